Source: an optimization exercise on an open RTL-to-GDS flow (aim: small area). Production flows keep margins and buffers that such runs may drop. In this exercise RTL edits were held to simulation tests only and were not proved equivalent to the original. Order is by start time. A run may have started before the one above it ended, and the first run may already hold edits. The series may have gaps, and a smaller design here may also do less where the tests do not look. Power and IR drop assume default switching activity.

<file path="design/flow/config.mk">
export PLATFORM = sky130hd
export DESIGN_NAME = MIPS
export DESIGN_NICKNAME = MIPS
export VERILOG_FILES = /design/flow/design.v
export SDC_FILE = /design/flow/constraint.sdc
export NUM_CORES = 4
export LEC_CHECK = 0
export CAP_MARGIN = 20
export CORE_MARGIN = 2
export CORE_UTILIZATION = 40
export SLEW_MARGIN = 20
</file>
<file path="design/flow/constraint.sdc">
create_clock -name core_clock -period 6.5 [get_ports {clk}]
set_input_delay 1.3000 -clock core_clock [delete_from_list [all_inputs] [get_ports {clk}]]
set_output_delay 1.3000 -clock core_clock [all_outputs]
set_load 0.01 [all_outputs]
</file>
<file path="design/flow/design.v">
module MIPS(
    clk,
    rst_n,
    in_valid,
    instruction,
	output_reg,
    out_valid,
    out_1,
	out_2,
	out_3,
	out_4,
	instruction_fail
);
input clk;
input rst_n;
input in_valid;
input [31:0] instruction;
input [19:0] output_reg;
output logic out_valid, instruction_fail;
output logic [31:0] out_1, out_2, out_3, out_4;
logic out_valid_comb;
logic [31:0] out_1_comb, out_2_comb, out_3_comb, out_4_comb;
logic instruction_fail_comb;
logic [31:0] judge;
logic [31:0] address[0:5], address_reg[0:5];
logic [31:0] ins_reg1, ins_reg1_comb, ins_reg2;
logic [31:0] write_value, write_value_reg, rt, rs, write_value1, write_value2;
logic [2:0] write_address, write_address_reg, rs_index, rt_index, rd_index;
logic [19:0] out_reg1, out_reg1_comb, out_reg2, out_reg3;
logic fail, fail_reg, in_valid1, in_valid1_comb, in_valid2, in_valid3;
logic func_judge;
assign judge = 32'b10000000100001110000000100000000;
assign ins_reg1_comb = (in_valid) ? instruction : 0;
assign out_reg1_comb = (in_valid) ? output_reg : 0;
always_ff @(posedge clk or negedge rst_n) begin
    if(!rst_n) 
        ins_reg1 <= 0;
    else
        ins_reg1 <= ins_reg1_comb;
end
always_ff @(posedge clk ) begin
    out_reg1 <= out_reg1_comb;
end
always_ff @(posedge clk or negedge rst_n) begin
    if(!rst_n) 
        in_valid1 <= 0;
    else
        in_valid1 <= in_valid;
end
always_ff @(posedge clk ) begin
    ins_reg2 <= ins_reg1;
end
always_ff @(posedge clk) begin
    out_reg2 <= out_reg1;
end
always_ff @(posedge clk or negedge rst_n) begin
    if(!rst_n) 
        in_valid2 <= 0;
    else
        in_valid2 <= in_valid1;
end
always_ff @(posedge clk or negedge rst_n) begin
    if(!rst_n) 
        out_valid_comb <= 0;
    else
        out_valid_comb <= in_valid2;
end
assign rs_index = {ins_reg2[25]^ins_reg2[21],ins_reg2[24],ins_reg2[22]};
assign rt_index = {ins_reg2[20]^ins_reg2[16],ins_reg2[19],ins_reg2[17]};
assign rd_index = {ins_reg2[15]^ins_reg2[11],ins_reg2[14],ins_reg2[12]};
assign rs = address[rs_index];
assign rt = address[rt_index];
assign write_value1 = rs + ins_reg2[15:0];
always_comb begin
    func_judge = 0;
    case(ins_reg2[5:0])
        6'b100000: begin write_value2 = rs + rt; end
        6'b100100: begin write_value2 = rs & rt; end
        6'b100101: begin write_value2 = rs | rt; end
        6'b100111: begin write_value2 = ~(rs | rt); end
        6'b000000: begin write_value2 = rt << ins_reg2[10:6]; end
        6'b000010: begin write_value2 = rt >> ins_reg2[10:6]; end
        default: begin write_value2 = 0; func_judge = 1; end
    endcase
end
assign fail = ((ins_reg2[31:30] || ins_reg2[28:26]) || (!(judge[ins_reg2[25:21]] && judge[ins_reg2[20:16]]))) || ((!(ins_reg2[29] || judge[ins_reg2[15:11]]))||(!ins_reg2[29] && func_judge) );
assign write_value = (ins_reg2[29]) ? write_value1 : write_value2;
assign write_address = (ins_reg2[29]) ? rt_index : rd_index;
always_ff @(posedge clk) begin
    fail_reg <= fail;
end
always_ff @(posedge clk) begin
    write_address_reg <= write_address;
end
always_ff @(posedge clk) begin
    write_value_reg <= write_value;
end
always_ff @(posedge clk) begin
    out_reg3 <= out_reg2;
end
always_comb begin
    for (int k=0;k<6;k++) address[k] = address_reg[k];
    if(out_valid_comb && !fail_reg)
        address[write_address_reg] = write_value_reg;
end
always_ff @(posedge clk or negedge rst_n) begin
    if(!rst_n)
        for (int k=0;k<6;k++) address_reg[k] <= 0;
    else
        for (int k=0;k<6;k++) address_reg[k] <= address[k];
end
assign instruction_fail_comb = (out_valid_comb) ? fail_reg : 0;
assign out_1_comb = (fail_reg) ? 0 : address[{out_reg3[4]^out_reg3[0],out_reg3[3],out_reg3[1]}];
assign out_2_comb = (fail_reg) ? 0 : address[{out_reg3[9]^out_reg3[5],out_reg3[8],out_reg3[6]}];
assign out_3_comb = (fail_reg) ? 0 : address[{out_reg3[14]^out_reg3[10],out_reg3[13],out_reg3[11]}];
assign out_4_comb = (fail_reg) ? 0 : address[{out_reg3[19]^out_reg3[15],out_reg3[18],out_reg3[16]}];
always_ff @(posedge clk or negedge rst_n) begin
    if(!rst_n)
        out_valid <= 0;
    else 
        out_valid <= out_valid_comb;
end
always_ff @(posedge clk or negedge rst_n) begin
    if(!rst_n)
        out_1 <= 0;
    else 
        out_1 <= out_1_comb;
end
always_ff @(posedge clk or negedge rst_n) begin
    if(!rst_n)
        out_2 <= 0;
    else 
        out_2 <= out_2_comb;
end
always_ff @(posedge clk or negedge rst_n) begin
    if(!rst_n)
        out_3 <= 0;
    else 
        out_3 <= out_3_comb;
end
always_ff @(posedge clk or negedge rst_n) begin
    if(!rst_n)
        out_4 <= 0;
    else 
        out_4 <= out_4_comb;
end
always_ff @(posedge clk or negedge rst_n) begin
    if(!rst_n)
        instruction_fail <= 0;
    else 
        instruction_fail <= instruction_fail_comb;
end
endmodule
</file>
<file path="design/flow/run.sh">
#!/bin/bash
# synth_recipe.tcl (not shown) runs the flow's synth.tcl, then flattens the netlist and writes it again
# the make line also repeats each setting of config.mk as NAME=value (left out here)
make -C /OpenROAD-flow-scripts/flow DESIGN_CONFIG=/design/flow/config.mk WORK_HOME=/design/flow/orfs CLKGATE_MAP_FILE= SYNTH_SCRIPT=/design/flow/synth_recipe.tcl finish
</file>
==> impl_metrics.tcl, run 1 <==
set metrics [dict create \
    ios 185 \
    grt_usage_pct 37.4 \
    synth_top_area_share_pct 29.9 \
    rsz0062_at_grt "no" \
    initial_core_util_pct 40.3 \
    ctsHoldBuffers 0 \
    required_ns 7.01 \
    worstHoldPathCells 0 \
    grt_overflow_total 0 \
    power.leakage_nw 16.7 \
    fmax_mhz 168 \
    ctsResizeCount 0 \
    clock-sinks 473 \
    cp_cell_sequence "nor3b_4 > and3b_2 > buf_12 > mux2i_1 > o22ai_1 > or4_1 > a21boi_0 > buf_4 > fa_1 > a211oi_1 > nor4_1 > nor2_1 > a21oi_1 > buf_4 > o211ai_1 > a211oi_1 > buf_4 > a311oi_1 > a21oi_1 > xnor2_1 > o311ai_1" \
    relSlewSlack_pct 17.8 \
    ir_drop_v 0.000232 \
    gp_congestion 1.09 \
    synthToLayoutAreaGrowth_pct 22.1 \
    min_period_ns 5.94 \
    timing.final.crit_share_pct 91.4 \
    largest_register_ffs 192 \
    outcome "timing/DRC/antenna clean" \
    die_h_um 277 \
    cts_buffer_depth 3 \
    startpoint_type "flop" \
    crit_cells 21 \
    clk_pin_slew_worst_paths_ns 0.06 \
    synth_edf_count 0 \
    synthMostInstantiatedCell "o22ai_1" \
    setup_tns_ns 0 \
    vias 32100 \
    hold_viol 0 \
    syn_nets 3562 \
    tightest_slew_ns 1.22 \
    die_width_um 277 \
    synthCells 3425 \
    worstSetupPathType "flop to flop" \
    critical-path-top-delay-family "compound AO/OA/AOI/OAI gates" \
    crit_path_frequent_cell "buf_4" \
    drive_gt1_share_pct 13.8 \
    stdcell_count 4743 \
    arrival_ns 6.45 \
    ys_types 89 \
    clkLatencyLatePin_ns 0.67 \
    ys.flop_type "dfrtp_1" \
    synth_seq_area_share_pct 37.7 \
    synth_top_cell_by_area "dfrtp_1" \
    antenna_found_initial 3 \
    rows 100 \
    synth_area_um2 29900 \
    cts_max_level 2 \
    dp_hpwl_mm 101 \
    wl_per_cell_um 31.5 \
    end_kind "flop" \
    cts_tree "built" \
    p_total_mw 8.63 \
    hold_ws_ns 0.321 \
    dpl.cell_count 4641 \
    clockRootBuffer "clkbuf_16" \
    fill_cells 7107 \
    setup-violations-final 0 \
    r2r_cells 21 \
    portBuffers 180 \
    drtAntennaViolNets 0 \
    critPathMaxStageDelay_ns 0.69 \
    worstPathMaxFanout 23 \
    grt_max_degree 136 \
    finalClockSkew_ns 0.0643 \
    synth_top_cells_by_area "dfrtp_1, o22ai_1, mux2i_1" \
    drv_cap 0 \
    avgSynthCellArea_um2 8.72 \
    postCtsSetupRepairBufs 0 \
    die-area_um2 76900 \
    core-area_um2 74200 \
    vias_per_cell 6.76 \
    nets 3865 \
    grt_pass1_wl_mm 213 \
    hold_path_class "flop to flop" \
    drt_iter0_drc 4945 \
    path_buf_inv 4 \
    finalMaxSlewViolations 0 \
    dr.pass1.iters 12 \
    grt_pass1_vias 30300 \
    drc 0 \
    async_reset_ff_share_pct 75.5 \
    yosysWarningCount 3 \
    cts_buffers 54 \
    cp_slowest_cell "a311oi_1" \
    powerDensity_nw_per_um2 236 \
    synth_common_cells "o22ai_1, dfrtp_1, nor2_1" \
    ys_seq_elements 473 \
    wl_mm 149 \
]
[stage by stage]
step | instance area [µm²] | worst slack [ns] | util, %
finish | 36500 | 0.556 | 49.2
global route | 36500 | 0.338 | 49.2
CTS | 36500 | 0.729 | 49.2
detailed placement | 34500 | 0.762 | 46.5
global placement | 34500 | 0.812 | 46.5
floorplan | 29900 | 1.46 | -
[worst register-to-register path: cells and delay by family, from the launching register on]
kind	cells	cell delay, ns
buffers and inverters	4	0.85
flip-flops	1	0.42
multiplexers	1	0.30
adder cells (fa/ha/maj)	1	0.43
XOR/XNOR	1	0.17
AND/OR/NAND/NOR	5	1.47
AO/OA/AOI/OAI	9	2.17
[layer usage]
layer	share of wire, %	global-route usage (%)
met2	41	53.5
met4	7.1	21.5
met5	0.086	0
met3	14	13.1
met1	38	48.9
[power by group]
part	internal (mW)	switching (mW)
clock network	2.01	1.35
registers	3.01	0.0887
logic	0.690	1.48
total	5.71	2.92
[area by class of cell]
type                    count  area (µm²)  share of cell area, %
inverters                 274        1030                   2.82
clock inverters            29         450                   1.23
multi-input cells        2425       16700                   45.7
clock buffers              72        1540                   4.23
repair buffers            500        4320                   11.8
well taps                 969        1210                   3.32
flip-flops and latches    473       11300                   30.9
diodes                      1        2.50                0.00686
[placed cells by master, fill, tap and decap left out, drive strengths merged, types with 30 or more instances in the layout]
cell	instances
o221ai	33
a21oi	93
buf	322
dfxtp	116
inv	276
xnor2	77
nor2	295
ha	80
a22oi	52
o21ai	113
dfrtp	357
and2	55
o22ai	500
nand2	151
clkdlybuf4s50	178
mux2i	269
nand3	64
o32a	30
clkbuf	72
nor3	162
[logic make-up after synthesis]
kind of cell / share of synthesized area, %
buffers and inverters: 6.95
xor gates and xnor gates: 2.67
muxes: 10.4
and+or+nand+nor: 13.5
adders and majority gates: 3.48
DFF: 37.7
AOI/OAI and AO/OA: 25.3
[worst paths after layout]
kind | startpoint | endpoint | slack [ns]
hold reg to reg | out_reg2[4] | out_reg3[4] | 0.32
min in group asynchronous | rst_n | address_reg[0][22] | 0.66
max in group asynchronous | rst_n | address_reg[0][4] | 4.55
hold / removal | out_reg2[4] | out_reg3[4] | 0.32
setup / recovery | out_valid_comb | write_value_reg[28] | 0.56
setup reg to reg | out_valid_comb | write_value_reg[28] | 0.56
==> run 2: changes to the inputs <==
==> design/flow/design.v (replaced) <==
module MIPS(
    clk,
    rst_n,
    in_valid,
    instruction,
    output_reg,
    out_valid,
    out_1,
    out_2,
    out_3,
    out_4,
    instruction_fail
);
input clk;
input rst_n;
input in_valid;
input [31:0] instruction;
input [19:0] output_reg;
output logic out_valid, instruction_fail;
output logic [31:0] out_1, out_2, out_3, out_4;
function automatic [5:0] dec(input [2:0] c);
    dec[0] = ~c[2] & ~c[1] & ~c[0];
    dec[1] = ~c[2] & ~c[1] &  c[0];
    dec[2] = ~c[2] &  c[1] & ~c[0];
    dec[3] = ~c[2] &  c[1] &  c[0];
    dec[4] =  c[2] & ~c[0];
    dec[5] =  c[2] &  c[0];
endfunction
function automatic legal_reg(input [4:0] r);
    legal_reg = (r == 5'd8) || (r == 5'd16) || (r == 5'd17) ||
                (r == 5'd18) || (r == 5'd23) || (r == 5'd31);
endfunction
logic is_r, is_i, funct_ok, legal_r, legal_i;
logic [1:0] st0;
always_comb begin
    is_r = instruction[31:26] == 6'b000000;
    is_i = instruction[31:26] == 6'b001000;
    case (instruction[5:0])
        6'b100000, 6'b100100, 6'b100101, 6'b100111, 6'b000000, 6'b000010: funct_ok = 1'b1;
        default: funct_ok = 1'b0;
    endcase
    legal_i = is_i & legal_reg(instruction[25:21]) & legal_reg(instruction[20:16]);
    legal_r = is_r & legal_reg(instruction[25:21]) & legal_reg(instruction[20:16]) &
              legal_reg(instruction[15:11]) & funct_ok;
    st0[1] = in_valid & (legal_r | legal_i);
    st0[0] = in_valid & ~legal_r;
end
logic [1:0] st1, st2, st3, st4;
logic [2:0] rs1, rs2, rs3, rt1, rt2, rt3;
logic [15:0] imm1, imm2, imm3;
logic [11:0] or1, or2, or3, or4;
always_ff @(posedge clk or negedge rst_n) begin
    if (!rst_n) begin
        st1 <= 2'b00;
        st2 <= 2'b00;
        st3 <= 2'b00;
        st4 <= 2'b00;
    end else begin
        st1 <= st0;
        st2 <= st1;
        st3 <= st2;
        st4 <= st3;
    end
end
always_ff @(posedge clk) begin
    rs1  <= {instruction[24], instruction[22], instruction[21]};
    rt1  <= {instruction[19], instruction[17], instruction[16]};
    imm1 <= instruction[15:0];
    or1  <= {output_reg[18], output_reg[16], output_reg[15],
             output_reg[13], output_reg[11], output_reg[10],
             output_reg[8],  output_reg[6],  output_reg[5],
             output_reg[3],  output_reg[1],  output_reg[0]};
    rs2 <= rs1;  rt2 <= rt1;  imm2 <= imm1;  or2 <= or1;
    rs3 <= rs2;  rt3 <= rt2;  imm3 <= imm2;  or3 <= or2;
    or4 <= or3;
end
logic [31:0] rf [0:5];
logic [5:0] wr;    
logic is_addi3, we3;
logic [5:0] rs_sel, rt_sel, wsel;
logic [31:0] a, b, rtv, sum, lg, shx, shy, wdata;
logic [4:0] shamt;
logic [2:0] dst;
always_comb begin
    is_addi3 = st3[1] & st3[0];
    we3 = st3[1];
    rs_sel = dec(rs3) & wr;
    rt_sel = dec(rt3) & wr & {6{~st3[0]}};
    a = 32'd0;
    rtv = 32'd0;
    for (int i = 0; i < 6; i++) begin
        a   = a   | (rf[i] & {32{rs_sel[i]}});
        rtv = rtv | (rf[i] & {32{rt_sel[i]}});
    end
    b = rtv | {16'd0, imm3 & {16{st3[0]}}};
    sum = a + b;
    if (imm3[1])
        lg = ~(a | rtv);
    else if (imm3[0])
        lg = a | rtv;
    else
        lg = a & rtv;
    shamt = imm3[10:6];
    for (int i = 0; i < 32; i++)
        shx[i] = imm3[1] ? rtv[i] : rtv[31 - i];
    shy = shx >> shamt;
    if (st3[0] | (imm3[5] & ~imm3[2]))
        wdata = sum;
    else if (imm3[5])
        wdata = lg;
    else
        for (int i = 0; i < 32; i++)
            wdata[i] = imm3[1] ? shy[i] : shy[31 - i];
    dst = st3[0] ? rt3 : {imm3[14], imm3[12], imm3[11]};
    wsel = dec(dst) & {6{we3}};
end
always_ff @(posedge clk or negedge rst_n) begin
    if (!rst_n)
        wr <= 6'd0;
    else
        wr <= wr | wsel;
end
always_ff @(posedge clk) begin
    for (int i = 0; i < 6; i++)
        if (wsel[i])
            rf[i] <= wdata;
end
logic [5:0] s1, s2, s3, s4;
logic oe;
always_comb begin
    oe = st4[1];
    s1 = dec(or4[2:0])  & wr & {6{oe}};
    s2 = dec(or4[5:3])  & wr & {6{oe}};
    s3 = dec(or4[8:6])  & wr & {6{oe}};
    s4 = dec(or4[11:9]) & wr & {6{oe}};
    out_1 = 32'd0;
    out_2 = 32'd0;
    out_3 = 32'd0;
    out_4 = 32'd0;
    for (int i = 0; i < 6; i++) begin
        out_1 = out_1 | (rf[i] & {32{s1[i]}});
        out_2 = out_2 | (rf[i] & {32{s2[i]}});
        out_3 = out_3 | (rf[i] & {32{s3[i]}});
        out_4 = out_4 | (rf[i] & {32{s4[i]}});
    end
    out_valid = st4[1] | st4[0];
    instruction_fail = ~st4[1] & st4[0];
end
endmodule
==> run 2 against run 1 <==
  * Still clean on timing, DRC and antenna
  * Routed wire length is 36% lower
  * Flip-flop and latch count is 153 lower
  * Sequential power is 28% lower
  * First-iteration DRC count is 19% higher
  * Area after synthesis is 33% lower
  * Sequential share of layout area is 4.2 points higher
  * Worst setup slack better by 0.072 ns
  * Hold slack worse by 0.020 ns
  * Power is 45% lower
  * Combinational power is 84% lower
==> impl_metrics.tcl, run 2 <==
set metrics [dict create \
    r2r_cells 17 \
    fin_area_um2 23900 \
    relSlewSlack_pct 16.2 \
    postPlaceCellArea_um2 22700 \
    cts_tree "built" \
    min_period_ns 5.87 \
    grt_max_degree 47 \
    core-area_um2 50000 \
    drv_cap 0 \
    synth_edf_count 192 \
    hold_viol 0 \
    worstSetupPathType "flop to flop" \
    pwr-share-seq_pct 47.2 \
    ir_drop_v 0.000206 \
    portBuffers 176 \
    clock-sinks 320 \
    r2r_setup_slack_ns 0.63 \
    p_int_mw 3.58 \
    r2r-start "rt3[2]" \
    required_ns 6.77 \
    gp_congestion 1.06 \
    power_frac_comb_pct 7.6 \
    vias_per_cell 7.59 \
    regArea_um2 8400 \
    hold_path_class "flop to flop" \
    startpoint "rt3[2]" \
    synth_top_cells_by_area "edfxtp_1, a222oi_1, dfxtp_1" \
    rr_endpoint "rf[1][20]" \
    die_h_um 228 \
    netSwitchingFraction_pct 24.1 \
    synthMostInstantiatedCell "a222oi_1" \
    setup-violations-final 0 \
    async_reset_ff_share_pct 4.38 \
    wl_per_cell_um 34.2 \
    vias 21200 \
    dr.pass1.iters 22 \
    synthToLayoutAreaGrowth_pct 18.8 \
    fill_cells 4537 \
    ys_types 73 \
    layout_common_cells "a222oi_1, nand2_1, edfxtp_1" \
    ys_seq_elements 320 \
    finalClockSkew_ns 0.0465 \
    drt_iter0_drc 5903 \
    synthCells 1992 \
    synth_seq_area_share_pct 41.7 \
    wl_mm 95.6 \
    ys.flop_type "edfxtp_1" \
    rsz0062_at_grt "no" \
    power.leakage_nw 9.16 \
    synth_top_cell_by_area "edfxtp_1" \
    rows 82 \
    synth_top_area_share_pct 28.6 \
    tightest_slew_ns 1.26 \
    p_total_mw 4.71 \
    antenna_found_initial 1 \
    startpoint_type "flop" \
    grt_pass1_wl_mm 137 \
    avgSynthCellArea_um2 10.1 \
    finalMaxSlewViolations 0 \
    synth_common_cells "a222oi_1, nand2_1, edfxtp_1" \
    drtAntennaViolNets 0 \
    final_common_cell "a222oi_1" \
    fmax_mhz 170 \
    die-area_um2 52200 \
    stdcell_count 2791 \
    die_width_um 228 \
    finalWorstSetupSlack_ns 0.628 \
    cts_buffers 36 \
    dpl_worst_slack_ns 0.899 \
    grt_pass1_vias 20300 \
    switching_power_mw 1.14 \
    grt_overflow_total 0 \
    powerDensity_nw_per_um2 197 \
    ctsResizeCount 0 \
    drc 0 \
    cts_max_level 2 \
    nets 2194 \
    largest_register_ffs 192 \
    outcome "timing/DRC/antenna clean" \
    cts_buffer_depth 3 \
    clk_pin_slew_worst_paths_ns 0.06 \
    worstPathMaxFanout 16 \
    postCtsSetupRepairBufs 0 \
    syn_nets 2096 \
    dpl.cell_count 2724 \
    timing.final.crit_share_pct 90.3 \
    grt_usage_pct 34.9 \
    dp_hpwl_mm 62.5 \
    clkLatencyLatePin_ns 0.58 \
    yosysWarningCount 2 \
    clockRootBuffer "clkbuf_16" \
    ios 185 \
    ctsHoldBuffers 0 \
    initial_core_util_pct 40.3 \
    drive_gt1_share_pct 11.7 \
    multi_input_area_um2 10900 \
    synth_area_um2 20100 \
    end_kind "flop" \
    arrival_ns 6.14 \
    endpoint "rf[1][20]" \
    p_clk_share_pct 45.2 \
    setup_tns_ns 0 \
]
run 2: worst min path at each step:
stage	from	end	slack, ns	depth (start not counted)
final	imm1[13]	imm2[13]	0.30	0
after detailed placement	imm2[6]	imm3[6]	0.31	0
after CTS	imm1[13]	imm2[13]	0.30	0
after floorplan	imm1[0]	imm2[0]	0.31	0
after global routing	imm2[0]	imm3[0]	0.31	0
after global placement	rs1[2]	rs2[2]	0.31	0
run 2: per-layer routing:
metal,routed length [µm],vias to the layer above,track usage (%)
li1,-,8548,-
met1,33400,9986,43.2
met2,41200,2105,52.7
met3,13900,543,11.4
met4,7110,0,21.6
met5,0,-,0
run 2: area by class of cell:
cell class	count	area share (%)
antenna	1	0.0105
clock buffer	46	4.25
multi-input combinational	1427	45.5
timing repair buffer	252	9.75
clock inverter	20	1.01
tap	672	3.52
sequential	320	35.1
inverter	53	0.832
run 2: worst max-delay path: stages (launching register included):
cell,delay (ns)
dfxtp_1,0.35
nor2_1,0.24
and4b_1,0.98
nand2_1,0.18
nand3_1,0.33
a21o_1,0.13
ha_1,0.24
inv_1,0.09
fa_1,0.46
nor2b_1,0.12
o21ai_0,0.16
a211oi_1,0.36
nor3_1,0.16
nor4_1,0.57
o21a_1,0.20
o21ai_0,0.14
o31a_1,0.28
o21ai_0,0.58
run 2: stage by stage:
| step | utilization, % | hold slack [ns] |
|---|---|---|
| 3_3_place_gp | 45.3 | 0.310 |
| 2_1_floorplan | - | 0.310 |
| 5_1_grt | 47.9 | 0.308 |
| 3_5_place_dp | 45.3 | 0.312 |
| 4_1_cts | 47.9 | 0.303 |
| 6_report | 47.9 | 0.301 |
run 2: cell families after synthesis:
kind of cell	Yosys count	synth area share, %
AO/OA/AOI/OAI	739	29.9
XOR/XNOR	23	1.00
adder cells (fa/ha/maj)	64	3.83
buffers and inverters	245	5.02
flip-flops	320	41.7
multiplexers	97	6.78
AND/OR/NAND/NOR	504	11.7
run 2: power groups by stage:
stage	clock [mW]	sequential [mW]	combinational, mW
floorplan	0	2.25	0.204
global placement	0	2.27	0.346
detailed placement	0	2.27	0.346
CTS	2.16	2.23	0.348
global route	2.24	2.23	0.375
finish	2.13	2.23	0.357
==> run 3: changes to the inputs <==
==> design/flow/flow/run.sh (new file) <==
#!/bin/bash
# The standard layout (standard.sh), with two changes:
#  - ports are buffered with the smallest buffer (buf_1) instead of the default;
#  - CTS uses small clock buffers and inserts no dummy loads.
set -euo pipefail
export BUFFER_PORTS_ARGS="-buffer_cell sky130_fd_sc_hd__buf_1"
export CTS_ARGS="-sink_clustering_enable -repair_clock_nets -dont_use_dummy_load -buf_list {sky130_fd_sc_hd__clkbuf_2 sky130_fd_sc_hd__clkbuf_4}"
bash standard.sh > standard.log 2>&1
==> design/flow/standard.sh (new file) <==
#!/bin/bash
# synth_recipe.tcl (not shown) runs the flow's synth.tcl, then flattens the netlist and writes it again
# the make line also repeats each setting of config.mk as NAME=value (left out here)
make -C /OpenROAD-flow-scripts/flow DESIGN_CONFIG=/design/flow/config.mk WORK_HOME=/design/flow/orfs CLKGATE_MAP_FILE= SYNTH_SCRIPT=/design/flow/synth_recipe.tcl "${@:-finish}"
removed: design/flow/run.sh
==> run 3 against run 2 <==
  * Global-route usage is 0.82 points higher
  * Routed wire length is 1.2% higher
  * Still clean
  * Power is 18% lower
==> impl_metrics.tcl, run 3 <==
set metrics [dict create \
    outcome "timing/DRC/antenna clean" \
    grt_usage_pct 35.7 \
    dr.pass1.iters 13 \
    syn_nets 2096 \
    wl_per_cell_um 34.3 \
    synth_area_um2 20100 \
    synth_top_area_share_pct 28.6 \
    hold_viol 0 \
    postCtsSetupRepairBufs 0 \
    die_h_um 228 \
    synth_edf_count 192 \
    fin_area_um2 22300 \
    postPlaceCellArea_um2 21600 \
    synthMostInstantiatedCell "a222oi_1" \
    ios 185 \
    ys_types 73 \
    min_period_ns 5.93 \
    cp_slowest_cell "o21ai_0" \
    fill_cells 4850 \
    required_ns 6.96 \
    p_int_mw 2.89 \
    ys.flop_type "edfxtp_1" \
    powerDensity_nw_per_um2 175 \
    initial_core_util_pct 40.3 \
    tightest_slew_ns 1.18 \
    fin_util_pct 44.6 \
    ctsResizeCount 0 \
    rows 82 \
    antenna_found_initial 2 \
    synth_top_cell_by_area "edfxtp_1" \
    critPathMaxStageDelay_ns 0.75 \
    grt_pass1_wl_mm 138 \
    timing.final.crit_share_pct 91.2 \
    drtAntennaViolNets 0 \
    drive_gt1_share_pct 13.2 \
    die-area_um2 52200 \
    worstPathMaxFanout 12 \
    finalClockSkew_ns 0.0963 \
    gp_congestion 1.01 \
    synthCells 1992 \
    startpoint_type "flop" \
    portBuffers 176 \
    async_reset_ff_share_pct 4.38 \
    regArea_um2 8400 \
    worstSetupPathType "flop to flop" \
    arrival_ns 6.39 \
    setup-violations-final 0 \
    netSwitchingFraction_pct 25.7 \
    switching_power_mw 0.999 \
    clockRootBuffer "clkbuf_4" \
    avgSynthCellArea_um2 10.1 \
    fmax_mhz 169 \
    synthToLayoutAreaGrowth_pct 10.6 \
    cts_buffer_depth 3 \
    clock-sinks 320 \
    multi_input_area_um2 10900 \
    cts_max_level 3 \
    cp_cell_sequence "nor2_1 > and3_1 > a222oi_1 > nand3_1 > a21o_1 > ha_1 > inv_1 > fa_1 > nor2b_1 > o21ai_0 > a211oi_1 > nor3_1 > or4_1 > a31oi_1 > nor3_1 > nor2_1 > a22oi_1 > o21ai_0" \
    clkLatencyLatePin_ns 0.83 \
    yosysWarningCount 2 \
    relSlewSlack_pct 21.5 \
    synth_top_cells_by_area "edfxtp_1, a222oi_1, dfxtp_1" \
    die_width_um 228 \
    largest_register_ffs 192 \
    drt_iter0_drc 5869 \
    cts_buffers 83 \
    hold_path_class "flop to flop" \
    synth_seq_area_share_pct 41.7 \
    finalMaxSlewViolations 0 \
    pwr-share-seq_pct 57.3 \
    final_common_cell "a222oi_1" \
    synth_common_cells "a222oi_1, nand2_1, edfxtp_1" \
    grt_pass1_vias 20300 \
    power_frac_comb_pct 9.2 \
    end_kind "flop" \
    clk_pin_slew_worst_paths_ns 0.07 \
    core-area_um2 50000 \
    vias_per_cell 7.54 \
    ir_drop_v 0.000148 \
    p_clk_share_pct 33.5 \
    drv_cap 0 \
    grt_max_degree 47 \
    cts_tree "built" \
    ys_seq_elements 320 \
    ctsHoldBuffers 0 \
    setup_tns_ns 0 \
    power.leakage_nw 8.57 \
    rsz0062_at_grt "no" \
    nets 2250 \
    layout_common_cells "a222oi_1, nand2_1, edfxtp_1" \
    dp_hpwl_mm 63.6 \
    wl_mm 96.7 \
    vias 21300 \
    drc 0 \
    grt_overflow_total 0 \
]
==> run 3: cell counts after synthesis <==
Identical to the previous run, type by type.
==> run 3: path summary, 6_finish.rpt <==
path                            cells after the start  startpoint  slack (ns)         to
worst max-delay path                               18      st3[0]        0.57  rf[0][30]
worst min-delay path                                0      rt2[1]        0.31     rt3[1]
worst max register to register                     18      st3[0]        0.57  rf[0][30]
worst min register to register                      0      rt2[1]        0.31     rt3[1]
max in group asynchronous                           1       rst_n        5.42     st1[1]
min in group asynchronous                           1       rst_n        0.55     st4[1]
==> run 3: routing by layer <==
layer / up-vias / global-route usage (%) / share of wire [%]
met5: - / 0.735 / 0
met4: 0 / 23.4 / 8.1
met3: 530 / 11.0 / 14
met2: 2083 / 54.3 / 43
met1: 10000 / 43.9 / 35
li1: 8649 / - / -
==> run 3: kinds of logic (layout without fill, tap and decap cells) <==
logic type / after synthesis / count (layout) / share of synthesized area (%)
compound gates: 739 / 739 / 29.9
simple gates: 504 / 504 / 11.7
other cells: 0 / 3 / 0
mux: 97 / 97 / 6.78
flops: 320 / 320 / 41.7
buf+inv: 245 / 397 / 5.02
xor+xnor: 23 / 23 / 1.00
fa+ha+maj: 64 / 64 / 3.83
==> run 3: layout make-up <==
| class | count | area share [%] |
|---|---|---|
| Antenna cell | 3 | 0.0337 |
| Clock buffer | 83 | 2.80 |
| Inverter | 53 | 0.893 |
| Multi-Input combinational cell | 1427 | 48.9 |
| Sequential cell | 320 | 37.7 |
| Tap cell | 672 | 3.78 |
| Timing Repair Buffer | 261 | 5.89 |
==> run 3: per-stage QoR <==
step	setup slack, ns	cells	power [mW]	hold slack, ns
2_1_floorplan	1.79	1992	2.46	0.310
3_3_place_gp	0.831	2733	2.61	0.310
3_5_place_dp	0.708	2733	2.61	0.312
4_1_cts	0.632	2816	3.92	0.317
5_1_grt	0.265	2819	4.04	0.322
6_report	0.573	2819	3.89	0.312
==> run 3: critical path: cells and delay by family (launching register included) <==
| kind | cells | cell delay, ns |
|---|---|---|
| AO/OA/AOI/OAI | 7 | 2.03 |
| adder cells (fa/ha/maj) | 2 | 0.68 |
| buffers and inverters | 1 | 0.08 |
| flip-flops | 1 | 0.48 |
| AND/OR/NAND/NOR | 8 | 2.29 |
==> run 3: power by group through the flow <==
stage                     Clock, mW  Combinational [mW]  Sequential (mW)
after floorplan                   0               0.204             2.25
after global placement            0               0.347             2.27
after detailed placement          0               0.346             2.27
after CTS                      1.34               0.348             2.23
after global routing           1.44               0.374             2.23
final                          1.30               0.359             2.23
==> run 4: changes to the inputs <==
--- a/design/flow/design.v
+++ b/design/flow/design.v
@@ -81,4 +81,5 @@
 logic [31:0] a, b, rtv, sum, lg, shx, shy, wdata;
 logic [4:0] shamt;
+logic [31:0] g, p, gg, pp;
 logic [2:0] dst;
 always_comb begin
@@ -94,5 +95,16 @@
     end
     b = rtv | {16'd0, imm3 & {16{st3[0]}}};
-    sum = a + b;
+    g = a & b;
+    p = a ^ b;
+    gg = g; pp = p;
+    for (int l = 0; l < 5; l++)
+        for (int i = 0; i < 32; i++)
+            if ((i >> l) % 2 == 1) begin
+                gg[i] = gg[i] | (pp[i] & gg[((i >> l) << l) - 1]);
+                pp[i] = pp[i] & pp[((i >> l) << l) - 1];
+            end
+    sum[0] = p[0];
+    for (int i = 1; i < 32; i++)
+        sum[i] = p[i] ^ gg[i - 1];
     if (imm3[1])
         lg = ~(a | rtv);
--- a/design/flow/config.mk
+++ b/design/flow/config.mk
@@ -9,3 +9,4 @@
 export CORE_MARGIN = 2
 export CORE_UTILIZATION = 40
+export PLACE_DENSITY = 0.45
 export SLEW_MARGIN = 20
==> run 4 against run 3 <==
  * Still clean
  * Clock power up 5%
  * Maximum frequency up 2.5%
  * Via count down 3.9%
  * Power up 0.99%
  * Design area down 1.9%
  * Non-clock buffer count down 11
  * Final cell count down 2.6%
  * Hold slack worse by 0.013 ns
  * Clock skew up 0.082 ns
  * Combinational power down 5.8%
  * Critical path depth down 2
  * Largest cell class unchanged
  * Largest power group unchanged
  * Highest routed layer unchanged
==> impl_metrics.tcl, run 4 <==
set metrics [dict create \
    cts_tree "built" \
    switching_power_mw 1.01 \
    worstSetupPathType "flop to flop" \
    yosysWarningCount 2 \
    cp_slowest_cell "and2_0" \
    portBuffers 176 \
    synth_top_cell_by_area "edfxtp_1" \
    power.leakage_nw 8.39 \
    timing.final.crit_share_pct 88.9 \
    dpl_worst_slack_ns 0.810 \
    startpoint_type "flop" \
    drt_iter0_drc 5035 \
    setup_tns_ns 0 \
    end_kind "flop" \
    drtAntennaViolNets 0 \
    clkLatencyLatePin_ns 0.88 \
    finalWorstSetupSlack_ns 0.720 \
    synth_seq_area_share_pct 42.6 \
    wl_mm 96.6 \
    ys_types 81 \
    vias_per_cell 7.44 \
    hold_ws_ns 0.298 \
    r2r_setup_slack_ns 0.72 \
    clock-sinks 320 \
    grt_max_degree 47 \
    p_clk_share_pct 34.6 \
    fmax_mhz 173 \
    avgSynthCellArea_um2 10.2 \
    rsz0062_at_grt "no" \
    startpoint "st3[0]" \
    cts_buffer_depth 3 \
    dr.pass1.iters 14 \
    critPathMaxStageDelay_ns 0.55 \
    ir_drop_v 0.000186 \
    wl_per_cell_um 35.2 \
    largest_register_ffs 192 \
    p_total_mw 3.93 \
    synthToLayoutAreaGrowth_pct 10.9 \
    outcome "timing/DRC/antenna clean" \
    rows 81 \
    endpoint "rf[1][22]" \
    postCtsSetupRepairBufs 0 \
    core-area_um2 48700 \
    vias 20400 \
    gp_congestion 1.03 \
    cts_max_level 3 \
    synth_edf_count 192 \
    die_width_um 226 \
    clockRootBuffer "clkbuf_4" \
    setup-violations-final 0 \
    die-area_um2 51100 \
    postPlaceCellArea_um2 21200 \
    relSlewSlack_pct 16.6 \
    path_buf_inv 1 \
    worstPathMaxFanout 20 \
    required_ns 7.01 \
    drive_gt1_share_pct 11.9 \
    r2r_cells 16 \
    ys.flop_type "edfxtp_1" \
    ys_seq_elements 320 \
    rr_endpoint "rf[1][22]" \
    synth_top_area_share_pct 29.2 \
    syn_nets 2037 \
    async_reset_ff_share_pct 4.38 \
    nets 2188 \
    grt_usage_pct 37.6 \
    r2r-start "st3[0]" \
    die_h_um 226 \
    hold_path_class "flop to flop" \
    power_frac_comb_pct 8.6 \
    synthMostInstantiatedCell "a222oi_1" \
    synth_common_cells "a222oi_1, nand2_1, edfxtp_1" \
    min_period_ns 5.78 \
    cts_buffers 88 \
    powerDensity_nw_per_um2 180 \
    stdcell_count 2747 \
    pwr-share-seq_pct 56.8 \
    dp_hpwl_mm 63.9 \
    fin_area_um2 21900 \
    synth_top_cells_by_area "edfxtp_1, a222oi_1, dfxtp_1" \
    grt_pass1_wl_mm 138 \
    arrival_ns 6.29 \
    hold_viol 0 \
    p_int_mw 2.92 \
    tightest_slew_ns 1.24 \
    grt_pass1_vias 19900 \
    clk_pin_slew_worst_paths_ns 0.06 \
    ctsHoldBuffers 0 \
    ios 185 \
    fin_util_pct 44.8 \
    critical-path-top-delay-family "compound AO/OA/AOI/OAI gates" \
    ctsResizeCount 0 \
    antenna_found_initial 3 \
    netSwitchingFraction_pct 25.6 \
    drc 0 \
    cp_cell_sequence "and4bb_4 > buf_4 > a222oi_1 > and2_0 > nand2_1 > ha_1 > a21o_1 > a2111oi_0 > and3b_1 > a21oi_1 > o41ai_1 > o21bai_1 > a21o_1 > a21oi_1 > xor2_1 > o211ai_1" \
    synth_area_um2 19700 \
    synthCells 1930 \
    dpl.cell_count 2655 \
    finalMaxSlewViolations 0 \
    crit_cells 16 \
    finalClockSkew_ns 0.178 \
    initial_core_util_pct 40.4 \
    drv_cap 0 \
    layout_common_cells "a222oi_1, nand2_1, edfxtp_1" \
    grt_overflow_total 0 \
    final_common_cell "a222oi_1" \
]
run 4: cell types whose count changed after synthesis, moves of 7 or more:
cell,change
a21o_1,-8
a21oi_1,-10
and2_1,+7
and3_1,-8
mux2_2,-12
mux2i_1,-12
nand2_1,-13
nor2_1,-19
nor3_1,-9
o21ai_0,+8
o22ai_1,-8
run 4: layout make-up:
| class | instances | area [µm²] |
|---|---|---|
| Inverter | 59 | 221 |
| Antenna cell | 4 | 10.0 |
| Fill cell | 4717 | 26900 |
| Timing Repair Buffer | 250 | 1220 |
| Multi-Input combinational cell | 1362 | 10500 |
| Sequential cell | 320 | 8400 |
| Clock buffer | 88 | 661 |
| Tap cell | 664 | 831 |
run 4: power groups by stage:
stage / clock (mW) / sequential, mW / combinational (mW)
global placement: 0 / 2.27 / 0.330
floorplan: 0 / 2.25 / 0.205
CTS: 1.40 / 2.23 / 0.331
detailed placement: 0 / 2.27 / 0.329
finish: 1.36 / 2.23 / 0.338
global route: 1.50 / 2.23 / 0.361
run 4: metal layers:
metal	vias to the layer above	global-route usage (%)	share of wire, %
met3	426	10.7	11
met4	0	22.9	6.6
met5	-	0.293	0
met1	9883	46.2	37
li1	8401	-	-
met2	1730	58.3	45
run 4: worst min-delay path by stage:
stage / from / to / slack [ns] / cells after the start
2_1_floorplan: imm1[0] / imm2[0] / 0.31 / 0
3_3_place_gp: or1[7] / or2[7] / 0.31 / 0
3_5_place_dp: imm2[1] / imm3[1] / 0.31 / 0
4_1_cts: rs1[0] / rs2[0] / 0.28 / 0
5_1_grt: rs1[0] / rs2[0] / 0.27 / 0
6_report: rs1[0] / rs2[0] / 0.30 / 0
run 4: cells by family (layout without fill, tap and decap cells):
| kind of cell | Yosys count | count (layout) | share of synthesized area, % |
|---|---|---|---|
| flip-flops | 320 | 320 | 42.6 |
| XOR/XNOR | 25 | 25 | 1.11 |
| adder cells (fa/ha/maj) | 68 | 68 | 4.30 |
| buffers and inverters | 248 | 397 | 5.03 |
| multiplexers | 66 | 66 | 4.87 |
| AO/OA/AOI/OAI | 739 | 739 | 30.8 |
| AND/OR/NAND/NOR | 464 | 464 | 11.3 |
| other | 0 | 4 | 0 |
run 4: worst reg2reg max path: stages, from the launching register on:
cell and delay, ns:
dfrtp_1 0.47, and4bb_4 0.42, buf_4 0.29, a222oi_1 0.33
and2_0 0.55, nand2_1 0.13, ha_1 0.40, a21o_1 0.20
a2111oi_0 0.42, and3b_1 0.27, a21oi_1 0.13, o41ai_1 0.50
o21bai_1 0.22, a21o_1 0.24, a21oi_1 0.25, xor2_1 0.11
o211ai_1 0.53
==> run 5: changes to the inputs <==
==> design/flow/flow/run.sh (replaced) <==
#!/bin/bash
# The standard layout (standard.sh), with these changes:
#  - ports are buffered with the smallest buffer (buf_1) instead of the default;
#  - CTS uses clkbuf_8 with sink clusters of up to 20 and inserts no dummy loads.
set -euo pipefail
export BUFFER_PORTS_ARGS="-buffer_cell sky130_fd_sc_hd__buf_1"
export CTS_ARGS="-sink_clustering_enable -repair_clock_nets -dont_use_dummy_load -buf_list {sky130_fd_sc_hd__clkbuf_8} -sink_clustering_size 20 -sink_clustering_max_diameter 60"
bash standard.sh > standard.log 2>&1
--- a/design/flow/config.mk
+++ b/design/flow/config.mk
@@ -6,7 +6,9 @@
 export NUM_CORES = 4
 export LEC_CHECK = 0
-export CAP_MARGIN = 20
+export CAP_MARGIN = 10
+export CELL_PAD_IN_SITES_DETAIL_PLACEMENT = 1
+export CELL_PAD_IN_SITES_GLOBAL_PLACEMENT = 1
 export CORE_MARGIN = 2
 export CORE_UTILIZATION = 40
 export PLACE_DENSITY = 0.45
-export SLEW_MARGIN = 20
+export SLEW_MARGIN = 10
==> run 5 against run 4 <==
  * Critical path type unchanged
  * First-iteration DRC count decreased by 17%
  * Combinational power increased by 3%
  * Register-to-register slack got worse by 0.23 ns
  * Sequential power is essentially flat
  * Hold slack got worse by 0.0090 ns
  * Worst setup slack worse by 0.23 ns
  * Largest power group unchanged
  * Sequential share of layout area increased by 0.36 points
  * Design area down 0.92%
  * Area after synthesis unchanged
  * Critical path depth is the same
  * Clock skew decreased by 0.039 ns
  * Routed wire length is 0.63% higher
==> impl_metrics.tcl, run 5 <==
set metrics [dict create \
    outcome "timing/DRC/antenna clean" \
    diodes 0 \
    setup_tns_ns 0 \
    powerDensity_nw_per_um2 167 \
    gp_congestion 1.02 \
    drc 0 \
    startpoint_type "flop" \
    layout_common_cells "a222oi_1, nand2_1, edfxtp_1" \
    arrival_ns 6.34 \
    clockRootBuffer "clkbuf_8" \
    synth_top_cells_by_area "edfxtp_1, a222oi_1, dfxtp_1" \
    postCtsSetupRepairBufs 0 \
    fill_cells 5420 \
    ir_drop_v 0.000176 \
    vias 20300 \
    antenna_found_initial 0 \
    setup-violations-final 0 \
    clock-sinks 320 \
    yosysWarningCount 2 \
    wl_per_cell_um 36.1 \
    grt_overflow_total 0 \
    core-area_um2 48700 \
    grt_pass1_wl_mm 139 \
    synth_seq_area_share_pct 42.6 \
    ys.flop_type "edfxtp_1" \
    ctsResizeCount 0 \
    drive_gt1_share_pct 9.76 \
    synth_top_area_share_pct 29.2 \
    die_h_um 226 \
    grt_usage_pct 37.1 \
    end_kind "flop" \
    worstPathMaxFanout 10 \
    power.leakage_nw 8.23 \
    synthMostInstantiatedCell "a222oi_1" \
    fmax_mhz 166 \
    ys_seq_elements 320 \
    min_period_ns 6.01 \
    avgSynthCellArea_um2 10.2 \
    initial_core_util_pct 40.4 \
    cts_buffer_depth 3 \
    required_ns 6.84 \
    rsz0062_at_grt "no" \
    die-area_um2 51100 \
    vias_per_cell 7.53 \
    synthToLayoutAreaGrowth_pct 9.85 \
    rows 81 \
    async_reset_ff_share_pct 4.38 \
    ys_types 81 \
    ios 185 \
    grt_pass1_vias 19800 \
    relSlewSlack_pct 15.3 \
    drt_iter0_drc 4159 \
    clk_pin_slew_worst_paths_ns 0.12 \
    hold_path_class "flop to flop" \
    startpoint "st3[0]" \
    drv_cap 0 \
    ctsHoldBuffers 0 \
    drtAntennaViolNets 0 \
    clkLatencyLatePin_ns 0.69 \
    final_common_cell "a222oi_1" \
    r2r-start "st3[0]" \
    synth_edf_count 192 \
    wl_mm 97.2 \
    hold_viol 0 \
    cts_max_level 1 \
    portBuffers 176 \
    worstSetupPathType "flop to flop" \
    synth_common_cells "a222oi_1, nand2_1, edfxtp_1" \
    synth_top_cell_by_area "edfxtp_1" \
    tightest_slew_ns 1.26 \
    cts_buffers 30 \
    dp_hpwl_mm 66.6 \
    hp-start "imm2[1]" \
    finalMaxSlewViolations 0 \
    grt_max_degree 47 \
    cts_tree "built" \
    synth_area_um2 19700 \
    die_width_um 226 \
    finalClockSkew_ns 0.139 \
    nets 2138 \
    timing.final.crit_share_pct 92.4 \
    largest_register_ffs 192 \
    dr.pass1.iters 14 \
    fin_util_pct 44.4 \
    synthCells 1930 \
    syn_nets 2037 \
]
==> run 5: power breakdown <==
group | switching, mW | total (mW) | internal, mW
Clock | 0.634 | 1.04 | 0.407
Sequential | 0.0249 | 2.22 | 2.20
Combinational | 0.237 | 0.347 | 0.110
Total | 0.895 | 3.61 | 2.72
==> run 5: layer usage <==
| layer | GRT usage (%) | share of wire [%] | vias to the layer above | routed length (µm) |
|---|---|---|---|---|
| met4 | 16.6 | 4.8 | 0 | 4720 |
| met1 | 49.9 | 39 | 10200 | 38000 |
| met3 | 6.44 | 11 | 311 | 10900 |
| met5 | 0 | 0 | - | 0 |
| li1 | - | - | 8259 | - |
| met2 | 58.6 | 45 | 1561 | 43600 |
==> run 5: area by class of cell <==
cell class | instances | area, µm² | share of cell area [%]
Multi-Input combinational cell | 1362 | 10500 | 48.4
Sequential cell | 320 | 8400 | 38.8
Timing Repair Buffer | 258 | 1300 | 6.01
Tap cell | 664 | 831 | 3.84
Clock buffer | 30 | 413 | 1.91
Inverter | 59 | 221 | 1.02
==> run 5: final timing paths <==
check                            end  slack (ns)  depth (start not counted)
setup / recovery           rf[3][16]        0.49                         16
hold reg to reg              imm3[1]        0.29                          0
max in group asynchronous      wr[4]        5.28                          1
min in group asynchronous      wr[1]        0.69                          1
hold / removal               imm3[1]        0.29                          0
setup reg to reg           rf[3][16]        0.49                         16
==> run 5: worst max-delay path, stage by stage, from the launching register on <==
cell      delay (ns)
dfrtp_1         0.59
nor2b_1         0.12
and3_1          0.45
a222oi_1        0.44
nand3_1         0.47
a21o_1          0.32
ha_1            0.33
and3_1          0.21
o31a_1          0.32
o211ai_1        0.34
nand3b_1        0.19
o21ai_0         0.25
o211ai_1        0.16
a21oi_1         0.24
fa_1            0.43
a22o_1          0.22
a211oi_1        0.66
==> run 5: stage by stage <==
stage	worst slack (ns)	instance area, µm²	hold WS (ns)	total power, mW	instances
CTS	0.664	21700	0.288	3.63	2693
floorplan	1.81	19700	0.310	2.46	1930
global route	0.188	21700	0.290	3.72	2693
detailed placement	0.682	21200	0.313	2.61	2663
finish	0.492	21700	0.289	3.61	2693
global placement	0.720	21200	0.310	2.60	2663
==> run 5: logic make-up (layout without fill, tap and decap cells) <==
kind of cell / after synthesis / after routing / synth area share [%]
AOI/OAI and AO/OA: 739 / 739 / 30.8
and+or+nand+nor: 464 / 464 / 11.3
DFF: 320 / 320 / 42.6
buffers and inverters: 248 / 347 / 5.03
adders and majority gates: 68 / 68 / 4.30
muxes: 66 / 66 / 4.87
xor gates and xnor gates: 25 / 25 / 1.11
==> run 6: changes to the inputs <==
==> design/flow/flow/run.sh (replaced) <==
#!/bin/bash
# The standard layout (standard.sh), with these changes:
#  - ports are buffered with the smallest buffer (buf_1) instead of the default;
#  - CTS uses clkbuf_4 with sink clusters of up to 10 and inserts no dummy loads.
set -euo pipefail
export BUFFER_PORTS_ARGS="-buffer_cell sky130_fd_sc_hd__buf_1"
export CTS_ARGS="-sink_clustering_enable -repair_clock_nets -dont_use_dummy_load -buf_list {sky130_fd_sc_hd__clkbuf_4} -sink_clustering_size 10 -sink_clustering_max_diameter 50"
bash standard.sh > standard.log 2>&1
==> run 6 against run 5 <==
  * Still clean
  * Flip-flop and latch count unchanged
  * Routed wire length increased by 0.25%
  * Sequential power about the same
  * Clock power decreased by 7%
  * Final cell count increased by 0.63%
  * Design area decreased by 0.32%
  * Die area unchanged
  * Sequential share of layout area increased by 0.13 points
  * Combinational power about the same
  * Clock skew increased by 0.085 ns
  * Critical endpoint is now rf[5][16]
==> impl_metrics.tcl, run 6 <==
set metrics [dict create \
    outcome "timing/DRC/antenna clean" \
    finalMaxSlewViolations 0 \
    vias 20300 \
    die_width_um 226 \
    critPathMaxStageDelay_ns 0.70 \
    synthToLayoutAreaGrowth_pct 9.50 \
    drtAntennaViolNets 0 \
    fmax_mhz 164 \
    ir_drop_v 0.000120 \
    min_period_ns 6.10 \
    final_common_cell "a222oi_1" \
    timing.final.crit_share_pct 93.8 \
    tightest_slew_ns 1.33 \
    finalClockSkew_ns 0.224 \
    startpoint_type "flop" \
    powerDensity_nw_per_um2 164 \
    core-area_um2 48700 \
    worstSetupPathType "flop to flop" \
    regArea_um2 8400 \
    p_total_mw 3.54 \
    ctsResizeCount 0 \
    cts_buffers 45 \
    cts_max_level 2 \
    fill_cells 5430 \
    layout_common_cells "a222oi_1, nand2_1, edfxtp_1" \
    setup_tns_ns 0 \
    cts_tree "built" \
    synth_top_area_share_pct 29.2 \
    hold_ws_ns 0.253 \
    gp_congestion 1.02 \
    cp_cell_sequence "nor2b_1 > and3_1 > a222oi_1 > nand3_1 > a21o_1 > ha_1 > and3_1 > o31a_1 > o211ai_1 > nand3b_1 > o21ai_0 > o211ai_1 > a21oi_1 > fa_1 > a22o_1 > a211oi_1" \
    synth_area_um2 19700 \
    clock-sinks 320 \
    dp_hpwl_mm 66.6 \
    nets 2153 \
    power.leakage_nw 8.22 \
    drt_iter0_drc 4306 \
    grt_overflow_total 0 \
    synth_common_cells "a222oi_1, nand2_1, edfxtp_1" \
    relSlewSlack_pct 10.6 \
    drive_gt1_share_pct 10.4 \
    synthCells 1930 \
    critical-path-top-delay-family "compound AO/OA/AOI/OAI gates" \
    wl_mm 97.5 \
    yosysWarningCount 2 \
    rows 81 \
    clkLatencyLatePin_ns 0.84 \
    wl_per_cell_um 36.0 \
    synth_top_cell_by_area "edfxtp_1" \
    antenna_found_initial 1 \
    portBuffers 176 \
    cp_slowest_cell "a211oi_1" \
    drv_cap 0 \
    vias_per_cell 7.50 \
    ctsHoldBuffers 0 \
    worstPathMaxFanout 10 \
    cts_buffer_depth 3 \
    path_buf_inv 0 \
    grt_pass1_wl_mm 140 \
    synth_seq_area_share_pct 42.6 \
    grt_usage_pct 37.4 \
    finalWorstSetupSlack_ns 0.403 \
    arrival_ns 6.51 \
    postCtsSetupRepairBufs 0 \
    synth_top_cells_by_area "edfxtp_1, a222oi_1, dfxtp_1" \
    die_h_um 226 \
    grt_max_degree 47 \
    synthMostInstantiatedCell "a222oi_1" \
    grt_pass1_vias 20100 \
    drc 0 \
    ios 185 \
    syn_nets 2037 \
    clk_pin_slew_worst_paths_ns 0.11 \
    clockRootBuffer "clkbuf_4" \
    avgSynthCellArea_um2 10.2 \
    ys_seq_elements 320 \
    dr.pass1.iters 14 \
    setup-violations-final 0 \
    required_ns 6.92 \
    async_reset_ff_share_pct 4.38 \
    die-area_um2 51100 \
    end_kind "flop" \
    ys.flop_type "edfxtp_1" \
    hold_viol 0 \
    largest_register_ffs 192 \
    synth_edf_count 192 \
    hold_path_class "flop to flop" \
    ys_types 81 \
    multi_input_area_um2 10500 \
    initial_core_util_pct 40.4 \
    dpl_worst_slack_ns 0.682 \
    rsz0062_at_grt "no" \
]
## run 6: cell types whose count changed in the layout (fill, tap and decap cells not counted), sizes merged
cell    change
clkbuf     +15
diode       +2
## run 6: layer usage
layer  routed length, µm  vias to the layer above  global-route usage [%]
li1                    -                     8319                       -
met1               37800                    10100                    49.9
met2               43300                     1563                    57.8
met3               11100                      347                    7.27
met4                5250                        0                    19.1
met5                   0                        -                       0
## run 6: cells by family (layout without fill, tap and decap cells)
group | count (synthesis) | count (layout) | synth area share [%]
mux | 66 | 66 | 4.87
buf+inv | 248 | 362 | 5.03
flops | 320 | 320 | 42.6
xor+xnor | 25 | 25 | 1.11
simple gates | 464 | 464 | 11.3
fa+ha+maj | 68 | 68 | 4.30
compound gates | 739 | 739 | 30.8
other cells | 0 | 2 | 0
## run 6: power by group
group	total [mW]	internal [mW]	switching (mW)	leakage, nW
sequential	2.22	2.20	0.0247	3.13
clock	0.969	0.316	0.653	0.207
combinational	0.347	0.110	0.236	4.89
## run 6: path summary, 6_finish.rpt
path	startpoint	to	slack, ns	depth (start not counted)
worst min register to register	imm2[12]	imm3[12]	0.25	0
worst max-delay path	st3[0]	rf[5][16]	0.40	16
worst max register to register	st3[0]	rf[5][16]	0.40	16
worst min-delay path	imm2[12]	imm3[12]	0.25	0
min in group asynchronous	rst_n	wr[1]	0.51	1
max in group asynchronous	rst_n	st3[1]	5.46	1
## run 6: metrics by stage
step,cell area (µm²),utilization [%],cells
CTS,21600,44.3,2708
detailed placement,21200,43.6,2663
floorplan,19700,-,1930
finish,21600,44.3,2710
global route,21600,44.3,2710
global placement,21200,43.6,2663
## run 6: final cells by class
class / count / area share [%]
inverter: 59 / 1.03
tap: 664 / 3.85
clock buffer: 45 / 1.57
sequential: 320 / 38.9
antenna: 2 / 0.0232
multi-input combinational: 1362 / 48.6
timing repair buffer: 258 / 6.03
==> run 7: changes to the inputs <==
--- a/design/flow/design.v
+++ b/design/flow/design.v
@@ -100,7 +100,13 @@
     for (int l = 0; l < 5; l++)
         for (int i = 0; i < 32; i++)
-            if ((i >> l) % 2 == 1) begin
-                gg[i] = gg[i] | (pp[i] & gg[((i >> l) << l) - 1]);
-                pp[i] = pp[i] & pp[((i >> l) << l) - 1];
+            if ((i % (2 << l)) == (2 << l) - 1) begin
+                gg[i] = gg[i] | (pp[i] & gg[i - (1 << l)]);
+                pp[i] = pp[i] & pp[i - (1 << l)];
+            end
+    for (int l = 3; l >= 0; l--)
+        for (int i = 0; i < 32; i++)
+            if ((i % (2 << l)) == (1 << l) - 1 && i >= (2 << l)) begin
+                gg[i] = gg[i] | (pp[i] & gg[i - (1 << l)]);
+                pp[i] = pp[i] & pp[i - (1 << l)];
             end
     sum[0] = p[0];
==> design/flow/flow/run.sh (replaced) <==
#!/bin/bash
# The standard layout (standard.sh), with these changes:
#  - ports are buffered with the smallest buffer (buf_1) instead of the default;
#  - CTS uses clkbuf_8 with sink clusters of up to 20 and inserts no dummy loads.
set -euo pipefail
export BUFFER_PORTS_ARGS="-buffer_cell sky130_fd_sc_hd__buf_1"
export CTS_ARGS="-sink_clustering_enable -repair_clock_nets -dont_use_dummy_load -buf_list {sky130_fd_sc_hd__clkbuf_8} -sink_clustering_size 20 -sink_clustering_max_diameter 60"
bash standard.sh > standard.log 2>&1
==> run 7 against run 6 <==
  * Still clean
  * Largest cell class unchanged
  * Global-route usage about the same
  * Hold slack got worse by 0.025 ns
  * Sequential share of layout area decreased by 0.29 points
  * Largest power group unchanged
  * Non-clock buffer count decreased by 14
  * Critical path depth increased by 5
  * Die area increased by 0.90%
  * Design area increased by 0.72%
  * First-iteration DRC count increased by 4.2%
  * Critical endpoint is now rf[4][31]
  * Sequential power about the same
  * Core utilization about the same
==> impl_metrics.tcl, run 7 <==
set metrics [dict create \
    outcome "timing/DRC/antenna clean" \
    rows 81 \
    yosysWarningCount 2 \
    relSlewSlack_pct 17.8 \
    syn_nets 2038 \
    clkLatencyLatePin_ns 0.63 \
    synthCells 1920 \
    synthMostInstantiatedCell "a222oi_1" \
    initial_core_util_pct 40.6 \
    diodes 0 \
    startpoint_type "flop" \
    powerDensity_nw_per_um2 170 \
    dpl_worst_slack_ns 0.299 \
    required_ns 6.85 \
    worstPathMaxFanout 6 \
    worstSetupPathType "flop to flop" \
    vias_per_cell 7.57 \
    gr-usage-met1_pct 50.8 \
    ir_drop_v 0.000177 \
    drc 0 \
    ys.flop_type "edfxtp_1" \
    hold_ws_ns 0.228 \
    grt_overflow_total 0 \
    finalClockSkew_ns 0.0835 \
    final_common_cell "a222oi_1" \
    grt_pass1_wl_mm 139 \
    synth_top_cell_by_area "edfxtp_1" \
    async_reset_ff_share_pct 4.38 \
    drv_cap 0 \
    synth_edf_count 192 \
    dr.pass1.iters 11 \
    vias 20200 \
    synth_area_um2 19900 \
    cts_buffers 34 \
    postCtsSetupRepairBufs 0 \
    portBuffers 176 \
    synth_top_area_share_pct 29.0 \
    use_met2_pct 55.4 \
    die-area_um2 51500 \
    layout_common_cells "a222oi_1, nand2_1, edfxtp_1" \
    timing.final.crit_share_pct 95.6 \
    p_total_mw 3.69 \
    use_met3_pct 10.4 \
    end_kind "flop" \
    setup-violations-final 0 \
    power.leakage_nw 8.27 \
    wl_mm 98.0 \
    die_h_um 227 \
    avgSynthCellArea_um2 10.4 \
    clk_pin_slew_worst_paths_ns 0.11 \
    multi_input_area_um2 10600 \
    hold_viol 0 \
    core-area_um2 49100 \
    drive_gt1_share_pct 10.4 \
    die_width_um 227 \
    min_period_ns 6.22 \
    fill_cells 5509 \
    r2r_setup_slack_ns 0.28 \
    cts_tree "built" \
    arrival_ns 6.56 \
    top_usage_layer "met2" \
    synth_top_cells_by_area "edfxtp_1, a222oi_1, dfxtp_1" \
    largest_register_ffs 192 \
    synth_common_cells "a222oi_1, nand2_1, edfxtp_1" \
    drt_iter0_drc 4486 \
    clock-sinks 320 \
    r2r_cells 21 \
    finalWorstSetupSlack_ns 0.284 \
    worstHoldPathCells 0 \
    grt_usage_pct 37.4 \
    ctsHoldBuffers 0 \
    hold_path_class "flop to flop" \
    ios 185 \
    synth_seq_area_share_pct 42.2 \
    dp_hpwl_mm 63.5 \
    regArea_um2 8400 \
    synthToLayoutAreaGrowth_pct 9.28 \
    cts_max_level 2 \
    setup_tns_ns 0 \
    grt_max_degree 75 \
    grt_pass1_vias 19900 \
    fmax_mhz 161 \
    nets 2123 \
    cts_buffer_depth 3 \
    ys_seq_elements 320 \
    wl_per_cell_um 36.7 \
    gp_congestion 0.958 \
    ctsResizeCount 0 \
    ys_types 77 \
    clockRootBuffer "clkbuf_8" \
    finalMaxSlewViolations 0 \
    drtAntennaViolNets 0 \
    rsz0062_at_grt "no" \
    antenna_found_initial 2 \
    tightest_slew_ns 1.23 \
]
## run 7: changes by cell type after synthesis, sizes merged, moves of 9 or more
cell    change
a22oi      -21
a211oi     -17
mux2i      +15
a222oi     +15
o22ai       -9
xnor2      -13
nand2      +10
o21ai      +14
fa         +11
nand3      -11
mux4        +9
a21o       -11
## run 7: kinds of logic after synthesis
group / count (synthesis) / synth area share [%]
AOI/OAI and AO/OA: 695 / 28.9
and+or+nand+nor: 460 / 10.8
DFF: 320 / 42.2
buffers and inverters: 260 / 5.34
muxes: 93 / 6.77
adders and majority gates: 76 / 5.22
xor gates and xnor gates: 16 / 0.704
## run 7: worst max-delay path, cell delays in order (launching register included)
cell and delay [ns]:
dfrtp_1 0.41, and4bb_4 0.28, a22o_1 0.24, a221o_1 0.35, nor2_1 0.18, o21ai_0 0.11, ha_1 0.25, fa_1 0.45
a21o_1 0.20, a21oi_1 0.26, o21bai_1 0.18, o311a_1 0.38, a21o_1 0.23, and3_1 0.23, a21o_1 0.21, a31o_2 0.29
and2_1 0.18, a41oi_1 0.29, a21oi_1 0.14, fa_1 0.47, xor2_1 0.16, a221o_2 0.44
## run 7: report_power, final
group          leakage [nW]  switching [mW]  internal, mW
clock                 0.244           0.673         0.466
combinational          5.00           0.221         0.108
sequential             3.02          0.0230          2.20
total                  8.27           0.917          2.77
## run 7: stage by stage
| step | area (µm²) | util, % | cells |
|---|---|---|---|
| global placement | 21300 | 43.3 | 2633 |
| CTS | 21700 | 44.3 | 2667 |
| finish | 21700 | 44.3 | 2667 |
| floorplan | 19900 | - | 1920 |
| detailed placement | 21300 | 43.3 | 2633 |
| global route | 21700 | 44.3 | 2667 |
## run 7: routing by layer
| layer | vias to the layer above | share of wire (%) |
|---|---|---|
| met2 | 1654 | 43 |
| met5 | - | 0 |
| met4 | 0 | 4.5 |
| met1 | 10100 | 39 |
| met3 | 306 | 13 |
| li1 | 8142 | - |
## run 7: final timing paths
check,end,start
max reg2reg,rf[4][31],st3[0]
min,imm2[0],imm1[0]
max in group asynchronous,st1[0],rst_n
min reg2reg,imm2[0],imm1[0]
min in group asynchronous,st4[0],rst_n
max,rf[4][31],st3[0]
## run 7: cell type report
| type | instances | share of cell area (%) |
|---|---|---|
| multi-input cells | 1340 | 48.9 |
| flip-flops and latches | 320 | 38.6 |
| repair buffers | 244 | 5.39 |
| well taps | 664 | 3.82 |
| clock buffers | 34 | 2.15 |
| inverters | 65 | 1.12 |
==> run 8: changes to the inputs <==
--- a/design/flow/design.v
+++ b/design/flow/design.v
@@ -77,5 +77,5 @@
 logic [31:0] rf [0:5];
 logic [5:0] wr;    
-logic is_addi3, we3;
+logic is_addi3, we3, sll3, srl3;
 logic [5:0] rs_sel, rt_sel, wsel;
 logic [31:0] a, b, rtv, sum, lg, shx, shy, wdata;
@@ -86,6 +86,8 @@
     is_addi3 = st3[1] & st3[0];
     we3 = st3[1];
-    rs_sel = dec(rs3) & wr;
-    rt_sel = dec(rt3) & wr & {6{~st3[0]}};
+    sll3 = ~st3[0] & ~imm3[5] & ~imm3[1];
+    srl3 = ~st3[0] & ~imm3[5] &  imm3[1];
+    rs_sel = dec(sll3 ? rt3 : rs3) & wr & {6{~srl3}};
+    rt_sel = dec(rt3) & wr & {6{~st3[0] & ~sll3}};
     a = 32'd0;
     rtv = 32'd0;
@@ -100,13 +102,7 @@
     for (int l = 0; l < 5; l++)
         for (int i = 0; i < 32; i++)
-            if ((i % (2 << l)) == (2 << l) - 1) begin
-                gg[i] = gg[i] | (pp[i] & gg[i - (1 << l)]);
-                pp[i] = pp[i] & pp[i - (1 << l)];
-            end
-    for (int l = 3; l >= 0; l--)
-        for (int i = 0; i < 32; i++)
-            if ((i % (2 << l)) == (1 << l) - 1 && i >= (2 << l)) begin
-                gg[i] = gg[i] | (pp[i] & gg[i - (1 << l)]);
-                pp[i] = pp[i] & pp[i - (1 << l)];
+            if ((i >> l) % 2 == 1) begin
+                gg[i] = gg[i] | (pp[i] & gg[((i >> l) << l) - 1]);
+                pp[i] = pp[i] & pp[((i >> l) << l) - 1];
             end
     sum[0] = p[0];
@@ -121,5 +117,5 @@
     shamt = imm3[10:6];
     for (int i = 0; i < 32; i++)
-        shx[i] = imm3[1] ? rtv[i] : rtv[31 - i];
+        shx[i] = rtv[i] | a[31 - i];
     shy = shx >> shamt;
     if (st3[0] | (imm3[5] & ~imm3[2]))
==> design/flow/flow/run.sh (replaced) <==
#!/bin/bash
# The standard layout (standard.sh), with these changes:
#  - ports are buffered with the smallest buffer (buf_1) instead of the default;
#  - CTS uses clkbuf_4 with sink clusters of up to 10 and inserts no dummy loads.
set -euo pipefail
export BUFFER_PORTS_ARGS="-buffer_cell sky130_fd_sc_hd__buf_1"
export CTS_ARGS="-sink_clustering_enable -repair_clock_nets -dont_use_dummy_load -buf_list {sky130_fd_sc_hd__clkbuf_4} -sink_clustering_size 10 -sink_clustering_max_diameter 50"
bash standard.sh > standard.log 2>&1
==> run 8 against run 7 <==
  * Still clean
  * Clock power fell by 13%
  * Combinational power up 110%
  * Core utilization increased by 0.74 points
  * Die area up 4.7%
==> impl_metrics.tcl, run 8 <==
set metrics [dict create \
    outcome "timing/DRC/antenna clean" \
    drv_cap 0 \
    stdcell_count 2955 \
    powerDensity_nw_per_um2 170 \
    ctsResizeCount 0 \
    finalWorstSetupSlack_ns 0.364 \
    required_ns 6.94 \
    ys.flop_type "edfxtp_1" \
    setup_tns_ns 0 \
    wl_per_cell_um 38.2 \
    synth_top_area_share_pct 27.6 \
    dr.pass1.iters 13 \
    rows 83 \
    tightest_slew_ns 1.16 \
    synth_top_cells_by_area "edfxtp_1, a222oi_1, dfxtp_1" \
    hold_path_class "flop to flop" \
    timing.final.crit_share_pct 94.4 \
    postPlaceCellArea_um2 22800 \
    die_h_um 232 \
    min_period_ns 6.14 \
    synth_top_cell_by_area "edfxtp_1" \
    wl_mm 113 \
    r2r_cells 19 \
    grt_pass1_wl_mm 160 \
    worstPathMaxFanout 14 \
    drt_iter0_drc 5152 \
    clock-sinks 320 \
    vias 22700 \
    avgSynthCellArea_um2 9.90 \
    grt_pass1_vias 22300 \
    cts_buffers 45 \
    vias_per_cell 7.69 \
    postCtsSetupRepairBufs 0 \
    startpoint_type "flop" \
    antenna_found_initial 3 \
    synthMostInstantiatedCell "a222oi_1" \
    hold_ws_ns 0.283 \
    worstSetupPathType "flop to flop" \
    initial_core_util_pct 40.6 \
    async_reset_ff_share_pct 4.38 \
    grt_usage_pct 40.8 \
    ys_seq_elements 320 \
    relSlewSlack_pct 22.6 \
    die_width_um 232 \
    dpl.cell_count 2908 \
    portBuffers 176 \
    drc 0 \
    p_total_mw 3.93 \
    layout_common_cells "a222oi_1, nand2_1, edfxtp_1" \
    ir_drop_v 0.000125 \
    clk_pin_slew_worst_paths_ns 0.10 \
    hp-start "imm2[11]" \
    end_kind "flop" \
    die-area_um2 54000 \
    grt_max_degree 44 \
    fmax_mhz 163 \
    yosysWarningCount 2 \
    cts_tree "built" \
    fin_area_um2 23200 \
    synth_edf_count 192 \
    synth_seq_area_share_pct 40.3 \
    r2r-start "st3[0]" \
    core-area_um2 51400 \
    syn_nets 2214 \
    clkLatencyLatePin_ns 0.82 \
    gp_congestion 0.995 \
    fin_util_pct 45.1 \
    drive_gt1_share_pct 13.2 \
    final_common_cell "a222oi_1" \
    arrival_ns 6.58 \
    dpl_worst_slack_ns 0.561 \
    nets 2382 \
    setup-violations-final 0 \
    cts_buffer_depth 3 \
    synthCells 2107 \
    startpoint "st3[0]" \
    synth_common_cells "a222oi_1, nand2_1, edfxtp_1" \
    worstHoldPathCells 0 \
    drtAntennaViolNets 0 \
    cts_max_level 2 \
    hold_viol 0 \
    clockRootBuffer "clkbuf_4" \
    finalClockSkew_ns 0.0967 \
    ctsHoldBuffers 0 \
    synthToLayoutAreaGrowth_pct 11.1 \
    ios 185 \
    rsz0062_at_grt "no" \
    dp_hpwl_mm 79.1 \
    grt_overflow_total 0 \
    power.leakage_nw 8.62 \
    ys_types 94 \
    finalMaxSlewViolations 0 \
    largest_register_ffs 192 \
    synth_area_um2 20900 \
]
run 8: cell types whose count changed after synthesis, moves of 23 or more:
cell,delta
mux2i_1,-26
a222oi_1,-49
a221oi_1,+65
nor2_1,+25
o21ai_0,-32
a31oi_1,+23
a22oi_1,-44
run 8: final timing paths:
| check | end | slack [ns] |
|---|---|---|
| max reg2reg | rf[2][30] | 0.36 |
| min in group asynchronous | st1[1] | 0.65 |
| min reg2reg | imm3[11] | 0.28 |
| min | imm3[11] | 0.28 |
| max in group asynchronous | st2[0] | 5.23 |
| max | rf[2][30] | 0.36 |
run 8: routing by layer:
layer / up-vias / share of wire [%] / routed length, µm / track usage, %
met5: - / 0.016 / 18 / 0
met4: 4 / 6.5 / 7360 / 23.5
met3: 414 / 13 / 14400 / 11.1
met2: 1958 / 43 / 48900 / 62.2
met1: 11200 / 37 / 42200 / 51.9
li1: 9093 / - / - / -
run 8: logic make-up (layout without fill, tap and decap cells):
| group | after synthesis | in the layout | synth area share [%] |
|---|---|---|---|
| other cells | 0 | 2 | 0 |
| xor+xnor | 22 | 22 | 0.924 |
| buf+inv | 261 | 427 | 5.24 |
| mux | 57 | 57 | 4.18 |
| fa+ha+maj | 67 | 67 | 4.02 |
| flops | 320 | 320 | 40.3 |
| simple gates | 563 | 563 | 12.9 |
| compound gates | 817 | 817 | 32.5 |
run 8: area by class of cell:
cell class | instances | area (µm²)
antenna | 2 | 5.00
clock buffer | 45 | 338
fill | 5847 | 28200
inverter | 54 | 203
multi-input combinational | 1526 | 11600
sequential | 320 | 8400
tap | 680 | 851
timing repair buffer | 328 | 1800
run 8: power by group:
part	internal [mW]	switching, mW
combinational	0.224	0.468
clock	0.316	0.677
sequential	2.22	0.0298
run 8: critical path, stage by stage, from the launching register on:
cell	delay, ns
dfrtp_1	0.47
buf_4	0.23
nor4b_1	0.50
o21a_1	0.69
buf_4	0.30
a31oi_1	0.11
a21oi_1	0.37
nor2_1	0.18
inv_1	0.09
ha_1	0.19
nand4_1	0.17
nor3_1	0.36
a221oi_1	0.22
a21bo_2	0.25
o21ai_0	0.46
a31oi_1	0.22
o21bai_1	0.24
a21oi_1	0.17
xnor2_1	0.15
a221o_1	0.44
==> run 9: changes to the inputs <==
--- a/design/flow/design.v
+++ b/design/flow/design.v
@@ -77,5 +77,5 @@
 logic [31:0] rf [0:5];
 logic [5:0] wr;    
-logic is_addi3, we3, sll3, srl3;
+logic is_addi3, we3;
 logic [5:0] rs_sel, rt_sel, wsel;
 logic [31:0] a, b, rtv, sum, lg, shx, shy, wdata;
@@ -86,8 +86,6 @@
     is_addi3 = st3[1] & st3[0];
     we3 = st3[1];
-    sll3 = ~st3[0] & ~imm3[5] & ~imm3[1];
-    srl3 = ~st3[0] & ~imm3[5] &  imm3[1];
-    rs_sel = dec(sll3 ? rt3 : rs3) & wr & {6{~srl3}};
-    rt_sel = dec(rt3) & wr & {6{~st3[0] & ~sll3}};
+    rs_sel = dec(rs3) & wr;
+    rt_sel = dec(rt3) & wr & {6{~st3[0]}};
     a = 32'd0;
     rtv = 32'd0;
@@ -117,5 +115,5 @@
     shamt = imm3[10:6];
     for (int i = 0; i < 32; i++)
-        shx[i] = rtv[i] | a[31 - i];
+        shx[i] = imm3[1] ? rtv[i] : rtv[31 - i];
     shy = shx >> shamt;
     if (st3[0] | (imm3[5] & ~imm3[2]))
--- a/design/flow/config.mk
+++ b/design/flow/config.mk
@@ -10,5 +10,5 @@
 export CELL_PAD_IN_SITES_GLOBAL_PLACEMENT = 1
 export CORE_MARGIN = 2
-export CORE_UTILIZATION = 40
-export PLACE_DENSITY = 0.45
+export CORE_UTILIZATION = 50
+export PLACE_DENSITY = 0.55
 export SLEW_MARGIN = 10
==> run 9 against run 8 <==
  * Global-route usage increased by 3.8 points
  * Sequential power is essentially flat
  * Flip-flop and latch count is the same
  * Critical path type unchanged
  * Combinational power down 53%
  * Non-clock buffer count is 97 lower
  * Synthesized cell count decreased by 8.4%
  * Still clean on timing, DRC and antenna
  * Hold slack improved by 0.036 ns
==> impl_metrics.tcl, run 9 <==
set metrics [dict create \
    outcome "timing/DRC/antenna clean" \
    hold_path_class "flop to flop" \
    rows 72 \
    grt_usage_pct 44.6 \
    layout_common_cells "a222oi_1, nand2_1, edfxtp_1" \
    tightest_slew_ns 1.23 \
    vias 20700 \
    initial_core_util_pct 50.8 \
    synthMuxAreaShare_pct 4.87 \
    top_usage_layer "met2" \
    synth_edf_count 192 \
    ios 185 \
    async_reset_ff_share_pct 4.38 \
    vias_per_cell 8.18 \
    r2r-start "st3[0]" \
    required_ns 6.85 \
    fin_area_um2 21200 \
    wl_mm 93.9 \
    ctsHoldBuffers 0 \
    power.leakage_nw 8.07 \
    fmax_mhz 168 \
    finalMaxSlewViolations 0 \
    ctsResizeCount 0 \
    clockRootBuffer "clkbuf_4" \
    clkLatencyLatePin_ns 0.81 \
    synthMostInstantiatedCell "a222oi_1" \
    drive_gt1_share_pct 9.34 \
    clock-sinks 320 \
    clk_pin_slew_worst_paths_ns 0.11 \
    r2r_setup_slack_ns 0.53 \
    worstPathMaxFanout 21 \
    synth_common_cells "a222oi_1, nand2_1, edfxtp_1" \
    die_h_um 203 \
    startpoint "st3[0]" \
    dr.pass1.iters 16 \
    wl_per_cell_um 37.1 \
    cts_buffers 41 \
    cts_tree "built" \
    yosys.area_share.adder_pct 4.30 \
    avgSynthCellArea_um2 10.2 \
    arrival_ns 6.32 \
    synth_area_um2 19700 \
    postCtsSetupRepairBufs 0 \
    fill_cells 4320 \
    relSlewSlack_pct 17.8 \
    worstSetupPathType "flop to flop" \
    setup_tns_ns 0 \
    synth_top_family_by_area "compound AO/OA/AOI/OAI gates" \
    grt_max_degree 67 \
    largest_register_ffs 192 \
    grt_overflow_total 0 \
    use_met3_pct 12.9 \
    use_met2_pct 67.8 \
    synth_seq_area_share_pct 42.6 \
    syn_nets 2037 \
    rr_endpoint "rf[1][29]" \
    die-area_um2 41000 \
    antenna_found_initial 2 \
    portBuffers 176 \
    synth-xor-area-share_pct 1.11 \
    dpl.cell_count 2490 \
    synthToLayoutAreaGrowth_pct 7.39 \
    synth_top_cell_by_area "edfxtp_1" \
    p_total_mw 3.50 \
    ys_seq_elements 320 \
    timing.final.crit_share_pct 91.8 \
    startpoint_type "flop" \
    nets 2122 \
    grt_pass1_vias 20600 \
    finalClockSkew_ns 0.102 \
    synth_top_area_share_pct 29.2 \
    r2r_cells 15 \
    yosysWarningCount 2 \
    postPlaceCellArea_um2 20900 \
    powerDensity_nw_per_um2 165 \
    stdcell_count 2534 \
    endpoint "rf[1][29]" \
    end_kind "flop" \
    yosys.area_share.simple_pct 11.3 \
    cts_max_level 2 \
    cts_buffer_depth 3 \
    synthCells 1930 \
    core-area_um2 38800 \
    final_common_cell "a222oi_1" \
    min_period_ns 5.97 \
    drt_iter0_drc 5172 \
    ys_types 81 \
    drc 0 \
    fin_util_pct 54.5 \
    dp_hpwl_mm 60.8 \
    ys.flop_type "edfxtp_1" \
    drtAntennaViolNets 0 \
    synth_compound_area_share_pct 30.8 \
    setup-violations-final 0 \
    hold_viol 0 \
    grt_pass1_wl_mm 136 \
    die_width_um 203 \
    gp_congestion 1.03 \
    synth_top_cells_by_area "edfxtp_1, a222oi_1, dfxtp_1" \
    rsz0062_at_grt "no" \
    ir_drop_v 0.000220 \
    gr-usage-met1_pct 54.7 \
    drv_cap 0 \
]
[run 9: cell count changes after synthesis, sizes merged, moves of 16 or more]
cell,before,now
a21oi,77,59
a311oi,17,1
a221oi,76,8
a22o,30,12
a31oi,30,5
o211ai,28,11
nor2,92,61
nor3,38,19
a222oi,260,294
nand2,245,215
a22oi,71,137
o21ai,51,68
[run 9: per-layer routing]
layer	wire length (µm)	vias to the layer above
met5	0	-
met4	7200	0
met3	13900	568
met2	41200	2042
met1	31600	9871
li1	-	8244
[run 9: how the worst min path moves through the flow]
stage,from,cells past startpoint,endpoint
final,or2[9],0,or3[9]
after detailed placement,rs1[2],0,rs2[2]
after global routing,rt1[1],0,rt2[1]
after CTS,or2[9],0,or3[9]
after global placement,or1[5],0,or2[5]
after floorplan,imm1[0],0,imm2[0]
[run 9: cell type report]
| cell class | instances | area (µm²) | share of cell area, % |
|---|---|---|---|
| multi-input combinational | 1362 | 10500 | 49.6 |
| sequential | 320 | 8400 | 39.7 |
| timing repair buffer | 231 | 1090 | 5.13 |
| tap | 518 | 648 | 3.06 |
| clock buffer | 41 | 308 | 1.45 |
| inverter | 59 | 221 | 1.05 |
| antenna | 3 | 7.51 | 0.0355 |
[run 9: through the flow]
step	hold slack, ns	setup slack (ns)
2_1_floorplan	0.310	1.81
3_3_place_gp	0.310	0.867
3_5_place_dp	0.313	0.647
4_1_cts	0.327	0.554
5_1_grt	0.333	0.109
6_report	0.319	0.533
[run 9: power by group]
| group | internal (mW) | total [mW] | leakage [nW] | switching, mW |
|---|---|---|---|---|
| clock | 0.289 | 0.944 | 0.189 | 0.655 |
| combinational | 0.105 | 0.323 | 4.75 | 0.217 |
| sequential | 2.20 | 2.23 | 3.13 | 0.0365 |
[run 9: logic make-up (layout without fill, tap and decap cells)]
kind of cell,Yosys count,count (layout)
compound gates,739,739
simple gates,464,464
flops,320,320
buf+inv,248,331
fa+ha+maj,68,68
mux,66,66
xor+xnor,25,25
other cells,0,3
[run 9: worst max-delay path, stage by stage (launching register included)]
cell and delay (ns):
dfrtp_1 0.53, and4b_1 0.51, buf_12 0.31, a222oi_1 0.26
and2_0 0.53, nand2_1 0.14, ha_1 0.40, a21o_1 0.19
a2111oi_0 0.53, and3b_1 0.28, a211oi_1 0.13, o21ai_0 0.51
o21ai_0 0.22, xnor2_1 0.16, a222oi_1 0.32, o21ai_0 0.49
==> run 10: changes to the inputs <==
==> design/flow/flow/run.sh (replaced) <==
#!/bin/bash
# The standard layout (standard.sh), with these changes:
#  - synthesis is the standard synthesis (synth_recipe.tcl) except that
#    ABC runs flow/abc_area.script: ORFS's abc_speed.script with its &nf
#    mapping steps allowed a 30% delay relaxation (&nf -R 30) to recover area.
#    Registers are mapped before ABC, so they are the standard synthesis's.
#  - ports are buffered with the smallest buffer (buf_1) instead of the default;
#  - CTS uses clkbuf_4 with sink clusters of up to 10 and inserts no dummy loads.
set -euo pipefail
rm -rf scripts_abc
cp -r "$FLOW_HOME/scripts" scripts_abc
cp flow/abc_area.script scripts_abc/abc_area.script
export BUFFER_PORTS_ARGS="-buffer_cell sky130_fd_sc_hd__buf_1"
export CTS_ARGS="-sink_clustering_enable -repair_clock_nets -dont_use_dummy_load -buf_list {sky130_fd_sc_hd__clkbuf_4} -sink_clustering_size 10 -sink_clustering_max_diameter 50"
SCRIPTS_DIR="$PWD/scripts_abc" ABC_AREA=1 bash standard.sh synth > synth.log 2>&1
bash standard.sh > standard.log 2>&1
==> design/flow/flow/abc_area.script (new file) <==
&get -n
&st
&dch
&nf -R 30
&st
&syn2
&if -g -K 6
&synch2
&nf -R 30
&st
&syn2
&if -g -K 6
&synch2
&nf -R 30
&st
&syn2
&if -g -K 6
&synch2
&nf -R 30
&st
&syn2
&if -g -K 6
&synch2
&nf -R 30
&st
&syn2
&if -g -K 6
&synch2
&nf -R 30
&put
buffer -c
topo
stime -c
upsize -c
dnsize -c
--- a/design/flow/config.mk
+++ b/design/flow/config.mk
@@ -10,5 +10,5 @@
 export CELL_PAD_IN_SITES_GLOBAL_PLACEMENT = 1
 export CORE_MARGIN = 2
-export CORE_UTILIZATION = 50
-export PLACE_DENSITY = 0.55
+export CORE_UTILIZATION = 40
+export PLACE_DENSITY = 0.45
 export SLEW_MARGIN = 10
==> run 10 against run 9 <==
  * Non-clock buffer count grew 22
  * Clock skew increased by 0.028 ns
  * Via count fell by 3.0%
  * Clock power rose by 3.0%
  * Combinational power is 14% higher
  * Sequential power barely moved
  * First-iteration DRC count is 9.0% lower
  * Final cell count grew 4.1%
  * Sequential share of layout area grew 0.52 points
  * Routed wire length grew 2.5%
  * Critical path type unchanged
==> impl_metrics.tcl, run 10 <==
set metrics [dict create \
    hp-start "imm2[15]" \
    clockRootBuffer "clkbuf_4" \
    synth_edf_count 192 \
    outcome "timing/DRC/antenna clean" \
    cts_tree "built" \
    ys_seq_elements 320 \
    finalClockSkew_ns 0.129 \
    startpoint_type "flop" \
    async_reset_ff_share_pct 4.38 \
    setup_tns_ns 0 \
    synthMostInstantiatedCell "a222oi_1" \
    final_common_cell "a222oi_1" \
    yosysWarningCount 2 \
    grt_usage_pct 37.6 \
    syn_nets 2026 \
    drt_iter0_drc 4704 \
    die-area_um2 49800 \
    hold_path_class "flop to flop" \
    tightest_slew_ns 1.17 \
    die_width_um 223 \
    cts_max_level 2 \
    dpl_worst_slack_ns 0.836 \
    synth_seq_area_share_pct 43.7 \
    r2r-start "st3[0]" \
    core-area_um2 47500 \
    stdcell_count 2639 \
    portBuffers 176 \
    largest_register_ffs 192 \
    drtAntennaViolNets 0 \
    drive_gt1_share_pct 9.84 \
    finalWorstSetupSlack_ns 0.823 \
    wl_per_cell_um 36.5 \
    clkLatencyLatePin_ns 0.85 \
    ys_types 75 \
    worstPathMaxFanout 14 \
    layout_common_cells "a222oi_1, nand2_1, edfxtp_1" \
    hold_viol 0 \
    cts_buffer_depth 3 \
    synth_common_cells "a222oi_1, nand2_1, edfxtp_1" \
    synthCells 1919 \
    vias_per_cell 7.62 \
    min_period_ns 5.68 \
    initial_core_util_pct 40.4 \
    ios 185 \
    end_kind "flop" \
    ctsHoldBuffers 0 \
    grt_pass1_wl_mm 137 \
    wl_mm 96.3 \
    startpoint "st3[0]" \
    required_ns 6.93 \
    cts_buffers 43 \
    grt_overflow_total 0 \
    synth_area_um2 19200 \
    synthToLayoutAreaGrowth_pct 8.87 \
    dp_hpwl_mm 64.5 \
    dpl.cell_count 2594 \
    synth_top_area_share_pct 30.0 \
    vias 20100 \
    grt_pass1_vias 19400 \
    timing.final.crit_share_pct 87.3 \
    finalMaxSlewViolations 0 \
    ctsResizeCount 0 \
    ys.flop_type "edfxtp_1" \
    clock-sinks 320 \
    arrival_ns 6.11 \
    setup-violations-final 0 \
    postCtsSetupRepairBufs 0 \
    relSlewSlack_pct 22.3 \
    power.leakage_nw 7.95 \
    clk_pin_slew_worst_paths_ns 0.10 \
    gp_congestion 0.986 \
    avgSynthCellArea_um2 10.0 \
    die_h_um 223 \
    antenna_found_initial 2 \
    synth_top_cell_by_area "edfxtp_1" \
    synth_top_cells_by_area "edfxtp_1, a222oi_1, dfxtp_1" \
    drv_cap 0 \
    rows 80 \
    rsz0062_at_grt "no" \
    ir_drop_v 0.000155 \
    fmax_mhz 176 \
    worstSetupPathType "flop to flop" \
    powerDensity_nw_per_um2 171 \
    dr.pass1.iters 15 \
    drc 0 \
    nets 2131 \
    grt_max_degree 61 \
]
run 10: where the power goes:
part | leakage, nW | internal [mW] | switching (mW)
Sequential | 3.09 | 2.20 | 0.0279
Combinational | 4.66 | 0.110 | 0.258
Clock | 0.198 | 0.302 | 0.669
run 10: final timing paths:
| check | to | slack [ns] | depth (start not counted) |
|---|---|---|---|
| worst max register to register | rf[2][29] | 0.82 | 18 |
| max in group asynchronous | wr[3] | 5.44 | 1 |
| worst min register to register | imm3[15] | 0.30 | 0 |
| worst min-delay path | imm3[15] | 0.30 | 0 |
| min in group asynchronous | st1[1] | 0.57 | 1 |
| worst max-delay path | rf[2][29] | 0.82 | 18 |
run 10: cell families after synthesis:
group / synth area share (%)
simple gates: 11.2
flops: 43.7
xor+xnor: 1.14
fa+ha+maj: 4.42
mux: 0.958
buf+inv: 5.29
compound gates: 33.2
run 10: stage by stage:
step / hold slack (ns) / util (%) / power (mW) / instance area (µm²)
2_1_floorplan: 0.310 / - / 2.48 / 19200
3_3_place_gp: 0.310 / 43.3 / 2.63 / 20600
3_5_place_dp: 0.313 / 43.3 / 2.63 / 20600
4_1_cts: 0.325 / 43.9 / 3.58 / 20900
5_1_grt: 0.325 / 44.0 / 3.68 / 20900
6_report: 0.301 / 44.0 / 3.57 / 20900
run 10: critical path, stage by stage (launching register included):
cell and delay (ns):
dfrtp_1 0.47, nor2b_1 0.16, and3_1 0.94, buf_4 0.26
a222oi_1 0.07, nand2_1 0.30, a21o_1 0.15, ha_1 0.27
a21oi_1 0.21, a31oi_1 0.18, o211ai_1 0.33, a21oi_1 0.17
a221oi_1 0.48, nor2b_1 0.14, nand3_1 0.14, o21ai_0 0.15
xor2_1 0.18, a222oi_1 0.34, o21ai_0 0.40
run 10: layout make-up:
cell class | count | area [µm²]
inverters | 52 | 195
well taps | 615 | 769
clock buffers | 43 | 323
flip-flops and latches | 320 | 8400
multi-input cells | 1354 | 9950
fillers | 5363 | 26600
diodes | 2 | 5.00
repair buffers | 253 | 1250
run 10: layer usage:
layer  vias up  track usage (%)  wire length, µm
met5         -                0                0
met1     10100             53.2            39700
met4         0             16.1             3890
met3       253             8.96            12400
met2      1606             54.6            40300
li1       8202                -                -
==> run 11: changes to the inputs <==
--- a/design/flow/config.mk
+++ b/design/flow/config.mk
@@ -10,5 +10,5 @@
 export CELL_PAD_IN_SITES_GLOBAL_PLACEMENT = 1
 export CORE_MARGIN = 2
-export CORE_UTILIZATION = 40
-export PLACE_DENSITY = 0.45
+export CORE_UTILIZATION = 50
+export PLACE_DENSITY = 0.55
 export SLEW_MARGIN = 10
==> run 11 against run 10 <==
  * Via count grew 4.0%
  * Sequential share of layout area grew 0.11 points
  * Global-route usage grew 7.9 points
  * Hold slack gained 0.019 ns
  * Critical endpoint is now rf[4][31]
  * Largest cell class unchanged
  * Largest power group unchanged
  * Highest routed layer is now met5
==> impl_metrics.tcl, run 11 <==
set metrics [dict create \
    hold_path_class "flop to flop" \
    grt_pass1_vias 20300 \
    hold_ws_ns 0.321 \
    ir_drop_v 0.000178 \
    initial_core_util_pct 50.8 \
    end_kind "flop" \
    dp_hpwl_mm 62.8 \
    die-area_um2 40000 \
    synth_top_cells_by_area "edfxtp_1, a222oi_1, dfxtp_1" \
    synth_edf_count 192 \
    synth_common_cells "a222oi_1, nand2_1, edfxtp_1" \
    setup-violations-final 0 \
    final_common_cell "a222oi_1" \
    wl_per_cell_um 36.3 \
    wl_mm 92.4 \
    relSlewSlack_pct 16.2 \
    ctsHoldBuffers 0 \
    ctsResizeCount 0 \
    finalMaxSlewViolations 0 \
    drv_cap 0 \
    grt_overflow_total 0 \
    ys_types 75 \
    arrival_ns 6.64 \
    power.leakage_nw 7.99 \
    cts_max_level 2 \
    stdcell_count 2546 \
    vias 20900 \
    yosysWarningCount 2 \
    worstSetupPathType "flop to flop" \
    rsz0062_at_grt "no" \
    timing.final.crit_share_pct 94.3 \
    startpoint_type "flop" \
    min_period_ns 6.13 \
    clk_pin_slew_worst_paths_ns 0.09 \
    cts_buffers 43 \
    cts_buffer_depth 3 \
    fmax_mhz 163 \
    gp_congestion 1.08 \
    setup_tns_ns 0 \
    grt_pass1_wl_mm 133 \
    vias_per_cell 8.21 \
    p_total_mw 3.55 \
    largest_register_ffs 192 \
    avgSynthCellArea_um2 10.0 \
    die_width_um 200 \
    finalClockSkew_ns 0.127 \
    synth_area_um2 19200 \
    layout_common_cells "a222oi_1, nand2_1, edfxtp_1" \
    dpl.cell_count 2496 \
    clock-sinks 320 \
    synthCells 1919 \
    ys.flop_type "edfxtp_1" \
    synth_top_cell_by_area "edfxtp_1" \
    tightest_slew_ns 1.25 \
    drive_gt1_share_pct 10.1 \
    cts_tree "built" \
    ys_seq_elements 320 \
    core-area_um2 37800 \
    die_h_um 200 \
    async_reset_ff_share_pct 4.38 \
    worstPathMaxFanout 12 \
    synth_top_area_share_pct 30.0 \
    dr.pass1.iters 17 \
    ios 185 \
    grt_usage_pct 45.4 \
    syn_nets 2026 \
    powerDensity_nw_per_um2 170 \
    portBuffers 176 \
    synthToLayoutAreaGrowth_pct 8.54 \
    postCtsSetupRepairBufs 0 \
    drtAntennaViolNets 0 \
    nets 2137 \
    hold_viol 0 \
    synth_seq_area_share_pct 43.7 \
    clkLatencyLatePin_ns 0.84 \
    outcome "timing/DRC/antenna clean" \
    required_ns 7.01 \
    drt_iter0_drc 5784 \
    clockRootBuffer "clkbuf_4" \
    drc 0 \
    antenna_found_initial 5 \
    synthMostInstantiatedCell "a222oi_1" \
    rows 71 \
    grt_max_degree 68 \
]
==> run 11: power by group <==
group | internal, mW | total (mW) | switching, mW
sequential | 2.20 | 2.23 | 0.0279
combinational | 0.108 | 0.362 | 0.254
clock | 0.303 | 0.960 | 0.658
total | 2.61 | 3.55 | 0.940
==> run 11: routing by layer <==
metal | routed length [µm] | vias up | share of wire (%) | GRT usage (%)
met4 | 6650 | 2 | 7.2 | 28.1
met2 | 37800 | 2072 | 41 | 64.4
met5 | 68 | - | 0.074 | 0
li1 | - | 8242 | - | -
met1 | 33100 | 10100 | 36 | 58.8
met3 | 14800 | 505 | 16 | 16.7
==> run 11: path summary, 6_finish.rpt <==
check	from	to	slack, ns	cells after the start
max in group asynchronous	rst_n	st2[1]	5.47	1
min in group asynchronous	rst_n	st4[0]	0.55	1
worst min-delay path	imm1[13]	imm2[13]	0.32	0
worst max-delay path	rt3[1]	rf[4][31]	0.37	19
worst min register to register	imm1[13]	imm2[13]	0.32	0
worst max register to register	rt3[1]	rf[4][31]	0.37	19
==> run 11: worst max-delay path, stage by stage, from the launching register on <==
cell	delay [ns]
dfxtp_1	0.36
nor2b_1	0.17
and3_1	0.55
a222oi_1	0.47
nand2_1	0.32
a21o_1	0.25
ha_1	0.21
fa_1	0.50
nand3_1	0.13
a31oi_1	0.14
o211ai_1	0.32
a21oi_1	0.20
a221oi_1	0.59
nor2b_1	0.15
nand3_1	0.14
o21ai_0	0.17
a21o_1	0.25
a21oi_1	0.17
xor2_1	0.08
o21ai_0	0.66
==> run 11: area by class of cell <==
| class | count | area, µm² |
|---|---|---|
| multi-input cells | 1354 | 9950 |
| clock buffers | 43 | 323 |
| flip-flops and latches | 320 | 8400 |
| repair buffers | 259 | 1310 |
| inverters | 52 | 195 |
| well taps | 511 | 639 |
| fillers | 4215 | 16900 |
| diodes | 7 | 17.5 |
==> run 11: logic make-up (layout without fill, tap and decap cells) <==
group / count (synthesis) / in the layout / synth area share, %
compound gates: 784 / 784 / 33.2
simple gates: 459 / 459 / 11.2
flops: 320 / 320 / 43.7
buf+inv: 245 / 354 / 5.29
fa+ha+maj: 68 / 68 / 4.42
xor+xnor: 25 / 25 / 1.14
mux: 18 / 18 / 0.958
other cells: 0 / 7 / 0
==> run 11: through the flow <==
stage	utilization (%)	setup slack (ns)	cell area (µm²)
floorplan	-	1.96	19200
global placement	54.3	0.783	20500
detailed placement	54.3	0.656	20500
CTS	55.1	0.628	20800
global route	55.2	0.171	20800
finish	55.2	0.368	20800
==> run 12: changes to the inputs <==
==> design/flow/flow/run.sh (replaced) <==
#!/bin/bash
# The standard layout (standard.sh), with these changes:
#  - synthesis is the standard synthesis (synth_recipe.tcl) except that
#    ABC runs flow/abc_area.script: ORFS's abc_speed.script with its &nf
#    mapping steps allowed a 30% delay relaxation (&nf -R 30) to recover area.
#    Registers are mapped before ABC, so they are the standard synthesis's.
#  - ports are buffered with the smallest buffer (buf_1) instead of the default;
#  - CTS uses clkbuf_4 with sink clusters of up to 8 and inserts no dummy loads.
set -euo pipefail
rm -rf scripts_abc
cp -r "$FLOW_HOME/scripts" scripts_abc
cp flow/abc_area.script scripts_abc/abc_area.script
export BUFFER_PORTS_ARGS="-buffer_cell sky130_fd_sc_hd__buf_1"
export CTS_ARGS="-sink_clustering_enable -repair_clock_nets -dont_use_dummy_load -buf_list {sky130_fd_sc_hd__clkbuf_4} -sink_clustering_size 8 -sink_clustering_max_diameter 40"
SCRIPTS_DIR="$PWD/scripts_abc" ABC_AREA=1 bash standard.sh synth > synth.log 2>&1
bash standard.sh > standard.log 2>&1
--- a/design/flow/config.mk
+++ b/design/flow/config.mk
@@ -10,5 +10,5 @@
 export CELL_PAD_IN_SITES_GLOBAL_PLACEMENT = 1
 export CORE_MARGIN = 2
-export CORE_UTILIZATION = 50
-export PLACE_DENSITY = 0.55
+export CORE_UTILIZATION = 40
+export PLACE_DENSITY = 0.45
 export SLEW_MARGIN = 10
==> run 12 against run 11 <==
  * Area after synthesis stayed put
  * Combinational power is 2% higher
  * Power is 3.7% higher
  * Global-route usage is 7.9 points lower
  * Hold slack better by 0.0028 ns
  * Highest routed layer is now met4
  * Sequential power hardly changed
  * Clock skew is 0.0095 ns higher
==> impl_metrics.tcl, run 12 <==
set metrics [dict create \
    drv_cap 0 \
    avgSynthCellArea_um2 10.0 \
    ir_drop_v 0.000167 \
    ctsHoldBuffers 0 \
    cts_buffers 58 \
    p_total_mw 3.68 \
    grt_usage_pct 37.6 \
    multi_input_area_um2 9950 \
    clockRootBuffer "clkbuf_4" \
    ys_types 75 \
    tightest_slew_ns 1.18 \
    clock-sinks 320 \
    worstPathMaxFanout 14 \
    synth_top_cells_by_area "edfxtp_1, a222oi_1, dfxtp_1" \
    drive_gt1_share_pct 10.5 \
    vias_per_cell 7.55 \
    min_period_ns 5.73 \
    synthCells 1919 \
    layout_common_cells "a222oi_1, nand2_1, edfxtp_1" \
    synth_edf_count 192 \
    worstHoldPathCells 0 \
    grt_max_degree 61 \
    vias 20000 \
    drt_iter0_drc 4678 \
    gp_congestion 0.986 \
    hp-start "imm2[9]" \
    stdcell_count 2654 \
    synth_common_cells "a222oi_1, nand2_1, edfxtp_1" \
    synthToLayoutAreaGrowth_pct 9.46 \
    finalClockSkew_ns 0.137 \
    cts_tree "built" \
    wl_per_cell_um 36.3 \
    drc 0 \
    hold_path_class "flop to flop" \
    outcome "timing/DRC/antenna clean" \
    dr.pass1.iters 13 \
    r2r-start "st3[0]" \
    hold-path-endpoint "imm3[9]" \
    cts_buffer_depth 3 \
    ctsResizeCount 0 \
    fmax_mhz 174 \
    synth_top_cell_by_area "edfxtp_1" \
    startpoint_type "flop" \
    ys_seq_elements 320 \
    die_width_um 223 \
    dpl.cell_count 2594 \
    clkLatencyLatePin_ns 0.86 \
    cts_max_level 2 \
    drtAntennaViolNets 0 \
    grt_overflow_total 0 \
    wl_mm 96.4 \
    setup-violations-final 0 \
    ios 185 \
    fin_util_pct 44.2 \
    synth_area_um2 19200 \
    die-area_um2 49800 \
    syn_nets 2026 \
    setup_tns_ns 0 \
    end_kind "flop" \
    yosysWarningCount 2 \
    r2r_cells 18 \
    regArea_um2 8400 \
    r2r_setup_slack_ns 0.77 \
    timing.final.crit_share_pct 88.2 \
    synthMostInstantiatedCell "a222oi_1" \
    initial_core_util_pct 40.4 \
    core-area_um2 47500 \
    antenna_found_initial 2 \
    hold_ws_ns 0.323 \
    clk_pin_slew_worst_paths_ns 0.08 \
    die_h_um 223 \
    postCtsSetupRepairBufs 0 \
    portBuffers 176 \
    grt_pass1_vias 19500 \
    async_reset_ff_share_pct 4.38 \
    finalMaxSlewViolations 0 \
    rr_endpoint "rf[2][29]" \
    rsz0062_at_grt "no" \
    largest_register_ffs 192 \
    nets 2146 \
    required_ns 6.93 \
    power.leakage_nw 8.02 \
    synth_seq_area_share_pct 43.7 \
    hold_viol 0 \
    dp_hpwl_mm 64.5 \
    arrival_ns 6.16 \
    ys.flop_type "edfxtp_1" \
    rows 80 \
    fill_cells 5373 \
    worstSetupPathType "flop to flop" \
    relSlewSlack_pct 21.3 \
    powerDensity_nw_per_um2 175 \
    synth_top_area_share_pct 30.0 \
    final_common_cell "a222oi_1" \
    grt_pass1_wl_mm 137 \
]
==> run 12: cell count changes in the layout (fill, tap and decap cells not counted), sizes merged <==
cell	previous run	this run
clkbuf	43	58
diode	7	2
buf	259	253
==> run 12: worst max path at each step <==
stage          depth (start not counted)        end  startpoint
2_1_floorplan                         22  rf[0][21]      st3[0]
3_3_place_gp                          19  rf[1][30]      rt3[2]
3_5_place_dp                          18  rf[5][29]      st3[0]
4_1_cts                               19  rf[4][30]      st3[0]
5_1_grt                               18  rf[5][29]      st3[0]
6_report                              18  rf[2][29]      st3[0]
==> run 12: logic make-up after synthesis <==
| logic type | share of synthesized area (%) |
|---|---|
| AOI/OAI and AO/OA | 33.2 |
| and+or+nand+nor | 11.2 |
| DFF | 43.7 |
| buffers and inverters | 5.29 |
| adders and majority gates | 4.42 |
| xor gates and xnor gates | 1.14 |
| muxes | 0.958 |
==> run 12: final cells by class <==
class / instances / area share, %
Timing Repair Buffer: 253 / 5.95
Sequential cell: 320 / 40.0
Tap cell: 615 / 3.66
Multi-Input combinational cell: 1354 / 47.4
Antenna cell: 2 / 0.0238
Inverter: 52 / 0.929
Clock buffer: 58 / 2.07
==> run 12: report_power, final <==
group,internal [mW],switching [mW],leakage [nW],total (mW)
Clock,0.402,0.681,0.267,1.08
Sequential,2.20,0.0279,3.09,2.23
Combinational,0.110,0.258,4.66,0.368
Total,2.71,0.967,8.02,3.68
==> run 12: critical path: stages (launching register included) <==
cell,delay (ns)
dfrtp_1,0.47
nor2b_1,0.16
and3_1,0.93
buf_4,0.26
a222oi_1,0.07
nand2_1,0.31
a21o_1,0.14
ha_1,0.27
a21oi_1,0.22
a31oi_1,0.19
o211ai_1,0.33
a21oi_1,0.17
a221oi_1,0.48
nor2b_1,0.14
nand3_1,0.13
o21ai_0,0.15
xor2_1,0.18
a222oi_1,0.34
o21ai_0,0.43
==> run 12: routing by layer <==
layer / share of wire (%) / GRT usage, % / vias to the layer above
met4: 4.1 / 16.3 / 0
li1: - / - / 8245
met1: 41 / 53.0 / 9962
met3: 13 / 9.07 / 237
met2: 42 / 54.6 / 1592
met5: 0 / 0 / -
==> run 12: per-stage QoR <==
| stage | area [µm²] | setup WS, ns |
|---|---|---|
| 2_1_floorplan | 19200 | 1.96 |
| 3_3_place_gp | 20600 | 0.945 |
| 3_5_place_dp | 20600 | 0.836 |
| 4_1_cts | 21000 | 0.829 |
| 5_1_grt | 21000 | 0.501 |
| 6_report | 21000 | 0.769 |
==> run 13: changes to the inputs <==
==> design/flow/flow/run.sh (replaced) <==
#!/bin/bash
# The standard layout (standard.sh), with these changes:
#  - synthesis is the standard synthesis (synth_recipe.tcl) except that
#    ABC runs flow/abc_area.script: ORFS's abc_speed.script with its &nf
#    mapping steps allowed a 30% delay relaxation (&nf -R 30) to recover area
#    and without its final upsize step.
#    Registers are mapped before ABC, so they are the standard synthesis's.
#  - ports are buffered with the smallest buffer (buf_1) instead of the default;
#  - CTS uses clkbuf_4 with sink clusters of up to 10 and inserts no dummy loads.
set -euo pipefail
rm -rf scripts_abc
cp -r "$FLOW_HOME/scripts" scripts_abc
cp flow/abc_area.script scripts_abc/abc_area.script
export BUFFER_PORTS_ARGS="-buffer_cell sky130_fd_sc_hd__buf_1"
export CTS_ARGS="-sink_clustering_enable -repair_clock_nets -dont_use_dummy_load -buf_list {sky130_fd_sc_hd__clkbuf_4} -sink_clustering_size 10 -sink_clustering_max_diameter 50"
SCRIPTS_DIR="$PWD/scripts_abc" ABC_AREA=1 bash standard.sh synth > synth.log 2>&1
bash standard.sh > standard.log 2>&1
--- a/design/flow/flow/abc_area.script
+++ b/design/flow/flow/abc_area.script
@@ -32,4 +32,3 @@
 topo
 stime -c
-upsize -c
 dnsize -c
==> run 13 against run 12 <==
  * Still clean on timing, DRC and antenna
  * Register-to-register slack worse by 0.15 ns
  * Critical path depth up 1
  * Sequential share of layout area rose by 0.28 points
  * Clock skew shrank 0.046 ns
  * Flip-flop and latch count unchanged
  * Critical endpoint is now rf[4][29]
==> impl_metrics.tcl, run 13 <==
set metrics [dict create \
    r2r_setup_slack_ns 0.62 \
    finalClockSkew_ns 0.0903 \
    synth_seq_area_share_pct 44.3 \
    final_common_cell "a222oi_1" \
    power.leakage_nw 7.98 \
    grt_pass1_wl_mm 135 \
    die-area_um2 49100 \
    dr.pass1.iters 22 \
    ir_drop_v 0.000141 \
    async_reset_ff_share_pct 4.38 \
    r2r-start "rt3[0]" \
    largest_register_ffs 192 \
    tightest_slew_ns 1.36 \
    fmax_mhz 170 \
    required_ns 6.83 \
    synth_area_um2 19000 \
    endpoint "rf[4][29]" \
    postCtsSetupRepairBufs 0 \
    die_h_um 222 \
    ctsResizeCount 0 \
    vias 20200 \
    r2r_cells 19 \
    synthCells 1919 \
    setup_tns_ns 0 \
    fin_util_pct 44.7 \
    timing.final.crit_share_pct 90.5 \
    wl_mm 93.9 \
    core-area_um2 46700 \
    clk_pin_slew_worst_paths_ns 0.10 \
    finalMaxSlewViolations 0 \
    ys.flop_type "edfxtp_1" \
    crit_path_frequent_cell "o21ai_0" \
    antenna_found_initial 4 \
    syn_nets 2026 \
    die_width_um 222 \
    crit_cells 19 \
    hold_viol 0 \
    grt_pass1_vias 19800 \
    outcome "timing/DRC/antenna clean" \
    gp_congestion 0.968 \
    portBuffers 176 \
    path_buf_inv 2 \
    clockRootBuffer "clkbuf_4" \
    synth_common_cells "a222oi_1, nand2_1, edfxtp_1" \
    worstPathMaxFanout 20 \
    grt_usage_pct 36.8 \
    synthToLayoutAreaGrowth_pct 10.1 \
    drc 0 \
    critPathMaxStageDelay_ns 0.99 \
    min_period_ns 5.88 \
    ios 185 \
    drtAntennaViolNets 0 \
    vias_per_cell 7.65 \
    cp_cell_sequence "nor2b_1 > and3_1 > buf_4 > a222oi_1 > nand2_1 > a21o_1 > ha_1 > o2111ai_1 > a31oi_1 > o21ai_0 > a21oi_1 > a221oi_1 > buf_4 > nor2b_1 > nand3_1 > o21ai_0 > xor2_1 > a222oi_1 > o21ai_0" \
    grt_overflow_total 0 \
    rsz0062_at_grt "no" \
    wl_per_cell_um 35.5 \
    dp_hpwl_mm 62.0 \
    clock-sinks 320 \
    drt_iter0_drc 5568 \
    startpoint "rt3[0]" \
    worstHoldPathCells 0 \
    powerDensity_nw_per_um2 170 \
    ctsHoldBuffers 0 \
    critical-path-top-delay-family "compound AO/OA/AOI/OAI gates" \
    grt_max_degree 75 \
    synth_top_area_share_pct 30.4 \
    cp_slowest_cell "and3_1" \
    yosysWarningCount 2 \
    hold_path_class "flop to flop" \
    synth_top_cells_by_area "edfxtp_1, a222oi_1, dfxtp_1" \
    layout_common_cells "a222oi_1, nand2_1, edfxtp_1" \
    ys_seq_elements 320 \
    synth_top_cell_by_area "edfxtp_1" \
    setup-violations-final 0 \
    avgSynthCellArea_um2 9.88 \
    initial_core_util_pct 40.6 \
    nets 2145 \
    end_kind "flop" \
    drive_gt1_share_pct 9.14 \
    ys_types 60 \
    fill_cells 5282 \
    hold_ws_ns 0.322 \
    rows 79 \
    relSlewSlack_pct 8.68 \
    cts_buffer_depth 3 \
    synth_edf_count 192 \
    clkLatencyLatePin_ns 0.81 \
    drv_cap 0 \
    synthMostInstantiatedCell "a222oi_1" \
    cts_tree "built" \
    cts_max_level 2 \
    startpoint_type "flop" \
    worstSetupPathType "flop to flop" \
    cts_buffers 43 \
    arrival_ns 6.21 \
    rr_endpoint "rf[4][29]" \
]
==> run 13: changes by cell type after synthesis, moves of 7 or more <==
cell | before | now
buf_4 | 7 | 0
buf_1 | 3 | 10
clkbuf_1 | 153 | 181
buf_2 | 23 | 2
o221ai_1 | 13 | 23
o21ai_1 | 8 | 0
o221ai_2 | 10 | 0
o21ai_0 | 75 | 84
==> run 13: final cells by class <==
cell class | instances | area [µm²] | share of cell area (%)
Multi-Input combinational cell | 1354 | 9820 | 47.0
Tap cell | 607 | 759 | 3.64
Timing Repair Buffer | 267 | 1370 | 6.56
Clock buffer | 43 | 323 | 1.55
Inverter | 52 | 195 | 0.935
Sequential cell | 320 | 8400 | 40.3
Antenna cell | 2 | 5.00 | 0.0240
==> run 13: where the power goes <==
group	switching, mW	total [mW]	internal (mW)
Clock	0.659	0.962	0.302
Sequential	0.0296	2.23	2.20
Combinational	0.246	0.357	0.110
Total	0.935	3.55	2.61
==> run 13: worst min-delay path by stage <==
| stage | from | slack [ns] | to |
|---|---|---|---|
| floorplan | imm1[0] | 0.31 | imm2[0] |
| global placement | imm1[7] | 0.31 | imm2[7] |
| detailed placement | imm2[12] | 0.31 | imm3[12] |
| CTS | or2[8] | 0.32 | or3[8] |
| global route | rs2[2] | 0.33 | rs3[2] |
| finish | or2[8] | 0.32 | or3[8] |
==> run 13: worst register-to-register path: cells and delay by family, from the launching register on <==
kind,cells,cell delay (ns)
XOR/XNOR,1,0.12
adder cells (fa/ha/maj),1,0.21
buffers and inverters,2,0.64
flip-flops,1,0.45
AND/OR/NAND/NOR,5,1.83
AO/OA/AOI/OAI,10,2.23
==> run 13: logic make-up (layout without fill, tap and decap cells) <==
family                   count (synthesis)  in the layout  synth area share (%)
buffers and inverters                  245            362                  4.87
flip-flops                             320            320                  44.3
AO/OA/AOI/OAI                          784            784                  33.0
other                                    0              2                     0
AND/OR/NAND/NOR                        459            459                  11.2
adder cells (fa/ha/maj)                 68             68                  4.48
multiplexers                            18             18                 0.970
XOR/XNOR                                25             25                  1.16
==> run 13: routing by layer <==
layer | global-route usage [%] | up-vias | share of wire [%]
met5 | 0 | - | 0.11
met4 | 14.2 | 6 | 3.9
met3 | 9.45 | 322 | 14
met2 | 55.9 | 1670 | 43
met1 | 50.3 | 9979 | 39
li1 | - | 8245 | -
==> run 13: metrics by stage <==
step / power (mW) / area, µm² / std cells / setup slack, ns
finish: 3.55 / 20900 / 2645 / 0.619
global placement: 2.61 / 20500 / 2599 / 0.877
detailed placement: 2.62 / 20500 / 2599 / 0.810
CTS: 3.56 / 20900 / 2642 / 0.794
global route: 3.67 / 20900 / 2645 / 0.334
floorplan: 2.47 / 19000 / 1919 / 1.79
==> run 14: changes to the inputs <==
--- a/design/flow/flow/run.sh
+++ b/design/flow/flow/run.sh
@@ -7,5 +7,5 @@
 #    Registers are mapped before ABC, so they are the standard synthesis's.
 #  - ports are buffered with the smallest buffer (buf_1) instead of the default;
-#  - CTS uses clkbuf_4 with sink clusters of up to 10 and inserts no dummy loads.
+#  - CTS uses clkbuf_4 with sink clusters of up to 8 and inserts no dummy loads.
 set -euo pipefail
 rm -rf scripts_abc
@@ -13,5 +13,5 @@
 cp flow/abc_area.script scripts_abc/abc_area.script
 export BUFFER_PORTS_ARGS="-buffer_cell sky130_fd_sc_hd__buf_1"
-export CTS_ARGS="-sink_clustering_enable -repair_clock_nets -dont_use_dummy_load -buf_list {sky130_fd_sc_hd__clkbuf_4} -sink_clustering_size 10 -sink_clustering_max_diameter 50"
+export CTS_ARGS="-sink_clustering_enable -repair_clock_nets -dont_use_dummy_load -buf_list {sky130_fd_sc_hd__clkbuf_4} -sink_clustering_size 8 -sink_clustering_max_diameter 40"
 SCRIPTS_DIR="$PWD/scripts_abc" ABC_AREA=1 bash standard.sh synth > synth.log 2>&1
 bash standard.sh > standard.log 2>&1
==> run 14 against run 13 <==
  * Non-clock buffer count unchanged
  * Design area is 0.47% higher
  * Final cell count rose by 0.49%
  * Sequential power about the same
  * Maximum frequency rose by 0.26%
  * Critical endpoint unchanged
  * Core utilization is 0.21 points higher
  * Count of clock-buffer cells in the layout increased by 13
  * Area after synthesis is the same
==> impl_metrics.tcl, run 14 <==
set metrics [dict create \
    die_width_um 222 \
    ys.flop_type "edfxtp_1" \
    synthToLayoutAreaGrowth_pct 10.6 \
    vias 20300 \
    p_clk_share_pct 29.2 \
    synth_top_cells_by_area "edfxtp_1, a222oi_1, dfxtp_1" \
    grt_usage_pct 36.8 \
    power_frac_comb_pct 9.8 \
    dpl_worst_slack_ns 0.810 \
    p_int_mw 2.70 \
    core-area_um2 46700 \
    ios 185 \
    initial_core_util_pct 40.6 \
    powerDensity_nw_per_um2 174 \
    setup-violations-final 0 \
    relSlewSlack_pct 6.38 \
    synth_top_area_share_pct 30.4 \
    timing.final.crit_share_pct 90.2 \
    grt_pass1_wl_mm 135 \
    worstSetupPathType "flop to flop" \
    power.leakage_nw 8.04 \
    async_reset_ff_share_pct 4.38 \
    finalWorstSetupSlack_ns 0.634 \
    cts_buffer_depth 3 \
    grt_overflow_total 0 \
    ys_seq_elements 320 \
    hold_path_class "flop to flop" \
    die-area_um2 49100 \
    cts_tree "built" \
    syn_nets 2026 \
    layout_common_cells "a222oi_1, nand2_1, edfxtp_1" \
    ys_types 60 \
    drtAntennaViolNets 0 \
    end_kind "flop" \
    largest_register_ffs 192 \
    avgSynthCellArea_um2 9.88 \
    synth_top_cell_by_area "edfxtp_1" \
    ir_drop_v 0.000136 \
    finalClockSkew_ns 0.110 \
    gp_congestion 0.968 \
    synth_area_um2 19000 \
    ctsHoldBuffers 0 \
    nets 2158 \
    synth_edf_count 192 \
    clock-sinks 320 \
    finalMaxSlewViolations 0 \
    grt_pass1_vias 19800 \
    wl_per_cell_um 35.4 \
    synth_seq_area_share_pct 44.3 \
    drv_cap 0 \
    synthMostInstantiatedCell "a222oi_1" \
    portBuffers 176 \
    clkLatencyLatePin_ns 0.87 \
    drt_iter0_drc 5640 \
    startpoint_type "flop" \
    drive_gt1_share_pct 9.71 \
    synth_common_cells "a222oi_1, nand2_1, edfxtp_1" \
    tightest_slew_ns 1.40 \
    ctsResizeCount 0 \
    worstPathMaxFanout 20 \
    pwr-share-seq_pct 61.0 \
    rows 79 \
    regArea_um2 8400 \
    final_common_cell "a222oi_1" \
    setup_tns_ns 0 \
    cts_buffers 56 \
    rsz0062_at_grt "no" \
    arrival_ns 6.27 \
    fill_cells 5276 \
    required_ns 6.90 \
    multi_input_area_um2 9820 \
    clk_pin_slew_worst_paths_ns 0.09 \
    netSwitchingFraction_pct 26.1 \
    dp_hpwl_mm 62.0 \
    synthCells 1919 \
    die_h_um 222 \
    switching_power_mw 0.955 \
    drc 0 \
    wl_mm 94.0 \
    grt_max_degree 75 \
    dr.pass1.iters 22 \
    fmax_mhz 170 \
    hold_ws_ns 0.278 \
    min_period_ns 5.87 \
    hold_viol 0 \
    clockRootBuffer "clkbuf_4" \
    stdcell_count 2658 \
    cts_max_level 2 \
    vias_per_cell 7.64 \
    yosysWarningCount 2 \
    outcome "timing/DRC/antenna clean" \
    antenna_found_initial 3 \
    dpl.cell_count 2599 \
    postCtsSetupRepairBufs 0 \
]
run 14: final cells by class:
| cell class | instances | area share, % |
|---|---|---|
| Multi-Input combinational cell | 1354 | 46.8 |
| Sequential cell | 320 | 40.1 |
| Timing Repair Buffer | 267 | 6.53 |
| Tap cell | 607 | 3.62 |
| Clock buffer | 56 | 2.01 |
| Inverter | 52 | 0.931 |
| Antenna cell | 2 | 0.0239 |
run 14: metrics by stage:
stage / cell area [µm²] / utilization, % / total power [mW]
2_1_floorplan: 19000 / - / 2.47
3_3_place_gp: 20500 / 44.0 / 2.61
3_5_place_dp: 20500 / 44.0 / 2.62
4_1_cts: 21000 / 44.9 / 3.67
5_1_grt: 21000 / 44.9 / 3.78
6_report: 21000 / 44.9 / 3.65
run 14: per-layer routing:
layer	vias to the layer above	track usage (%)	share of wire, %
met5	-	0	0.039
met1	10000	50.1	39
met3	329	9.94	14
met2	1715	55.8	43
li1	8261	-	-
met4	6	14.3	4.0
run 14: critical path, stage by stage, from the launching register on:
cell and delay (ns):
dfxtp_1 0.45, nor2b_1 0.20, and3_1 1.02, buf_4 0.44, a222oi_1 0.12, nand2_1 0.33
a21o_1 0.13, ha_1 0.20, o2111ai_1 0.12, a31oi_1 0.17, o21ai_0 0.09, a21oi_1 0.26
a221oi_1 0.14, buf_4 0.17, nor2b_1 0.17, nand3_1 0.12, o21ai_0 0.40, xor2_1 0.12
a222oi_1 0.33, o21ai_0 0.45
run 14: worst paths after layout:
kind	from	end	slack, ns	cells past startpoint
worst max-delay path	rt3[0]	rf[4][29]	0.63	19
worst min-delay path	imm2[6]	imm3[6]	0.28	0
worst max register to register	rt3[0]	rf[4][29]	0.63	19
worst min register to register	imm2[6]	imm3[6]	0.28	0
max in group asynchronous	rst_n	st3[0]	5.32	1
min in group asynchronous	rst_n	wr[1]	0.55	1
run 14: power groups by stage:
stage	clock (mW)	sequential [mW]	combinational (mW)
after global routing	1.17	2.23	0.381
final	1.07	2.23	0.356
after floorplan	0	2.26	0.213
after CTS	1.10	2.23	0.347
after global placement	0	2.27	0.341
after detailed placement	0	2.28	0.345
run 14: logic make-up after synthesis:
kind of cell | after synthesis | synth area share [%]
muxes | 18 | 0.970
AOI/OAI and AO/OA | 784 | 33.0
xor gates and xnor gates | 25 | 1.16
adders and majority gates | 68 | 4.48
DFF | 320 | 44.3
buffers and inverters | 245 | 4.87
and+or+nand+nor | 459 | 11.2

what the ideal ports hide:
The results above use ideal ports. As a check the final layouts listed here were re-extracted and re-timed, cells and wires unchanged. Step 1: set_driving_cell puts a clkbuf_16 on clk and a buf_2 on each other input, an assumption about the parent block. Step 2 moves the port delays by t, midway between the first and last clock arrival at a register: inputs arrive t later, outputs are due t later. That takes back most of the time a late clock gives input paths. Three values: no drivers, after step 1, after step 2; two values: the first two.
run	t, ns	setup slack, ns	hold slack, ns
run 1	0.703	0.556 / 0.556 / 0.556	0.321 / 0.321 / 0.321
run 2	0.614	0.628 / 0.628 / 0.628	0.301 / 0.301 / 0.301
run 3	0.835	0.573 / 0.573 / 0.573	0.312 / 0.312 / 0.312
run 4	0.851	0.720 / 0.720 / 0.720	0.298 / 0.298 / 0.298
run 5	0.677	0.492 / 0.492 / 0.492	0.289 / 0.289 / 0.289
run 6	0.786	0.403 / 0.403 / 0.403	0.253 / 0.253 / 0.253
run 7	0.643	0.284 / 0.284 / 0.284	0.228 / 0.228 / 0.228
run 8	0.834	0.364 / 0.364 / 0.364	0.283 / 0.283 / 0.283
run 9	0.811	0.533 / 0.533 / 0.533	0.319 / 0.319 / 0.319
run 10	0.839	0.823 / 0.823 / 0.823	0.301 / 0.301 / 0.301
run 11	0.830	0.368 / 0.368 / 0.368	0.321 / 0.321 / 0.321
run 12	0.842	0.769 / 0.769 / 0.769	0.323 / 0.323 / 0.323
run 13	0.812	0.619 / 0.619 / 0.619	0.322 / 0.322 / 0.322
run 14	0.861	0.634 / 0.634 / 0.634	0.278 / 0.278 / 0.278
After both steps every run listed still meets setup and hold.
